Source: an optimization exercise on an open RTL-to-GDS flow (aim: small area and a short achievable clock period). Production flows keep margins and buffers that such runs may drop.
RTL that was checked went through simulation tests only; none was proved equivalent to the original.
The runs stand in the order in which they began. Some may have run side by side, so a run need not build on the results above it, and the first need not be the original design.
The series may have gaps, and a smaller design here may also do less where the tests do not look.
Function not checked in run 2: the RTL went through the layout flow alone.

$ cat flow/config.mk
export PLATFORM = sky130hd
export DESIGN_NAME = MIPS
export DESIGN_NICKNAME = MIPS
export VERILOG_FILES = /design/flow/design.v
export SDC_FILE = /design/flow/constraint.sdc
export NUM_CORES = 4
export LEC_CHECK = 0
export CAP_MARGIN = 20
export CORE_MARGIN = 2
export CORE_UTILIZATION = 25
export PLACE_DENSITY = 0.5
export SLEW_MARGIN = 20
$ cat flow/constraint.sdc
create_clock -name core_clock -period 14.0 [get_ports {clk}]
set_input_delay 2.8000 -clock core_clock [delete_from_list [all_inputs] [get_ports {clk}]]
set_output_delay 2.8000 -clock core_clock [all_outputs]
set_load 0.01 [all_outputs]
$ cat flow/design.v
`timescale 1ns / 1ps
module Control(
    input [31:26] c,
    output RegDst,
    output Branch,
    output MemRead,
    output MemtoReg,
    output [1:0] Alu_op,
    output MemWrite,
    output AluSrc,
    output RegWrite,
    output J
    );
	 assign RegDst = ( ~c[31] & ~c[30] & ~c[29] & ~c[28] & ~c[27] & ~c[26] );
	 assign Branch = ( ~c[31] & ~c[30] & ~c[29] & c[28] & ~c[27] & ~c[26] );
	 assign MemRead = ( c[31] & ~c[30] & ~c[29] & ~c[28] & c[27] & c[26] );
	 assign MemtoReg = ( c[31] & ~c[30] & ~c[28] & c[27] & c[26] );
	 assign Alu_op [1] = ( ~c[31] & ~c[30] & ~c[29] & ~c[28] & ~c[26] );
	 assign Alu_op [0] = ( ~c[31] & ~c[30] & ~c[29] & c[28] & ~c[27] & ~c[26] );
	 assign MemWrite = ( c[31] & ~c[30] & c[29] & ~c[28] & c[27] & c[26] );
	 assign AluSrc = ( ~c[31] & ~c[30] & c[29] & ~c[28] & ~c[27] & c[26] ) | ( c[31] & ~c[30] & ~c[28] & c[27] & c[26] );
	 assign RegWrite = ( ~c[31] & ~c[30] & ~c[29] & ~c[28] & ~c[27] & ~c[26] ) | ( ~c[31] & ~c[30] & c[29] & ~c[28] & ~c[27] & c[26] ) | ( c[31] & ~c[30] & ~c[29] & ~c[28] & c[27] & c[26] );
	 assign J = ( ~c[31] & ~c[30] & ~c[29] & ~c[28] & c[27] );
endmodule
`timescale 1ns / 1ps
module ControlInstructionMemory(
    input [31:0] ReadAddress,
    output RegDst,
    output Branch,
    output MemRead,
    output MemtoReg,
    output [1:0] Alu_op,
    output MemWrite,
    output AluSrc,
    output RegWrite,
    output J,
    output [4:0] Address1,
    output [4:0] Address2,
    output [4:0] Address3,
    output [15:0] extender,
    output [25:0] AddressJ
    );
	assign Address1 = ReadAddress [25:21];
	assign Address2 = ReadAddress [20:16];
	assign Address3 = ReadAddress [15:11];
	assign extender = ReadAddress [15:0];
	assign AddressJ = ReadAddress [25:0];
	Control C1(
	.c(ReadAddress[31:26]),
	.RegDst(RegDst),
	.Branch(Branch),
	.MemRead(MemRead),
	.MemtoReg(MemtoReg),
	.Alu_op(Alu_op),
	.MemWrite(MemWrite),
	.AluSrc(AluSrc),
	.RegWrite(RegWrite),
	.J(J)
	);
endmodule
`timescale 1ns / 1ps
module RegisterBank(
    input RegWrite,
    input [4:0] ReadRegister1,
    input [4:0] ReadRegister2,
    input [4:0] WriteRegister,
    input clk,
	 input rst,
    input [31:0] WriteData,
    output [31:0] ReadData1,
    output [31:0] ReadData2
    );
	 logic  [31:0] reg0, reg1, reg2, reg3, reg4, reg5, reg6, reg7, reg8, reg9, reg10,
					reg11, reg12, reg13, reg14, reg15, reg16, reg17, reg18, reg19, reg20,
					reg21, reg22, reg23, reg24, reg25, reg26, reg27, reg28, reg29, reg30, reg31;
	assign ReadData1 = (ReadRegister1 == 0) ? reg0 :
					       (ReadRegister1 == 1) ? reg1 :
							 (ReadRegister1 == 2) ? reg2 :
					       (ReadRegister1 == 3) ? reg3 :
							 (ReadRegister1 == 4) ? reg4 :
					       (ReadRegister1 == 5) ? reg5 :
							 (ReadRegister1 == 6) ? reg6 :
					       (ReadRegister1 == 7) ? reg7 :
							 (ReadRegister1 == 8) ? reg8 :
					       (ReadRegister1 == 9) ? reg9 :
							 (ReadRegister1 == 10) ? reg10 :
					       (ReadRegister1 == 11) ? reg11 :
							 (ReadRegister1 == 12) ? reg12 :
					       (ReadRegister1 == 13) ? reg13 :
							 (ReadRegister1 == 14) ? reg14 :
					       (ReadRegister1 == 15) ? reg15 :
							 (ReadRegister1 == 16) ? reg16 :
					       (ReadRegister1 == 17) ? reg17 :
							 (ReadRegister1 == 18) ? reg18 :
					       (ReadRegister1 == 19) ? reg19 :
							 (ReadRegister1 == 20) ? reg20 :
					       (ReadRegister1 == 21) ? reg21 :
							 (ReadRegister1 == 22) ? reg22 :
					       (ReadRegister1 == 23) ? reg23 :
							 (ReadRegister1 == 24) ? reg24 :
					       (ReadRegister1 == 25) ? reg25 :
							 (ReadRegister1 == 26) ? reg26 :
					       (ReadRegister1 == 27) ? reg27 :
							 (ReadRegister1 == 28) ? reg28 :
					       (ReadRegister1 == 29) ? reg29 :
							 (ReadRegister1 == 30) ? reg30 :
					       (ReadRegister1 == 31) ? reg31 :0;
	assign ReadData2 = (ReadRegister2 == 0) ? reg0 :
					       (ReadRegister2 == 1) ? reg1 :
							 (ReadRegister2 == 2) ? reg2 :
					       (ReadRegister2 == 3) ? reg3 :
							 (ReadRegister2 == 4) ? reg4 :
					       (ReadRegister2 == 5) ? reg5 :
							 (ReadRegister2 == 6) ? reg6 :
					       (ReadRegister2 == 7) ? reg7 :
							 (ReadRegister2 == 8) ? reg8 :
					       (ReadRegister2 == 9) ? reg9 :
							 (ReadRegister2 == 10) ? reg10 :
					       (ReadRegister2 == 11) ? reg11 :
							 (ReadRegister2 == 12) ? reg12 :
					       (ReadRegister2 == 13) ? reg13 :
							 (ReadRegister2 == 14) ? reg14 :
					       (ReadRegister2 == 15) ? reg15 :
							 (ReadRegister2 == 16) ? reg16 :
					       (ReadRegister2 == 17) ? reg17 :
							 (ReadRegister2 == 18) ? reg18 :
					       (ReadRegister2 == 19) ? reg19 :
							 (ReadRegister2 == 20) ? reg20 :
					       (ReadRegister2 == 21) ? reg21 :
							 (ReadRegister2 == 22) ? reg22 :
					       (ReadRegister2 == 23) ? reg23 :
							 (ReadRegister2 == 24) ? reg24 :
					       (ReadRegister2 == 25) ? reg25 :
							 (ReadRegister2 == 26) ? reg26 :
					       (ReadRegister2 == 27) ? reg27 :
							 (ReadRegister2 == 28) ? reg28 :
					       (ReadRegister2 == 29) ? reg29 :
							 (ReadRegister2 == 30) ? reg30 :
					       (ReadRegister2 == 31) ? reg31 :0;
		always @(posedge clk) begin
			if ( rst == 1 ) begin
				reg0 <= 0;
				reg1 <= 0;
				reg2 <= 0;
				reg3 <= 0;
				reg4 <= 0;
				reg5 <= 0;
				reg6 <= 0;
				reg7 <= 0;
				reg8 <= 0;
				reg9 <= 0;
				reg10 <= 0;
				reg11 <= 0;
				reg12 <= 0;
				reg13 <= 0;
				reg14 <= 0;
				reg15 <= 0;
				reg16 <= 0;
				reg17 <= 0;
				reg18 <= 0;
				reg19 <= 0;
				reg20 <= 0;
				reg21 <= 0;
				reg22 <= 0;
				reg23 <= 0;
				reg24 <= 0;
				reg25 <= 0;
				reg26 <= 0;
				reg27 <= 0;
				reg28 <= 0;
				reg29 <= 0;
				reg30 <= 0;
				reg31 <= 0;
			end
			else begin
				if (RegWrite)
					case(WriteRegister)
						0: reg0 <= WriteData;
						1: reg1 <= WriteData;
						2: reg2 <= WriteData;
						3: reg3 <= WriteData;
						4: reg4 <= WriteData;
						5: reg5 <= WriteData;
						6: reg6 <= WriteData;
						7: reg7 <= WriteData;
						8: reg8 <= WriteData;
						9: reg9 <= WriteData;
						10: reg10 <= WriteData;
						11: reg11 <= WriteData;
						12: reg12 <= WriteData;
						13: reg13 <= WriteData;
						14: reg14 <= WriteData;
						15: reg15 <= WriteData;
						16: reg16 <= WriteData;
						17: reg17 <= WriteData;
						18: reg18 <= WriteData;
						19: reg19 <= WriteData;
						20: reg20 <= WriteData;
						21: reg21 <= WriteData;
						22: reg22 <= WriteData;
						23: reg23 <= WriteData;
						24: reg24 <= WriteData;
						25: reg25 <= WriteData;
						26: reg26 <= WriteData;
						27: reg27 <= WriteData;
						28: reg28 <= WriteData;
						29: reg29 <= WriteData;
						30: reg30 <= WriteData;
						31: reg31 <= WriteData;
				endcase
			end
		end
endmodule
`timescale 1ns / 1ps
module SignExtend_16X32(
    input [15:0] Input_16,
    output [31:0] Output_32
    );
	 assign Output_32 = {{16{Input_16[15]}},Input_16[15:0]};
endmodule
`timescale 1ns / 1ps
module SignExtend_26X32(
    input [25:0] Input_26,
    output [31:0] Output_32
    );
	  assign Output_32 = {{6{Input_26[25]}},Input_26[25:0]};
endmodule
`timescale 1ns / 1ps
module Shifter_2(
    input [31:0] Input,
    output [31:0] Output
    );
	 assign Output = Input ;
endmodule
`timescale 1ns / 1ps
module ALU(
   input [31:0] a,
    input [31:0] b,
    input [3:0] ctrl,
    output zero,
    output reg [31:0] result
    );
	 always @ * begin
		case (ctrl)
			4'b0000: result = a & b;
			4'b0001: result = a | b;
			4'b0010: result = a + b;
			4'b0110: result = a - b;
			4'b0111: result = a < b;
			4'b1100: result = ~a;
			default: result = 0;
		endcase
	end
		assign zero = (result == 0);
endmodule
`timescale 1ns / 1ps
module Alu_ctrl(
    input [1:0] Alu_op,
    input [5:0] funct,
    output logic[3:0] ctrl
    );
	 always @ * begin
		case (Alu_op)
			2'b00: ctrl = 4'b0010;   
			2'b01: ctrl = 4'b0110;   
			2'b10: case (funct)
				6'b100000: ctrl = 4'b0010;  
				6'b100010: ctrl = 4'b0110;  
				6'b100100: ctrl = 4'b0000;  
				6'b100101: ctrl = 4'b0001;  
				6'b101010: ctrl = 4'b0111;  
				default: ctrl = 4'b1111;  
				endcase
			default: ctrl = 4'b1111;
		endcase
	end
endmodule
`timescale 1ns / 1ps
module Alu_final(
    input [31:0] a,
    input [31:0] b,
    input [1:0] Alu_op,
    input [5:0] funct,
    output zero,
    output [31:0] result
    );
	 logic [5:0] control;
	 ALU A1(
	 .a(a),
	 .b(b),
	 .ctrl(control),
	 .zero (zero),
	 .result (result)
	 );
	 Alu_ctrl C2(
	 .Alu_op(Alu_op),
	 .funct(funct),
	 .ctrl(control)
	 );
endmodule
`timescale 1ns / 1ps
module ReadEnable(
    input MemRead,
    input [31:0] read,
    output [31:0] ReadData
    );
	 assign ReadData = MemRead ? read:0; 
endmodule
`timescale 1ns / 1ps
module MIPS(
    input clk,
	 input rst,
	 input [31:0] instr,       
	 input [31:0] mem_rdata,   
	 output [31:0] mem_addr,
	 output [31:0] mem_wdata,
	 output mem_we,
	 output mem_re,
	 output [31:0] direccion,
	 output [31:0] palabra,
	 output [31:0] leer_dato,
	 output wr_en,
	 output [31:0] wr_addr,
	 output [31:0] wr_data
    );
	 logic [31:0] Word;  
	 logic [31:0] Word_4;   
	 logic [31:0] Address_branch;  
	 logic [31:0] Address_final;   
	 logic [25:0] Address_jump;   
	 logic [31:0] Address_jump_final;   
	 logic RegDst;   
	 logic Branch;
	 logic MemRead;
	 logic MemtoReg;
	 logic [1:0] Alu_op;
	 logic AluSrc;
	 logic RegWrite;
	 logic [4:0] Address1;
	 logic [4:0] Address2;
	 logic[4:0] Address3;
	 logic [15:0] extender;
	 logic J;  
	 logic [31:0] ReadData1;   
	 logic [31:0] ReadData2;   
	 logic [4:0] Mux_Address3;  
	 logic [31:0] Extend_32;   
	 logic [31:0] Shifter_32;   
	 logic [31:0] Mux_Alu;   
	 logic zero;  
	 logic [31:0] result;  
	 logic And;  
	 logic [31:0] Data_DataMemory;   
	 logic [31:0] WriteData;   
	 logic [31:0] Address;   
	 logic MemWrite;
	 assign wr_en = RegWrite;
	 assign wr_addr= Mux_Address3;
	 assign wr_data = WriteData;
	 assign Word = instr;
	 ControlInstructionMemory ControlInstructionMemory(
	.ReadAddress(Word),
   .RegDst(RegDst),
   .Branch(Branch),
   .MemRead(MemRead),
	.MemtoReg(MemtoReg),
	.Alu_op(Alu_op),
	.MemWrite(MemWrite),
	.AluSrc(AluSrc),
	.RegWrite(RegWrite),
	.J(J),
	.Address1(Address1),
	.Address2(Address2),
	.Address3(Address3),
	.extender(extender),
	.AddressJ(Address_jump)
	 );
	 SignExtend_26X32 SignExtend_26x32(
	 .Input_26(Address_jump),
	 .Output_32(Address_jump_final)
	 );
	 RegisterBank RegisterBank(
	 .RegWrite(RegWrite),
	 .ReadRegister1(Address1),
	 .ReadRegister2(Address2),
	 .WriteRegister(Mux_Address3),
	 .clk(clk),
	 .rst(rst),
	 .WriteData(WriteData), 
	 .ReadData1(ReadData1),
	 .ReadData2(ReadData2)
	 );
	 SignExtend_16X32 SignExtend_16X32(
	 .Input_16(extender),
	 .Output_32(Extend_32)
	 );
	 Shifter_2 Shifter_2(
	 .Input(Extend_32),
	 .Output(Shifter_32)
	 );
	 Alu_final Alu_final(
	 .a(ReadData1),
	 .b(Mux_Alu),
	 .Alu_op(Alu_op),
	 .funct(extender[5:0]),
	 .zero(zero),
	 .result(result)
	 );
	 assign mem_addr = result;
	 assign mem_wdata = ReadData2;
	 assign mem_we = MemWrite;
	 assign mem_re = MemRead;
	 ReadEnable ReadEnable(
	 .MemRead(MemRead),
	 .read(mem_rdata),
	 .ReadData(Data_DataMemory)
	 );
	 assign Word_4 = Address + 4;
	 assign Address_branch = Word_4 + Shifter_32; 
	 assign Address_final = (And) ? Address_branch:Word_4;               
	 always @(posedge clk) begin
		if (rst == 1 ) Address <= 0;
		else Address <= (J) ? Address_jump_final:Address_final; 
	 end
	 assign Mux_Address3 = (RegDst) ? Address3:Address2;
	 assign Mux_Alu = (AluSrc) ? Extend_32:ReadData2;
	 assign direccion = Address;
	 assign And = (Branch & zero);
	 assign WriteData = (MemtoReg) ? Data_DataMemory:result;
	 assign palabra = Word;
	 assign leer_dato = WriteData;
endmodule
$ cat flow/run.sh
#!/bin/bash
# synth_recipe.tcl (not shown) runs the flow's synth.tcl, then flattens the netlist and writes it again
# the make line also repeats each setting of config.mk as NAME=value (left out here)
make -C /OpenROAD-flow-scripts/flow DESIGN_CONFIG=/design/flow/config.mk WORK_HOME=/design/flow/orfs CLKGATE_MAP_FILE= SYNTH_SCRIPT=/design/flow/synth_recipe.tcl finish
==> key figures, run 1 <==
Floorplan
  • Starting Density: 0.251
  • Die width: 481 um
  • Die height: between 400 and 500 um
  • Core area: 227000 um^2
  • Total Die Area: between 200000 and 250000 um^2
  • I/O pin cnt: about 290
  • Row cnt: about 180

Clocking
  • H-tree levels: 3
  • Root Buffer Master: clkbuf_16
  • CTS tree: yes
  • TritonCTS buffer count: around 120
  • Clock tree buffer depth: 3
  • CTS sink cnt: 1056
  • Worst-path clk slew: around 60 ps
  • Clock latency on the worst-skew pair: approximately 800 ps

Cells and area
  • Most common cell after layout, fill and taps aside: nor2_1
  • Post-Route Utilization: 0.300
  • Share of layout cells above drive strength 1: 0.110
  • Net count, final: just over 7000
  • Final instance area: between 60000 and 70000 um^2
  • Most frequent cells in the layout: nor2_1 (1243), a211oi_1 (1065), dfxtp_1 (1056)
  • Synth-to-Final Area Change: 19.6%

Synthesis
  • Cell taking the most area after synthesis: dfxtp_1
  • Top-area cell type share of the netlist area: 0.371
  • Post-synth EDFFs: 0
  • Synth Instances: 7038
  • Synth top area cells: dfxtp_1 (37%), a211oi_1 (14%), nor2_1 (8.8%)
  • Flops & latches, synth: between 1000 and 1500
  • Seq/Total Area, Yosys: 0.371
  • Yosys Warn Count: 6
  • Mapped Avg Cell Area: a little over 8 um^2
  • Synth Flop Type: dfxtp_1
  • Synth cell types: 96
  • Synth Cell Area: ~57000 um^2
  • FFs w/ async S/R, synth: 0

Worst setup path
  • Crit-path slowest cell: a221oi_1
  • Family with the most delay on the worst path: compound AO/OA/AOI/OAI gates
  • Required time of the critical path: roughly 11000 ps
  • Setup CP Type: in2out
  • Worst reg-to-reg setup slack: around 5500 ps
  • FF-to-FF End: Address[29]
  • Slowest stage delay, CP: 680 ps
  • R2R cell count: 26
  • Worst setup path startpoint: instr[18]
  • Worst EP arrival: between 10000 and 15000 ps
  • Setup crit start kind: input pin
  • R2r startpoint: RegisterBank.reg30[27]
  • Crit path buf inv count: 7
  • Critical path fanouts, max: 25
  • Most Frequent Cell on Critical Path: buf_4
  • Crit path capture type: output port

STA
  • Final period utilization: 0.988
  • Slew Limit Fails: 0
  • Worst Skew: 38.5 ps
  • Tmin final: ~14000 ps
  • Setup TNS: 0 ps
  • Setup violators final: 0
  • Worst-margin pin slew: ~1300 ps
  • RSZ-0062 raised after global routing: false
  • Fin. Hold Viols: 0
  • Slew HR: 0.129
  • FMAX: between 0.07 and 0.08 GHz

Detailed routing
  • WL/cell: about 35 um
  • Wirelength, routed: roughly 350000 um
  • Post-route DRC: 0
  • Routed vias/inst: between 6 and 7
  • DR vias: ~64000
  • ANT nets after route: 0
  • Initial DRC count: about 11000
  • 1st-pass router iterations: 9

Global route
  • Largest net degree at the start of global routing: ~200
  • Initial antenna violation count: 18
  • GR Overflow Total: 0
  • All-Layer GR Usage: 0.290
  • Vias in the first global route: between 50000 and 60000
  • Global-route wire length before repair: about 480000 um

Placed design
  • DP Area: 64100 um^2
  • Placer Congestion: a little over 1
  • Port bufs: 265
  • Hpwl dp: between 200000 and 250000 um

Min path
  • Min-delay worst type: reg2reg
  • Hold endpoint: RegisterBank.reg19[17]
  • HP Start: RegisterBank.reg19[17]
  • Hold Path Depth: 2

Run status
  • Status: timing/DRC/antenna clean

Flow run
  • Max_cap viols: 0
## cells in the mapped netlist (26+ instances only)
cell      instances
inv_1           153
a22o_1          157
o221ai_1         26
mux2i_1          56
a222oi_1         26
a21o_1           38
nand3_1         172
a22oi_1         459
nor2_1         1330
buf_4            94
a221oi_1        182
o22ai_1          61
a211oi_1       1065
o21ai_0         141
ha_1            132
nand4_1          80
o21a_1           26
dfxtp_1        1056
nor4_1           43
clkbuf_1        645
a21oi_1         252
nor3_1           69
nand2_1         210
buf_1            29
a31oi_1          42
and3_1           46
xnor2_1          36
## layer usage
metal,share of wire,vias to the layer above,track usage
met5,0.00057,-,0
li1,-,26546,-
met4,0.073,24,0.174
met1,0.38,30671,0.366
met2,0.41,5119,0.425
met3,0.13,1466,0.0989
## worst max-delay path by stage
| stage | cells after the start | to |
|---|---|---|
| 6_report | 25 | leer_dato[0] |
| 5_1_grt | 25 | leer_dato[0] |
| 4_1_cts | 25 | leer_dato[0] |
| 3_5_place_dp | 25 | leer_dato[0] |
| 3_3_place_gp | 25 | wr_data[0] |
| 2_1_floorplan | 27 | wr_data[24] |
## stage by stage
step           cells  hold slack (ps)  setup WS, ps
4_1_cts        10147              512          90.9
2_1_floorplan   7064              486          2020
6_report       10166              515           171
5_1_grt        10150              530          70.9
3_5_place_dp    9929              504           114
3_3_place_gp    9928              500          68.7
## cell type report
class / count / area [um^2]
well taps: 3009 / 3760
clock inverters: 45 / 522
inverters: 154 / 578
multi-input cells: 5068 / 33100
clock buffers: 173 / 3400
fillers: 23877 / 159000
diodes: 17 / 42.5
repair buffers: 644 / 5610
flip-flops and latches: 1056 / 21100
## kinds of logic (layout without fill, tap and decap cells)
family | count (synthesis) | count (layout) | synth area share
fa+ha+maj | 135 | 135 | 0.0301
simple gates | 2097 | 2097 | 0.160
buf+inv | 940 | 1016 | 0.0693
flops | 1056 | 1056 | 0.371
other cells | 1 | 44 | 0.0000658
compound gates | 2685 | 2685 | 0.348
xor+xnor | 57 | 57 | 0.00876
mux | 67 | 67 | 0.0122
## worst reg2reg max path, cell delays in order (launching register included)
cell and delay [ps]:
dfxtp_1 360, a21oi_1 150, nor2_1 60, a21oi_1 180
o32a_1 210, o21ai_0 90, a222oi_1 300, a21o_1 160
a31oi_1 80, nor2_1 610, o2111ai_1 450, a221oi_1 680
buf_4 310, a21o_1 160, ha_1 320, nor4_2 440
nand3_1 200, o221ai_1 420, o2111ai_1 150, a21oi_1 530
o221ai_1 470, nand2b_1 330, nor4_4 510, and2_2 490
buf_12 270, mux2_2 370, a21oi_1 140
## what timing repair did
action                                  CTS  global route
resized for setup                         0             1
endpoints found under the setup margin    0             5
hold buffers                              0             0
setup buffers                             0             1
Power of run 1 is not shown: the default activity estimate is doubtful for this run.
==> run 2: changes to the inputs <==
--- a/flow/design.v
+++ b/flow/design.v
@@ -306,127 +306,85 @@
     );
 	 assign ReadData = MemRead ? read:0; 
 endmodule
-`timescale 1ns / 1ps
 module MIPS(
     input clk,
-	 input rst,
-	 input [31:0] instr,       
-	 input [31:0] mem_rdata,   
-	 output [31:0] mem_addr,
-	 output [31:0] mem_wdata,
-	 output mem_we,
-	 output mem_re,
-	 output [31:0] direccion,
-	 output [31:0] palabra,
-	 output [31:0] leer_dato,
-	 output wr_en,
-	 output [31:0] wr_addr,
-	 output [31:0] wr_data
+    input rst,
+    input [31:0] instr,
+    input [31:0] mem_rdata,
+    output [31:0] mem_addr,
+    output [31:0] mem_wdata,
+    output mem_we,
+    output mem_re,
+    output [31:0] direccion,
+    output [31:0] palabra,
+    output [31:0] leer_dato,
+    output wr_en,
+    output [31:0] wr_addr,
+    output [31:0] wr_data
     );
-	 logic [31:0] Word;  
-	 logic [31:0] Word_4;   
-	 logic [31:0] Address_branch;  
-	 logic [31:0] Address_final;   
-	 logic [25:0] Address_jump;   
-	 logic [31:0] Address_jump_final;   
-	 logic RegDst;   
-	 logic Branch;
-	 logic MemRead;
-	 logic MemtoReg;
-	 logic [1:0] Alu_op;
-	 logic AluSrc;
-	 logic RegWrite;
-	 logic [4:0] Address1;
-	 logic [4:0] Address2;
-	 logic[4:0] Address3;
-	 logic [15:0] extender;
-	 logic J;  
-	 logic [31:0] ReadData1;   
-	 logic [31:0] ReadData2;   
-	 logic [4:0] Mux_Address3;  
-	 logic [31:0] Extend_32;   
-	 logic [31:0] Shifter_32;   
-	 logic [31:0] Mux_Alu;   
-	 logic zero;  
-	 logic [31:0] result;  
-	 logic And;  
-	 logic [31:0] Data_DataMemory;   
-	 logic [31:0] WriteData;   
-	 logic [31:0] Address;   
-	 logic MemWrite;
-	 assign wr_en = RegWrite;
-	 assign wr_addr= Mux_Address3;
-	 assign wr_data = WriteData;
-	 assign Word = instr;
-	 ControlInstructionMemory ControlInstructionMemory(
-	.ReadAddress(Word),
-   .RegDst(RegDst),
-   .Branch(Branch),
-   .MemRead(MemRead),
-	.MemtoReg(MemtoReg),
-	.Alu_op(Alu_op),
-	.MemWrite(MemWrite),
-	.AluSrc(AluSrc),
-	.RegWrite(RegWrite),
-	.J(J),
-	.Address1(Address1),
-	.Address2(Address2),
-	.Address3(Address3),
-	.extender(extender),
-	.AddressJ(Address_jump)
-	 );
-	 SignExtend_26X32 SignExtend_26x32(
-	 .Input_26(Address_jump),
-	 .Output_32(Address_jump_final)
-	 );
-	 RegisterBank RegisterBank(
-	 .RegWrite(RegWrite),
-	 .ReadRegister1(Address1),
-	 .ReadRegister2(Address2),
-	 .WriteRegister(Mux_Address3),
-	 .clk(clk),
-	 .rst(rst),
-	 .WriteData(WriteData), 
-	 .ReadData1(ReadData1),
-	 .ReadData2(ReadData2)
-	 );
-	 SignExtend_16X32 SignExtend_16X32(
-	 .Input_16(extender),
-	 .Output_32(Extend_32)
-	 );
-	 Shifter_2 Shifter_2(
-	 .Input(Extend_32),
-	 .Output(Shifter_32)
-	 );
-	 Alu_final Alu_final(
-	 .a(ReadData1),
-	 .b(Mux_Alu),
-	 .Alu_op(Alu_op),
-	 .funct(extender[5:0]),
-	 .zero(zero),
-	 .result(result)
-	 );
-	 assign mem_addr = result;
-	 assign mem_wdata = ReadData2;
-	 assign mem_we = MemWrite;
-	 assign mem_re = MemRead;
-	 ReadEnable ReadEnable(
-	 .MemRead(MemRead),
-	 .read(mem_rdata),
-	 .ReadData(Data_DataMemory)
-	 );
-	 assign Word_4 = Address + 4;
-	 assign Address_branch = Word_4 + Shifter_32; 
-	 assign Address_final = (And) ? Address_branch:Word_4;               
-	 always @(posedge clk) begin
-		if (rst == 1 ) Address <= 0;
-		else Address <= (J) ? Address_jump_final:Address_final; 
-	 end
-	 assign Mux_Address3 = (RegDst) ? Address3:Address2;
-	 assign Mux_Alu = (AluSrc) ? Extend_32:ReadData2;
-	 assign direccion = Address;
-	 assign And = (Branch & zero);
-	 assign WriteData = (MemtoReg) ? Data_DataMemory:result;
-	 assign palabra = Word;
-	 assign leer_dato = WriteData;
+  wire [5:0] op = instr[31:26];
+  wire [4:0] rs = instr[25:21];
+  wire [4:0] rt = instr[20:16];
+  wire [4:0] rd = instr[15:11];
+  wire [5:0] fn = instr[5:0];
+  wire [31:0] ext = {{16{instr[15]}}, instr[15:0]};
+  wire RegDst   = (op == 6'b000000);
+  wire Branch   = (op == 6'b000100);
+  wire MemRead  = (op == 6'b100011);
+  wire MemtoReg = op[5] & ~op[4] & ~op[2] & op[1] & op[0];
+  wire AluOp1   = ~op[5] & ~op[4] & ~op[3] & ~op[2] & ~op[0];
+  wire MemWrite = (op == 6'b101011);
+  wire AluSrc   = (op == 6'b001001) | MemtoReg;
+  wire RegWrite = RegDst | (op == 6'b001001) | MemRead;
+  wire J        = (op[5:1] == 5'b00001);
+  wire f_add = AluOp1 & (fn == 6'b100000);
+  wire f_sub = AluOp1 & (fn == 6'b100010);
+  wire f_and = AluOp1 & (fn == 6'b100100);
+  wire f_or  = AluOp1 & (fn == 6'b100101);
+  wire f_slt = AluOp1 & (fn == 6'b101010);
+  wire s_add = f_add | (~AluOp1 & ~Branch);
+  wire s_sub = f_sub | Branch;
+  reg [31:0] R [0:31];
+  reg [31:0] PC;
+  wire [31:0] A  = R[rs];
+  wire [31:0] Rt = R[rt];
+  wire [31:0] B  = AluSrc ? ext : Rt;
+  wire [31:0] sum  = A + B;
+  wire [32:0] dif  = {1'b0, A} - {1'b0, Rt};
+  wire [31:0] result = ({32{s_add}} & sum) |
+                       ({32{s_sub}} & dif[31:0]) |
+                       ({32{f_and}} & (A & Rt)) |
+                       ({32{f_or}}  & (A | Rt)) |
+                       {31'b0, f_slt & dif[32]};
+  wire eq = (A == Rt);
+  wire [31:0] WriteData = MemtoReg ? (MemRead ? mem_rdata : 32'b0) : result;
+  wire [4:0]  wa = RegDst ? rd : rt;
+  wire [31:0] pc4 = PC + 32'd4;
+  wire [31:0] pcb = pc4 + ext;
+  wire [31:0] npc = J ? {{6{instr[25]}}, instr[25:0]} : ((Branch & eq) ? pcb : pc4);
+  always @(posedge clk) begin
+    if (rst) PC <= 32'b0;
+    else PC <= npc;
+  end
+  wire [31:0] wdm = WriteData & {32{~rst}};
+  reg  [31:0] wen;
+  integer i;
+  always @* begin
+    for (i = 0; i < 32; i = i + 1)
+      wen[i] = rst | (RegWrite & (wa == i[4:0]));
+  end
+  always @(posedge clk) begin
+    for (i = 0; i < 32; i = i + 1)
+      if (wen[i]) R[i] <= wdm;
+  end
+  assign mem_addr  = result;
+  assign mem_wdata = Rt;
+  assign mem_we    = MemWrite;
+  assign mem_re    = MemRead;
+  assign direccion = PC;
+  assign palabra   = instr;
+  assign leer_dato = WriteData;
+  assign wr_en     = RegWrite;
+  assign wr_addr   = {27'b0, wa};
+  assign wr_data   = WriteData;
 endmodule
--- a/flow/config.mk
+++ b/flow/config.mk
@@ -5,6 +5,7 @@
 export SDC_FILE = /design/flow/constraint.sdc
 export NUM_CORES = 4
 export LEC_CHECK = 0
+export ABC_AREA = 1
 export CAP_MARGIN = 20
 export CORE_MARGIN = 2
 export CORE_UTILIZATION = 25
==> key figures, run 2 <==
Worst setup path
  • Slowest stage delay, CP: 1050 ps (was 680 ps)
  • R2R cell count: 25 (was 26)
  • Worst setup path startpoint: instr[24] (was instr[18])
  • Setup CP Type: in2out (unchanged)
  • Crit path buf inv count: 6 (was 7)
  • Worst reg-to-reg setup slack: 7440 ps (was 5520 ps)
  • R2r startpoint: R[17][2] (was RegisterBank.reg30[27])
  • CP endpoint: wr_data[26] (was leer_dato[0])
  • Family with the most delay on the worst path: simple AND/OR/NAND/NOR gates (was compound AO/OA/AOI/OAI gates)
  • Crit path depth: 25 (unchanged)
  • Crit path capture type: output port (unchanged)
  • Required time of the critical path: 11200 ps (about the same)
  • Worst EP arrival: 10850 ps (was 11030 ps)
  • Critical path fanouts, max: 17 (was 25)
  • FF-to-FF End: R[11][20] (was Address[29])
  • Crit-path slowest cell: clkdlybuf4s50_1 (was a221oi_1)
  • Setup crit start kind: input pin (unchanged)
  • Most Frequent Cell on Critical Path: nand2_1 (was buf_4)

Synthesis
  • Post-synth EDFFs: 1024 (was 0)
  • Top-count cell post-synth: nand2_1 (was nor2_1)
  • Cell taking the most area after synthesis: edfxtp_1 (was dfxtp_1)
  • Flops & latches, synth: 1056 (unchanged)
  • Synth cell types: 59 (was 96)
  • Synth Cell Area: 55900 um^2 (was 57000 um^2)
  • Synth top area cells: edfxtp_1 (55%), nand2_1 (8.8%), inv_1 (4.8%) (was dfxtp_1 (37%), a211oi_1 (14%), nor2_1 (8.8%))
  • Top-area cell type share of the netlist area: 0.551 (was 0.371)
  • Synth Flop Type: edfxtp_1 (was dfxtp_1)
  • Mapped Avg Cell Area: 9.64 um^2 (was 8.09 um^2)
  • Synth Instances: 5793 (was 7038)
  • Yosys Warn Count: 2 (was 6)
  • Seq/Total Area, Yosys: 0.562 (was 0.371)
  • FFs w/ async S/R, synth: 0 (unchanged)
  • Most common library cells after synthesis: nand2_1 (1309), edfxtp_1 (1024), inv_1 (714), o21ai_0 (347), nor2_1 (333) (was nor2_1 (1330), a211oi_1 (1065), dfxtp_1 (1056), clkbuf_1 (645), a22oi_1 (459))

Clocking
  • Clock latency on the worst-skew pair: 770 ps (was 800 ps)
  • Hold buffer count at CTS: 0 (unchanged)
  • Postcts setup bufs: 0 (unchanged)
  • CTS sink cnt: 1056 (unchanged)
  • CTS tree: yes (unchanged)
  • H-tree levels: 3 (unchanged)
  • TritonCTS buffer count: 113 (was 117)
  • PostCTS Resize Cnt: 0 (unchanged)
  • Clock tree buffer depth: 3 (unchanged)
  • Worst-path clk slew: 50 ps (was 60 ps)
  • Root Buffer Master: clkbuf_16 (unchanged)

Min path
  • Hold Path Depth: 2 (unchanged)
  • Min-delay worst type: reg2reg (unchanged)
  • HP Start: PC[0] (was RegisterBank.reg19[17])

STA
  • Worst-margin pin slew: 1340 ps (was 1300 ps)
  • Final period utilization: 0.975 (was 0.988)
  • FMAX: 0.0733 GHz (was 0.0723 GHz)
  • Setup TNS: 0 ps (unchanged)
  • Slew Limit Fails: 0 (unchanged)
  • Slew HR: 0.109 (was 0.129)
  • Final worst-path setup slack: 350 ps (was 171 ps)
  • Fin. Hold Viols: 0 (unchanged)
  • Worst hold slack: 594 ps (was 515 ps)
  • Tmin final: 13650 ps (was 13830 ps)
  • RSZ-0062 raised after global routing: false (unchanged)
  • Worst Skew: 52.6 ps (was 38.5 ps)
  • Setup violators final: 0 (unchanged)

Global route
  • GR Overflow Total: 0 (unchanged)
  • All-Layer GR Usage: 0.247 (was 0.290)
  • Largest net degree at the start of global routing: 45 (was 201)
  • Initial antenna violation count: 36 (was 18)
  • Global-route wire length before repair: 395000 um (was 478000 um)
  • Vias in the first global route: 47831 (was 58043)

Detailed routing
  • Post-route DRC: 0 (unchanged)
  • Routed length on met3: 37200 um (was 46700 um)
  • WL met1: 114000 um (was 136000 um)
  • Routed wl met2: 125000 um (was 144000 um)
  • Top Layer Used: met5 (unchanged)
  • ANT nets after route: 0 (unchanged)
  • WL/cell: 31.4 um (was 34.6 um)
  • Routed vias/inst: 5.49 (was 6.28)
  • Wirelength, routed: 292000 um (was 352000 um)
  • 1st-pass router iterations: 8 (was 9)
  • Initial DRC count: 8062 (was 10906)
  • DR vias: 51217 (was 63826)

Cells and area
  • Post-Route Utilization: 0.307 (was 0.300)
  • Filler cell count in the final layout: 22952 (was 23877)
  • Largest reg by FF count: R
  • Synth-to-Final Area Change: 21.9% (was 19.6%)
  • Share of layout cells above drive strength 1: 0.107 (was 0.110)
  • Net count, final: 6475 (was 7242)
  • Most common cell after layout, fill and taps aside: nand2_1 (was nor2_1)
  • Flip-flop count of the largest register after layout: just over 1000
  • Most frequent cells in the layout: nand2_1 (1308), edfxtp_1 (1024), inv_1 (713) (was nor2_1 (1243), a211oi_1 (1065), dfxtp_1 (1056))
  • Largest regs: R (1024), PC (32)

Placed design
  • Dpl ws: 586 ps (was 114 ps)
  • Port bufs: 265 (unchanged)
  • Hpwl dp: 210000 um (was 235000 um)
  • Placer Congestion: 0.998 (was 1.04)

Floorplan
  • Die width: 477 um (was 481 um)
  • I/O pin cnt: 293 (unchanged)
  • Core area: 222000 um^2 (was 227000 um^2)
  • Die height: 477 um (was 481 um)
  • Starting Density: 0.252 (was 0.251)
  • Row cnt: 173 (was 175)
  • Total Die Area: 227000 um^2 (was 232000 um^2)

Flow run
  • Max_cap viols: 0 (unchanged)

Run status
  • Status: timing/DRC/antenna clean (unchanged)
==> run 2: cell count changes in the layout (fill, tap and decap cells not counted), moves of 399 or more <==
cell      previous run  this run
inv_1              153       713
edfxtp_1             0      1024
nand2_1            209      1308
nor2_1            1243       316
a22oi_1            454        55
dfxtp_1           1056        32
a211oi_1          1065        10
==> run 2: how the worst min path moves through the flow <==
stage	endpoint	slack, ps
2_1_floorplan	PC[0]	560
3_3_place_gp	PC[0]	550
3_5_place_dp	PC[0]	570
4_1_cts	PC[0]	580
5_1_grt	PC[0]	650
6_report	PC[0]	590
==> run 2: kinds of logic after synthesis <==
family,count (synthesis),synth area share
compound gates,1312,0.151
xor+xnor,38,0.00596
fa+ha+maj,162,0.0367
buf+inv,1041,0.0779
flops,1056,0.562
other cells,1,0.0000671
simple gates,2183,0.166
==> run 2: routing by layer <==
layer	track usage	vias to the layer above
met4	0.113	20
met5	0.00504	-
met3	0.0755	744
met1	0.320	25234
li1	-	21562
met2	0.376	3657
==> run 2: through the flow <==
step,cells,area [um^2]
after floorplan,5819,56000
after global placement,9100,64200
after detailed placement,9101,64200
after CTS,9307,67900
after global routing,9316,68100
final,9321,68100
==> run 2: cell type report <==
cell class | instances | area, um^2 | share of cell area
flip-flops and latches | 1056 | 31400 | 0.461
multi-input cells | 3722 | 21000 | 0.309
repair buffers | 616 | 5440 | 0.0799
well taps | 2975 | 3720 | 0.0547
clock buffers | 134 | 2930 | 0.0430
inverters | 738 | 2770 | 0.0407
clock inverters | 72 | 768 | 0.0113
diodes | 8 | 20.0 | 0.000294
==> run 2: tightest hold or removal path, cell delays in order (launching register included) <==
cell      delay (ps)
dfxtp_1          390
a221oi_1          90
nor2_1            80
Power of run 2 is not shown: the default activity estimate is doubtful for this run.
==> run 3: changes to the inputs <==
==> flow/design.v (replaced) <==
`timescale 1ns / 1ps
module Control(
    input [31:26] c,
    output RegDst,
    output Branch,
    output MemRead,
    output MemtoReg,
    output [1:0] Alu_op,
    output MemWrite,
    output AluSrc,
    output RegWrite,
    output J
    );
	 assign RegDst = ( ~c[31] & ~c[30] & ~c[29] & ~c[28] & ~c[27] & ~c[26] );
	 assign Branch = ( ~c[31] & ~c[30] & ~c[29] & c[28] & ~c[27] & ~c[26] );
	 assign MemRead = ( c[31] & ~c[30] & ~c[29] & ~c[28] & c[27] & c[26] );
	 assign MemtoReg = ( c[31] & ~c[30] & ~c[28] & c[27] & c[26] );
	 assign Alu_op [1] = ( ~c[31] & ~c[30] & ~c[29] & ~c[28] & ~c[26] );
	 assign Alu_op [0] = ( ~c[31] & ~c[30] & ~c[29] & c[28] & ~c[27] & ~c[26] );
	 assign MemWrite = ( c[31] & ~c[30] & c[29] & ~c[28] & c[27] & c[26] );
	 assign AluSrc = ( ~c[31] & ~c[30] & c[29] & ~c[28] & ~c[27] & c[26] ) | ( c[31] & ~c[30] & ~c[28] & c[27] & c[26] );
	 assign RegWrite = ( ~c[31] & ~c[30] & ~c[29] & ~c[28] & ~c[27] & ~c[26] ) | ( ~c[31] & ~c[30] & c[29] & ~c[28] & ~c[27] & c[26] ) | ( c[31] & ~c[30] & ~c[29] & ~c[28] & c[27] & c[26] );
	 assign J = ( ~c[31] & ~c[30] & ~c[29] & ~c[28] & c[27] );
endmodule
`timescale 1ns / 1ps
module ControlInstructionMemory(
    input [31:0] ReadAddress,
    output RegDst,
    output Branch,
    output MemRead,
    output MemtoReg,
    output [1:0] Alu_op,
    output MemWrite,
    output AluSrc,
    output RegWrite,
    output J,
    output [4:0] Address1,
    output [4:0] Address2,
    output [4:0] Address3,
    output [15:0] extender,
    output [25:0] AddressJ
    );
	assign Address1 = ReadAddress [25:21];
	assign Address2 = ReadAddress [20:16];
	assign Address3 = ReadAddress [15:11];
	assign extender = ReadAddress [15:0];
	assign AddressJ = ReadAddress [25:0];
	Control C1(
	.c(ReadAddress[31:26]),
	.RegDst(RegDst),
	.Branch(Branch),
	.MemRead(MemRead),
	.MemtoReg(MemtoReg),
	.Alu_op(Alu_op),
	.MemWrite(MemWrite),
	.AluSrc(AluSrc),
	.RegWrite(RegWrite),
	.J(J)
	);
endmodule
module rb_ao22(input a1, input a2, input b1, input b2, output y);
  assign y = (a1 & a2) | (b1 & b2);
endmodule
module rb_aoi222(input a1, input a2, input b1, input b2, input c1, input c2, output y);
  assign y = ~((a1 & a2) | (b1 & b2) | (c1 & c2));
endmodule
module rb_aoi22(input a1, input a2, input b1, input b2, output y);
  assign y = ~((a1 & a2) | (b1 & b2));
endmodule
module rb_nand4(input a, input b, input c, input d, output y);
  assign y = ~(a & b & c & d);
endmodule
module rb_nand3(input a, input b, input c, output y);
  assign y = ~(a & b & c);
endmodule
module rb_or3(input a, input b, input c, output y);
  assign y = a | b | c;
endmodule
module rb_mux32(input [31:0] d, input [31:0] s, output y);
  wire [10:0] n;
  genvar g;
  generate
    for (g = 0; g < 10; g = g + 1) begin : grp
      rb_aoi222 u(.a1(d[3*g]), .a2(s[3*g]), .b1(d[3*g+1]), .b2(s[3*g+1]),
                  .c1(d[3*g+2]), .c2(s[3*g+2]), .y(n[g]));
    end
  endgenerate
  rb_aoi22 u10(.a1(d[30]), .a2(s[30]), .b1(d[31]), .b2(s[31]), .y(n[10]));
  wire p0, p1, p2;
  rb_nand4 u11(.a(n[0]), .b(n[1]), .c(n[2]), .d(n[3]), .y(p0));
  rb_nand4 u12(.a(n[4]), .b(n[5]), .c(n[6]), .d(n[7]), .y(p1));
  rb_nand3 u13(.a(n[8]), .b(n[9]), .c(n[10]), .y(p2));
  rb_or3 u14(.a(p0), .b(p1), .c(p2), .y(y));
endmodule
`timescale 1ns / 1ps
module SignExtend_16X32(
    input [15:0] Input_16,
    output [31:0] Output_32
    );
	 assign Output_32 = {{16{Input_16[15]}},Input_16[15:0]};
endmodule
`timescale 1ns / 1ps
module SignExtend_26X32(
    input [25:0] Input_26,
    output [31:0] Output_32
    );
	  assign Output_32 = {{6{Input_26[25]}},Input_26[25:0]};
endmodule
`timescale 1ns / 1ps
module Shifter_2(
    input [31:0] Input,
    output [31:0] Output
    );
	 assign Output = Input ;
endmodule
`timescale 1ns / 1ps
module ALU(
   input [31:0] a,
    input [31:0] b,
    input [3:0] ctrl,
    output zero,
    output reg [31:0] result
    );
	 always @ * begin
		case (ctrl)
			4'b0000: result = a & b;
			4'b0001: result = a | b;
			4'b0010: result = a + b;
			4'b0110: result = a - b;
			4'b0111: result = a < b;
			4'b1100: result = ~a;
			default: result = 0;
		endcase
	end
		assign zero = (result == 0);
endmodule
`timescale 1ns / 1ps
module Alu_ctrl(
    input [1:0] Alu_op,
    input [5:0] funct,
    output logic[3:0] ctrl
    );
	 always @ * begin
		case (Alu_op)
			2'b00: ctrl = 4'b0010;   
			2'b01: ctrl = 4'b0110;   
			2'b10: case (funct)
				6'b100000: ctrl = 4'b0010;  
				6'b100010: ctrl = 4'b0110;  
				6'b100100: ctrl = 4'b0000;  
				6'b100101: ctrl = 4'b0001;  
				6'b101010: ctrl = 4'b0111;  
				default: ctrl = 4'b1111;  
				endcase
			default: ctrl = 4'b1111;
		endcase
	end
endmodule
`timescale 1ns / 1ps
module Alu_final(
    input [31:0] a,
    input [31:0] b,
    input [1:0] Alu_op,
    input [5:0] funct,
    output zero,
    output [31:0] result
    );
	 logic [5:0] control;
	 ALU A1(
	 .a(a),
	 .b(b),
	 .ctrl(control),
	 .zero (zero),
	 .result (result)
	 );
	 Alu_ctrl C2(
	 .Alu_op(Alu_op),
	 .funct(funct),
	 .ctrl(control)
	 );
endmodule
`timescale 1ns / 1ps
module ReadEnable(
    input MemRead,
    input [31:0] read,
    output [31:0] ReadData
    );
	 assign ReadData = MemRead ? read:0; 
endmodule
module MIPS(
    input clk,
    input rst,
    input [31:0] instr,
    input [31:0] mem_rdata,
    output [31:0] mem_addr,
    output [31:0] mem_wdata,
    output mem_we,
    output mem_re,
    output [31:0] direccion,
    output [31:0] palabra,
    output [31:0] leer_dato,
    output wr_en,
    output [31:0] wr_addr,
    output [31:0] wr_data
    );
  wire [5:0] op = instr[31:26];
  wire [4:0] rs = instr[25:21];
  wire [4:0] rt = instr[20:16];
  wire [4:0] rd = instr[15:11];
  wire [5:0] fn = instr[5:0];
  wire [31:0] ext = {{16{instr[15]}}, instr[15:0]};
  wire RegDst   = (op == 6'b000000);
  wire Branch   = (op == 6'b000100);
  wire MemRead  = (op == 6'b100011);
  wire MemtoReg = op[5] & ~op[4] & ~op[2] & op[1] & op[0];
  wire AluOp1   = ~op[5] & ~op[4] & ~op[3] & ~op[2] & ~op[0];
  wire MemWrite = (op == 6'b101011);
  wire AluSrc   = (op == 6'b001001) | MemtoReg;
  wire RegWrite = RegDst | (op == 6'b001001) | MemRead;
  wire J        = (op[5:1] == 5'b00001);
  wire f_add = AluOp1 & (fn == 6'b100000);
  wire f_sub = AluOp1 & (fn == 6'b100010);
  wire f_and = AluOp1 & (fn == 6'b100100);
  wire f_or  = AluOp1 & (fn == 6'b100101);
  wire f_slt = AluOp1 & (fn == 6'b101010);
  wire s_add = f_add | (~AluOp1 & ~Branch);
  wire s_sub = f_sub | Branch;
  reg [31:0] R [0:31];
  reg [31:0] PC;
  reg [31:0] sa, sb;
  integer k;
  always @* begin
    for (k = 0; k < 32; k = k + 1) begin
      sa[k] = (rs == k[4:0]);
      sb[k] = (rt == k[4:0]);
    end
  end
  wire [31:0] A, Rt;
  genvar gb, gr;
  generate
    for (gb = 0; gb < 32; gb = gb + 1) begin : rdbit
      wire [31:0] col;
      for (gr = 0; gr < 32; gr = gr + 1) begin : rdreg
        assign col[gr] = R[gr][gb];
      end
      rb_mux32 ma(.d(col), .s(sa), .y(A[gb]));
      rb_mux32 mb(.d(col), .s(sb), .y(Rt[gb]));
    end
  endgenerate
  wire [31:0] B  = AluSrc ? ext : Rt;
  wire [31:0] Bx = B ^ {32{s_sub | f_slt}};
  wire [32:0] sum = {1'b0, A} + {1'b0, Bx} + {32'b0, s_sub | f_slt};
  wire [31:0] result = ({32{s_add | s_sub}} & sum[31:0]) |
                       ({32{f_and}} & (A & Rt)) |
                       ({32{f_or}}  & (A | Rt)) |
                       {31'b0, f_slt & ~sum[32]};
  wire eq = (A == Rt);
  wire [31:0] WriteData = MemtoReg ? (MemRead ? mem_rdata : 32'b0) : result;
  wire [4:0]  wa = RegDst ? rd : rt;
  wire [31:0] pc4 = PC + 32'd4;
  wire [31:0] pcb = pc4 + ext;
  wire [31:0] npc = J ? {{6{instr[25]}}, instr[25:0]} : ((Branch & eq) ? pcb : pc4);
  always @(posedge clk) begin
    if (rst) PC <= 32'b0;
    else PC <= npc;
  end
  wire [31:0] wdm = WriteData & {32{~rst}};
  reg  [31:0] wen, hold;
  integer i;
  always @* begin
    for (i = 0; i < 32; i = i + 1) begin
      wen[i]  = rst | (RegWrite & (wa == i[4:0]));
      hold[i] = ~wen[i];
    end
  end
  wire [31:0] nxt [0:31];
  generate
    for (gr = 0; gr < 32; gr = gr + 1) begin : wrreg
      for (gb = 0; gb < 32; gb = gb + 1) begin : wrbit
        rb_ao22 u(.a1(wen[gr]), .a2(wdm[gb]), .b1(hold[gr]), .b2(R[gr][gb]), .y(nxt[gr][gb]));
      end
    end
  endgenerate
  always @(posedge clk) begin
    for (i = 0; i < 32; i = i + 1)
      R[i] <= nxt[i];
  end
  assign mem_addr  = result;
  assign mem_wdata = Rt;
  assign mem_we    = MemWrite;
  assign mem_re    = MemRead;
  assign direccion = PC;
  assign palabra   = instr;
  assign leer_dato = WriteData;
  assign wr_en     = RegWrite;
  assign wr_addr   = {27'b0, wa};
  assign wr_data   = WriteData;
endmodule
==> flow/config.mk (replaced) <==
export PLATFORM = sky130hd
export DESIGN_NAME = MIPS
export DESIGN_NICKNAME = MIPS
export VERILOG_FILES = /design/flow/design.v
export SDC_FILE = /design/flow/constraint.sdc
export NUM_CORES = 4
export LEC_CHECK = 0
export CAP_MARGIN = 20
export CORE_MARGIN = 2
export CORE_UTILIZATION = 50
export PLACE_DENSITY = 0.65
export SETUP_SLACK_MARGIN = 5
export SLEW_MARGIN = 20
export SYNTH_HIERARCHICAL = 1
export SYNTH_MINIMUM_KEEP_SIZE = 0
==> key figures, run 3 <==
STA
  • Fin. Hold Viols: 0 (unchanged)
  • Worst Skew: 49.9 ps (was 52.6 ps)
  • Slew HR: 0.137 (was 0.109)
  • RSZ-0062 raised after global routing: true (was false)
  • Setup TNS: 0 ps (unchanged)
  • FMAX: 0.0930 GHz (was 0.0733 GHz)
  • Setup violators final: 0 (unchanged)
  • Final period utilization: 0.768 (was 0.975)
  • Slew Limit Fails: 0 (unchanged)
  • Tmin final: 10750 ps (was 13650 ps)
  • Worst-margin pin slew: 1290 ps (was 1340 ps)

Clocking
  • CTS sink cnt: 1056 (unchanged)
  • TritonCTS buffer count: 109 (was 113)
  • Clock latency on the worst-skew pair: 750 ps (was 770 ps)
  • Root Buffer Master: clkbuf_16 (unchanged)
  • H-tree levels: 3 (unchanged)
  • CTS tree: yes (unchanged)
  • Worst-path clk slew: 60 ps (was 50 ps)
  • Clock tree buffer depth: 3 (unchanged)

Global route
  • All-Layer GR Usage: 0.485 (was 0.247)
  • Largest net degree at the start of global routing: 63 (was 45)
  • Met1 usage: 0.615 (was 0.320)
  • Gr busiest metal: met2 (unchanged)
  • GR Overflow Total: 0 (unchanged)
  • Initial antenna violation count: 29 (was 36)
  • Vias in the first global route: 48051 (was 47831)
  • Global-route wire length before repair: 352000 um (was 395000 um)
  • Routing usage on met2: 0.666 (was 0.376)
  • Met3 demand-to-capacity share in global routing: 0.204 (was 0.0755)

Worst setup path
  • Worst EP arrival: 7950 ps (was 10850 ps)
  • Setup CP Type: in2out (unchanged)
  • Worst reg-to-reg setup slack: 8000 ps (was 7440 ps)
  • Critical path fanouts, max: 8 (was 17)
  • Setup crit start kind: input pin (unchanged)
  • Crit path capture type: output port (unchanged)
  • Required time of the critical path: 11200 ps (about the same)

Synthesis
  • Top-area cell type share of the netlist area: 0.437 (was 0.551)
  • Synth cell types: 86 (was 59)
  • Cell taking the most area after synthesis: dfxtp_1 (was edfxtp_1)
  • Synth Flop Type: dfxtp_1 (was edfxtp_1)
  • Yosys Warn Count: 9 (was 2)
  • Most common library cells after synthesis: dfxtp_1 (1056), a22o_1 (1033), a222oi_1 (640), nor2_1 (194), nand2_1 (192) (was nand2_1 (1309), edfxtp_1 (1024), inv_1 (714), o21ai_0 (347), nor2_1 (333))
  • Synth Cell Area: 48400 um^2 (was 55900 um^2)
  • Mapped Avg Cell Area: 10.6 um^2 (was 9.64 um^2)
  • Seq/Total Area, Yosys: 0.437 (was 0.562)
  • Synth top area cells: dfxtp_1 (44%), a22o_1 (19%), a222oi_1 (13%) (was edfxtp_1 (55%), nand2_1 (8.8%), inv_1 (4.8%))
  • Flops & latches, synth: 1056 (unchanged)
  • Top-count cell post-synth: dfxtp_1 (was nand2_1)
  • Synth Instances: 4563 (was 5793)
  • FFs w/ async S/R, synth: 0 (unchanged)
  • Post-synth EDFFs: 0 (was 1024)

Floorplan
  • I/O pin cnt: 293 (unchanged)
  • Starting Density: 0.502 (was 0.252)
  • Total Die Area: 99200 um^2 (was 227000 um^2)
  • Row cnt: 114 (was 173)
  • Die height: 315 um (was 477 um)
  • Core area: 96300 um^2 (was 222000 um^2)
  • Die width: 315 um (was 477 um)

Cells and area
  • Synth-to-Final Area Change: 28.0% (was 21.9%)
  • Register cell area after layout: 21100 um^2 (was 31400 um^2)
  • Most frequent cells in the layout: dfxtp_1 (1056), a22o_1 (1032), a222oi_1 (640) (was nand2_1 (1308), edfxtp_1 (1024), inv_1 (713))
  • Share of layout cells above drive strength 1: 0.216 (was 0.107)
  • Largest regs: R (1024), PC (32) (unchanged)
  • Net count, final: 5469 (was 6475)
  • Largest reg by FF count: R (unchanged)
  • Filler cell count in the final layout: 7720 (was 22952)
  • Flip-flop count of the largest register after layout: 1024 (unchanged)
  • Multi-input combinational cell area: 28400 um^2 (was 21000 um^2)
  • Most common cell after layout, fill and taps aside: dfxtp_1 (was nand2_1)

Run status
  • Status: timing/DRC/antenna clean (unchanged)

Detailed routing
  • Wirelength, routed: 253000 um (was 292000 um)
  • Initial DRC count: 12577 (was 8062)
  • Routed vias/inst: 7.88 (was 5.49)
  • ANT nets after route: 0 (unchanged)
  • DR vias: 52418 (was 51217)
  • WL/cell: 38.0 um (was 31.4 um)
  • 1st-pass router iterations: 14 (was 8)
  • Post-route DRC: 0 (unchanged)

Min path
  • Min-delay worst type: reg2reg (unchanged)

Placed design
  • Hpwl dp: 154000 um (was 210000 um)
  • Port bufs: 265 (unchanged)
  • Placer Congestion: 1.04 (was 0.998)

Flow run
  • Max_cap viols: 0 (unchanged)
[run 3: changes by cell type after synthesis, sizes merged, moves of 109 or more]
| cell | previous run | this run |
|---|---|---|
| nand2 | 1318 | 192 |
| dfxtp | 32 | 1056 |
| edfxtp | 1024 | 0 |
| a22o | 27 | 1033 |
| a222oi | 0 | 640 |
| inv | 733 | 127 |
| o21ai | 358 | 82 |
| o22ai | 208 | 25 |
| nor2 | 340 | 195 |
| a21oi | 269 | 126 |
| a221oi | 146 | 6 |
| nand3 | 207 | 98 |
[run 3: final cells by class]
class,instances,area share
multi-input cells,3273,0.459
flip-flops and latches,1056,0.341
repair buffers,699,0.104
clock buffers,158,0.0517
well taps,1276,0.0258
clock inverters,44,0.00992
inverters,127,0.00770
diodes,15,0.000606
[run 3: per-module statistics from Yosys (local to each module, per instance), excerpt]
module	cell area, um^2	flip-flops and latches	copies in the design	cells
MIPS	30700	1056	1	2579
rb_nand3	5.00	0	64	1
rb_nand4	6.26	0	128	1
rb_aoi222	10.0	0	640	1
rb_ao22	8.76	0	1024	1
rb_aoi22	12.5	0	64	1
rb_or3	6.26	0	64	1
[run 3: worst paths after layout]
check / start / to / cells past startpoint
hold reg to reg: PC[0] / PC[0] / 2
setup reg to reg: R[6][0] / R[21][28] / 22
setup / recovery: instr[16] / wr_data[5] / 21
hold / removal: PC[0] / PC[0] / 2
[run 3: layer usage]
layer / wire, um / vias to the layer above
met4: 21400 / 22
met3: 41500 / 1093
li1: - / 21108
met5: 182 / -
met2: 99000 / 4905
met1: 90900 / 25290
[run 3: through the flow]
step / utilization / worst slack (ps) / area (um^2) / std cells / hold WS [ps]
CTS: 0.638 / 3570 / 61400 / 6613 / 495
detailed placement: 0.560 / 1610 / 53900 / 6133 / 477
global placement: 0.560 / 1620 / 53900 / 6133 / 466
finish: 0.643 / 3250 / 61900 / 6648 / 496
global route: 0.643 / 3230 / 61900 / 6634 / 508
floorplan: - / 4010 / 49300 / 4589 / 461
[run 3: timing repair]
action                     4_1_cts  5_1_grt
buffers inserted               242       19
hold buffers                     0        0
gates resized for setup        650      109
cloned                          36        0
pin swaps                      262       60
setup endpoints to repair      407       96
[run 3: cell families after synthesis]
family	after synthesis	share of synthesized area
fa+ha+maj	137	0.0358
simple gates	824	0.0853
flops	1056	0.437
other cells	1	0.0000776
compound gates	2126	0.388
xor+xnor	105	0.0190
buf+inv	289	0.0295
mux	25	0.00528
[run 3: critical path, cell delays in order]
cell,delay (ps)
buf_12,110
nand2b_4,230
buf_6,150
buf_4,110
nor2_4,80
buf_12,170
a222oi_1,440
nand4_1,490
or3_4,520
mux2i_1,170
xnor2_1,100
ha_2,410
a21oi_4,90
and2_4,180
o2bb2ai_4,170
a31oi_1,300
xnor2_1,120
o22ai_1,450
nor2_1,100
nor2_2,160
clkdlybuf4s50_1,560
Power of run 3 is not shown: the default activity estimate is doubtful for this run.
==> run 4: changes to the inputs <==
--- a/flow/config.mk
+++ b/flow/config.mk
@@ -7,8 +7,8 @@
 export LEC_CHECK = 0
 export CAP_MARGIN = 20
 export CORE_MARGIN = 2
-export CORE_UTILIZATION = 50
-export PLACE_DENSITY = 0.65
+export CORE_UTILIZATION = 42
+export PLACE_DENSITY = 0.58
 export SETUP_SLACK_MARGIN = 5
 export SLEW_MARGIN = 20
 export SYNTH_HIERARCHICAL = 1
==> key figures, run 4 <==
Worst setup path
  • Setup CP Type: in2out (unchanged)
  • Crit path capture type: output port (unchanged)
  • R2r startpoint: R[9][0] (was R[6][0])
  • Critical path fanouts, max: 16 (was 8)
  • Crit path depth: 27 (was 21)
  • Slowest stage delay, CP: 530 ps (was 560 ps)
  • Crit-path slowest cell: nor2_4 (was clkdlybuf4s50_1)
  • Worst EP arrival: 7910 ps (was 7950 ps)
  • Required time of the critical path: 11200 ps (about the same)
  • Most Frequent Cell on Critical Path: buf_4
  • Worst reg-to-reg setup slack: 8150 ps (was 8000 ps)
  • Setup crit start kind: input pin (unchanged)
  • Family with the most delay on the worst path: compound AO/OA/AOI/OAI gates (was simple AND/OR/NAND/NOR gates)
  • FF-to-FF End: R[12][26] (was R[21][28])
  • R2R cell count: 23 (was 22)
  • Crit path buf inv count: 7 (was 5)

Run status
  • Status: timing/DRC/antenna clean (unchanged)

Detailed routing
  • Wirelength, routed: 245000 um (was 253000 um)
  • Initial DRC count: 11401 (was 12577)
  • Post-route DRC: 0 (unchanged)
  • 1st-pass router iterations: 15 (was 14)
  • ANT nets after route: 0 (unchanged)
  • WL/cell: 35.7 um (was 38.0 um)
  • Routed vias/inst: 7.41 (was 7.88)
  • DR vias: 50788 (was 52418)

Synthesis
  • Cell taking the most area after synthesis: dfxtp_1 (unchanged)
  • Seq/Total Area, Yosys: 0.437 (unchanged)
  • Synth Instances: 4563 (unchanged)
  • Top-area cell type share of the netlist area: 0.437 (unchanged)
  • Yosys Warn Count: 9 (unchanged)
  • Synth cell types: 86 (unchanged)
  • Flops & latches, synth: 1056 (unchanged)
  • Synth Cell Area: 48400 um^2 (unchanged)
  • Most common library cells after synthesis: dfxtp_1 (1056), a22o_1 (1033), a222oi_1 (640), nor2_1 (194), nand2_1 (192) (unchanged)
  • FFs w/ async S/R, synth: 0 (unchanged)
  • Mapped Avg Cell Area: 10.6 um^2 (unchanged)
  • Synth Flop Type: dfxtp_1 (unchanged)
  • Post-synth EDFFs: 0 (unchanged)
  • Synth top area cells: dfxtp_1 (44%), a22o_1 (19%), a222oi_1 (13%) (unchanged)
  • Top-count cell post-synth: dfxtp_1 (unchanged)

Cells and area
  • Most common cell after layout, fill and taps aside: dfxtp_1 (unchanged)
  • Non-Filler Instances: 6852 (was 6648)
  • Flip-flop count of the largest register after layout: 1024 (unchanged)
  • Most frequent cells in the layout: dfxtp_1 (1056), a22o_1 (1033), a222oi_1 (640) (was dfxtp_1 (1056), a22o_1 (1032), a222oi_1 (640))
  • Final instance area: 62000 um^2 (was 61900 um^2)
  • Largest regs: R (1024), PC (32) (unchanged)
  • Share of layout cells above drive strength 1: 0.218 (was 0.216)
  • Largest reg by FF count: R (unchanged)
  • Synth-to-Final Area Change: 28.2% (was 28.0%)
  • Net count, final: 5451 (was 5469)

STA
  • Slew Limit Fails: 0 (unchanged)
  • Final period utilization: 0.765 (was 0.768)
  • Worst hold slack: 499 ps (was 496 ps)
  • Slew HR: 0.185 (was 0.137)
  • RSZ-0062 raised after global routing: true (unchanged)
  • Worst Skew: 57.6 ps (was 49.9 ps)
  • Setup violators final: 0 (unchanged)
  • Worst-margin pin slew: 1220 ps (was 1290 ps)
  • FMAX: 0.0934 GHz (was 0.0930 GHz)
  • Setup TNS: 0 ps (unchanged)
  • Tmin final: 10710 ps (was 10750 ps)
  • Fin. Hold Viols: 0 (unchanged)

Clocking
  • CTS tree: yes (unchanged)
  • Worst-path clk slew: 60 ps (about the same)
  • H-tree levels: 3 (unchanged)
  • Clock tree buffer depth: 3 (unchanged)
  • Clock latency on the worst-skew pair: 730 ps (was 750 ps)
  • CTS sink cnt: 1056 (unchanged)
  • Root Buffer Master: clkbuf_16 (unchanged)
  • TritonCTS buffer count: 111 (was 109)

Min path
  • HP Start: R[16][24] (was PC[0])
  • Hold Path Depth: 1 (was 2)
  • Hold endpoint: R[16][24] (was PC[0])
  • Min-delay worst type: reg2reg (unchanged)

Floorplan
  • Die height: 343 um (was 315 um)
  • Core area: 114000 um^2 (was 96300 um^2)
  • Starting Density: 0.423 (was 0.502)
  • I/O pin cnt: 293 (unchanged)
  • Row cnt: 124 (was 114)
  • Die width: 343 um (was 315 um)
  • Total Die Area: 118000 um^2 (was 99200 um^2)

Placed design
  • Hpwl dp: 154000 um (about the same)
  • Placed insts: 6380 (was 6133)
  • Port bufs: 265 (unchanged)
  • Placer Congestion: 1.04 (about the same)
  • DP Area: 54400 um^2 (was 53900 um^2)

Flow run
  • Max_cap viols: 0 (unchanged)

Global route
  • GR Overflow Total: 0 (unchanged)
  • All-Layer GR Usage: 0.396 (was 0.485)
  • Global-route wire length before repair: 344000 um (was 352000 um)
  • Met3 demand-to-capacity share in global routing: 0.119 (was 0.204)
  • Largest net degree at the start of global routing: 67 (was 63)
  • Met1 usage: 0.531 (was 0.615)
  • Routing usage on met2: 0.546 (was 0.666)
  • Initial antenna violation count: 8 (was 29)
  • Vias in the first global route: 46876 (was 48051)
  • Gr busiest metal: met2 (unchanged)
[run 4: cell counts after synthesis]
Identical to the previous run, type by type.
[run 4: how the worst max path moves through the flow]
stage | slack, ps | endpoint | startpoint
after global routing | 3180 | wr_data[0] | instr[18]
after CTS | 3460 | wr_data[28] | instr[18]
after floorplan | 4010 | wr_data[30] | instr[19]
after global placement | 1440 | wr_data[28] | instr[20]
final | 3290 | leer_dato[30] | instr[18]
after detailed placement | 1380 | wr_data[28] | instr[20]
[run 4: through the flow]
step,setup slack [ps],util
2_1_floorplan,4010,-
3_3_place_gp,1440,0.476
3_5_place_dp,1380,0.476
4_1_cts,3460,0.536
5_1_grt,3180,0.543
6_report,3290,0.543
[run 4: cell families (layout without fill, tap and decap cells)]
family / after synthesis / count (layout) / synth area share
simple gates: 824 / 827 / 0.0853
mux: 25 / 25 / 0.00528
buf+inv: 289 / 1032 / 0.0295
flops: 1056 / 1056 / 0.437
other cells: 1 / 32 / 0.0000776
fa+ha+maj: 137 / 137 / 0.0358
xor+xnor: 105 / 105 / 0.0190
compound gates: 2126 / 2126 / 0.388
[run 4: final cells by class]
cell class / count / area (um^2)
sequential: 1056 / 21100
antenna: 5 / 12.5
clock inverter: 37 / 539
clock buffer: 163 / 3220
tap: 1512 / 1890
fill: 10061 / 52200
multi-input combinational: 3247 / 28300
inverter: 127 / 477
timing repair buffer: 705 / 6420
[run 4: repair_timing]
| action | CTS | global route |
|---|---|---|
| pin swaps | 231 | 94 |
| gates cloned | 8 | 0 |
| setup endpoints to repair | 266 | 96 |
| setup buffers | 204 | 52 |
| gates resized for setup | 675 | 140 |
| endpoints found under the hold margin | 0 | 0 |
| hold buffers | 0 | 0 |
[run 4: metal layers]
metal / part of all wire / up-vias
met5: 0.00022 / -
met4: 0.077 / 8
met3: 0.14 / 706
met2: 0.40 / 4242
met1: 0.39 / 24827
li1: - / 21005
[run 4: Yosys stat by module (local to each module, per instance), a selection]
module     times used  area [um^2]
rb_aoi22           64         12.5
rb_ao22          1024         8.76
rb_aoi222         640         10.0
rb_nand4          128         6.26
rb_or3             64         6.26
MIPS                1        30700
rb_nand3           64         5.00
Power of run 4 is not shown: the default activity estimate is doubtful for this run.
==> run 5: changes to the inputs <==
--- a/flow/design.v
+++ b/flow/design.v
@@ -113,26 +113,88 @@
     );
 	 assign Output = Input ;
 endmodule
-`timescale 1ns / 1ps
-module ALU(
-   input [31:0] a,
-    input [31:0] b,
-    input [3:0] ctrl,
-    output zero,
-    output reg [31:0] result
-    );
-	 always @ * begin
-		case (ctrl)
-			4'b0000: result = a & b;
-			4'b0001: result = a | b;
-			4'b0010: result = a + b;
-			4'b0110: result = a - b;
-			4'b0111: result = a < b;
-			4'b1100: result = ~a;
-			default: result = 0;
-		endcase
-	end
-		assign zero = (result == 0);
+module ks_xor(input a, input b, output y);
+  assign y = a ^ b;
+endmodule
+module ks_pa(input gh, input ph, input gl, input pl, output gn, output pn);
+  assign gn = ~(gh | (ph & gl));
+  assign pn = ~(ph & pl);
+endmodule
+module ks_pb(input ghn, input phn, input gln, input pln, output g, output p);
+  assign g = ~(ghn & (phn | gln));
+  assign p = ~(phn | pln);
+endmodule
+module ks_ga(input gh, input ph, input gl, output gn);
+  assign gn = ~(gh | (ph & gl));
+endmodule
+module ks_gb(input ghn, input phn, input gln, output g);
+  assign g = ~(ghn & (phn | gln));
+endmodule
+module ks_inv(input a, output y);
+  assign y = ~a;
+endmodule
+module ks_add32(input [31:0] a, input [31:0] b, input cin, output [31:0] s, output co);
+  wire [31:0] p, g;
+  genvar i;
+  generate
+    for (i = 0; i < 32; i = i + 1) begin : pg
+      ks_xor x(.a(a[i]), .b(b[i]), .y(p[i]));
+      if (i == 0) begin : g0
+        assign g[i] = (a[i] & b[i]) | (a[i] & cin) | (b[i] & cin);
+      end else begin : gi
+        assign g[i] = a[i] & b[i];
+      end
+    end
+  endgenerate
+  wire [31:0] g1, p1, g2, p2, g3, p3, g4, p4, g5;
+  generate
+    for (i = 0; i < 32; i = i + 1) begin : l1
+      if (i >= 1) begin : c
+        ks_pa u(.gh(g[i]), .ph(p[i]), .gl(g[i-1]), .pl(p[i-1]), .gn(g1[i]), .pn(p1[i]));
+      end else begin : t
+        ks_inv ug(.a(g[i]), .y(g1[i]));
+        assign p1[i] = 1'b1;
+      end
+    end
+    for (i = 0; i < 32; i = i + 1) begin : l2
+      if (i >= 2) begin : c
+        ks_pb u(.ghn(g1[i]), .phn(p1[i]), .gln(g1[i-2]), .pln(p1[i-2]), .g(g2[i]), .p(p2[i]));
+      end else begin : t
+        ks_inv ug(.a(g1[i]), .y(g2[i]));
+        assign p2[i] = 1'b0;
+      end
+    end
+    for (i = 0; i < 32; i = i + 1) begin : l3
+      if (i >= 4) begin : c
+        ks_pa u(.gh(g2[i]), .ph(p2[i]), .gl(g2[i-4]), .pl(p2[i-4]), .gn(g3[i]), .pn(p3[i]));
+      end else begin : t
+        ks_inv ug(.a(g2[i]), .y(g3[i]));
+        assign p3[i] = 1'b1;
+      end
+    end
+    for (i = 0; i < 32; i = i + 1) begin : l4
+      if (i >= 8) begin : c
+        ks_pb u(.ghn(g3[i]), .phn(p3[i]), .gln(g3[i-8]), .pln(p3[i-8]), .g(g4[i]), .p(p4[i]));
+      end else begin : t
+        ks_inv ug(.a(g3[i]), .y(g4[i]));
+        assign p4[i] = 1'b0;
+      end
+    end
+    for (i = 0; i < 32; i = i + 1) begin : l5
+      if (i >= 16) begin : c
+        ks_ga u(.gh(g4[i]), .ph(p4[i]), .gl(g4[i-16]), .gn(g5[i]));
+      end else begin : t
+        ks_inv ug(.a(g4[i]), .y(g5[i]));
+      end
+    end
+  endgenerate
+  assign s[0] = p[0] ^ cin;
+  generate
+    for (i = 1; i < 32; i = i + 1) begin : sm
+      assign s[i] = ~(p[i] ^ g5[i-1]);
+    end
+  endgenerate
+  assign co = ~g5[31];
 endmodule
 `timescale 1ns / 1ps
 module Alu_ctrl(
@@ -249,7 +311,8 @@
   endgenerate
   wire [31:0] B  = AluSrc ? ext : Rt;
   wire [31:0] Bx = B ^ {32{s_sub | f_slt}};
-  wire [32:0] sum = {1'b0, A} + {1'b0, Bx} + {32'b0, s_sub | f_slt};
+  wire [32:0] sum;
+  ks_add32 add(.a(A), .b(Bx), .cin(s_sub | f_slt), .s(sum[31:0]), .co(sum[32]));
   wire [31:0] result = ({32{s_add | s_sub}} & sum[31:0]) |
                        ({32{f_and}} & (A & Rt)) |
                        ({32{f_or}}  & (A | Rt)) |
--- a/flow/config.mk
+++ b/flow/config.mk
@@ -7,9 +7,10 @@
 export LEC_CHECK = 0
 export CAP_MARGIN = 20
 export CORE_MARGIN = 2
-export CORE_UTILIZATION = 42
-export PLACE_DENSITY = 0.58
-export SETUP_SLACK_MARGIN = 5
+export CORE_UTILIZATION = 50
+export CTS_BUF_LIST = sky130_fd_sc_hd__clkbuf_8
+export PLACE_DENSITY = 0.65
+export SETUP_SLACK_MARGIN = 4
 export SLEW_MARGIN = 20
 export SYNTH_HIERARCHICAL = 1
 export SYNTH_MINIMUM_KEEP_SIZE = 0
==> key figures, run 5 <==
Run status
  • Status: timing/DRC/antenna clean (unchanged)

Min path
  • Hold Path Depth: 2 (was 1)
  • Min-delay worst type: reg2reg (unchanged)
  • HP Start: PC[0] (was R[16][24])
  • Hold endpoint: PC[0] (was R[16][24])

Placed design
  • Placed insts: 6203 (was 6380)
  • Hpwl dp: 146000 um (was 154000 um)
  • Placer Congestion: 1.01 (was 1.04)
  • Port bufs: 265 (unchanged)

STA
  • Slew HR: 0.274 (was 0.185)
  • RSZ-0062 raised after global routing: true (unchanged)
  • Final period utilization: 0.739 (was 0.765)
  • Slew Limit Fails: 0 (unchanged)
  • Fin. Hold Viols: 0 (unchanged)
  • Tmin final: 10350 ps (was 10710 ps)
  • Setup violators final: 0 (unchanged)
  • Worst Skew: 55.9 ps (was 57.6 ps)
  • Worst hold slack: 476 ps (was 499 ps)
  • Setup TNS: 0 ps (unchanged)
  • Worst-margin pin slew: 1080 ps (was 1220 ps)
  • FMAX: 0.0966 GHz (was 0.0934 GHz)

Detailed routing
  • 1st-pass router iterations: 15 (unchanged)
  • Routed vias/inst: 7.71 (was 7.41)
  • Wirelength, routed: 250000 um (was 245000 um)
  • Post-route DRC: 0 (unchanged)
  • WL/cell: 36.7 um (was 35.7 um)
  • DR vias: 52584 (was 50788)
  • Initial DRC count: 11860 (was 11401)
  • ANT nets after route: 0 (unchanged)

Global route
  • Vias in the first global route: 47674 (was 46876)
  • Initial antenna violation count: 8 (unchanged)
  • All-Layer GR Usage: 0.467 (was 0.396)
  • Largest net degree at the start of global routing: 58 (was 67)
  • Global-route wire length before repair: 343000 um (was 344000 um)
  • GR Overflow Total: 0 (unchanged)

Cells and area
  • Net count, final: 5573 (was 5451)
  • Synth-to-Final Area Change: 28.3% (was 28.2%)
  • Non-Filler Instances: 6822 (was 6852)
  • Largest reg by FF count: R (unchanged)
  • Post-Route Utilization: 0.648 (was 0.543)
  • Flip-flop count of the largest register after layout: 1024 (unchanged)
  • Filler cell count in the final layout: 7734 (was 10061)
  • Most common cell after layout, fill and taps aside: dfxtp_1 (unchanged)
  • Largest regs: R (1024), PC (32) (unchanged)
  • Share of layout cells above drive strength 1: 0.250 (was 0.218)
  • Multi-input combinational cell area: 29100 um^2 (was 28300 um^2)
  • Register cell area after layout: 21100 um^2 (unchanged)
  • Most frequent cells in the layout: dfxtp_1 (1056), a22o_1 (1046), a222oi_1 (640) (was dfxtp_1 (1056), a22o_1 (1033), a222oi_1 (640))

Worst setup path
  • Family with the most delay on the worst path: simple AND/OR/NAND/NOR gates (was compound AO/OA/AOI/OAI gates)
  • Worst reg-to-reg setup slack: 8680 ps (was 8150 ps)
  • Worst EP arrival: 7550 ps (was 7910 ps)
  • FF-to-FF End: R[7][9] (was R[12][26])
  • Most Frequent Cell on Critical Path: buf_12 (was buf_4)
  • Critical path fanouts, max: 32 (was 16)
  • R2R cell count: 18 (was 23)
  • Required time of the critical path: 11200 ps (about the same)
  • Worst path cell trace: buf_12 -> nand2b_4 -> buf_4 -> nor2_4 -> buf_12 -> a222oi_1 -> nand4_1 -> or3_4 -> mux2i_4 -> xnor2_2 -> xor2_2 -> nand2_2 -> buf_6 -> nor2_4 -> buf_12 -> nand2_4 -> o21ai_4 -> inv_2 -> xnor2_2 -> a22o_1 -> nand2_1 -> o21ai_2 -> clkdlybuf4s15_2
  • Setup CP Type: in2out (unchanged)
  • Crit-path slowest cell: or3_4 (was nor2_4)
  • Slowest stage delay, CP: 620 ps (was 530 ps)
  • Crit path buf inv count: 7 (unchanged)
  • Setup crit start kind: input pin (unchanged)
  • Crit path capture type: output port (unchanged)
  • R2r startpoint: R[12][5] (was R[9][0])

Clocking
  • Clock latency on the worst-skew pair: 900 ps (was 730 ps)
  • CTS tree: yes (unchanged)
  • CTS sink cnt: 1056 (unchanged)
  • TritonCTS buffer count: 174 (was 111)
  • Hold buffer count at CTS: 0 (unchanged)
  • Clock tree buffer depth: 3 (unchanged)
  • H-tree levels: 4 (was 3)
  • Root Buffer Master: clkbuf_8 (was clkbuf_16)
  • Worst-path clk slew: 60 ps (about the same)

Floorplan
  • Total Die Area: 100000 um^2 (was 118000 um^2)
  • Starting Density: 0.505 (was 0.423)
  • Die height: 317 um (was 343 um)
  • I/O pin cnt: 293 (unchanged)
  • Die width: 317 um (was 343 um)
  • Core area: 96700 um^2 (was 114000 um^2)
  • Row cnt: 114 (was 124)

Synthesis
  • Synth Instances: 4618 (was 4563)
  • Mapped Avg Cell Area: 10.6 um^2 (about the same)
  • Yosys Warn Count: 9 (unchanged)
  • Synth Cell Area: 48900 um^2 (was 48400 um^2)

Flow run
  • Max_cap viols: 0 (unchanged)
-- run 5: through the flow --
| step | instance area, um^2 | worst slack [ps] |
|---|---|---|
| 2_1_floorplan | 49000 | 4010 |
| 3_3_place_gp | 54100 | 1790 |
| 3_5_place_dp | 54100 | 1880 |
| 4_1_cts | 60700 | 3880 |
| 5_1_grt | 62700 | 3700 |
| 6_report | 62700 | 3650 |
-- run 5: worst max-delay path by stage --
stage          startpoint             to  slack [ps]  cells after the start
2_1_floorplan   instr[24]     wr_data[0]        4010                     18
3_3_place_gp    instr[17]  leer_dato[22]        1790                     19
3_5_place_dp    instr[17]  leer_dato[28]        1880                     19
4_1_cts         instr[16]  leer_dato[15]        3880                     22
5_1_grt         instr[17]     wr_data[9]        3700                     21
6_report        instr[17]  leer_dato[12]        3650                     23
-- run 5: cell type report --
| cell class | count | area share |
|---|---|---|
| clock buffer | 212 | 0.0466 |
| timing repair buffer | 718 | 0.105 |
| sequential | 1056 | 0.337 |
| multi-input combinational | 3287 | 0.464 |
| antenna | 6 | 0.000240 |
| tap | 1276 | 0.0255 |
| clock inverter | 102 | 0.0105 |
| inverter | 165 | 0.0100 |
-- run 5: per-layer routing --
layer,share of wire,up-vias,GRT usage
met5,0.0017,-,0.0109
met4,0.086,14,0.323
met3,0.17,1104,0.205
met2,0.39,5117,0.641
met1,0.35,25145,0.584
li1,-,21204,-
-- run 5: timing repair --
item,CTS,global route
pin swaps,222,194
setup endpoints to repair,96,95
setup buffers,169,103
cloned,18,9
hold endpoints to repair,0,0
resized for setup,558,346
-- run 5: worst reg2reg max path, cell delays in order, from the launching register on --
cell      delay [ps]
dfxtp_1          340
a222oi_1         410
nand4_1          540
or3_4            580
mux2i_1          180
xnor2_1          200
xor2_2           170
buf_4            190
nand2_2          130
nor2_4           210
nand2_1          160
o21ai_4          240
inv_1            100
xnor2_1          200
a22o_1           230
nand2_1           70
o21ai_1          170
and2_2           810
a22o_1           310
Power of run 5 is not shown: the default activity estimate is doubtful for this run.
==> run 6: changes to the inputs <==
--- a/flow/design.v
+++ b/flow/design.v
@@ -92,6 +92,23 @@
   rb_nand3 u13(.a(n[8]), .b(n[9]), .c(n[10]), .y(p2));
   rb_or3 u14(.a(p0), .b(p1), .c(p2), .y(y));
 endmodule
+module rb_dec5(input [4:0] a, output [31:0] y);
+  genvar k;
+  generate
+    for (k = 0; k < 32; k = k + 1) begin : d
+      assign y[k] = (a == k);
+    end
+  endgenerate
+endmodule
+module rb_wdec(input [4:0] a, input we, input rst, output [31:0] en, output [31:0] hold);
+  genvar k;
+  generate
+    for (k = 0; k < 32; k = k + 1) begin : d
+      assign en[k]   = rst | (we & (a == k));
+      assign hold[k] = ~(rst | (we & (a == k)));
+    end
+  endgenerate
+endmodule
 `timescale 1ns / 1ps
 module SignExtend_16X32(
     input [15:0] Input_16,
@@ -196,6 +213,26 @@
   endgenerate
   assign co = ~g5[31];
 endmodule
+module ALU(
+   input [31:0] a,
+    input [31:0] b,
+    input [3:0] ctrl,
+    output zero,
+    output reg [31:0] result
+    );
+	 always @ * begin
+		case (ctrl)
+			4'b0000: result = a & b;
+			4'b0001: result = a | b;
+			4'b0010: result = a + b;
+			4'b0110: result = a - b;
+			4'b0111: result = a < b;
+			4'b1100: result = ~a;
+			default: result = 0;
+		endcase
+	end
+		assign zero = (result == 0);
+endmodule
 `timescale 1ns / 1ps
 module Alu_ctrl(
     input [1:0] Alu_op,
@@ -289,14 +326,19 @@
   wire s_sub = f_sub | Branch;
   reg [31:0] R [0:31];
   reg [31:0] PC;
-  reg [31:0] sa, sb;
-  integer k;
-  always @* begin
-    for (k = 0; k < 32; k = k + 1) begin
-      sa[k] = (rs == k[4:0]);
-      sb[k] = (rt == k[4:0]);
+  wire [31:0] sa [0:3];
+  wire [31:0] sb [0:3];
+  wire [31:0] wen [0:3];
+  wire [31:0] hold [0:3];
+  wire [4:0]  wa = RegDst ? rd : rt;
+  genvar gq;
+  generate
+    for (gq = 0; gq < 4; gq = gq + 1) begin : dq
+      rb_dec5 da(.a(rs), .y(sa[gq]));
+      rb_dec5 db(.a(rt), .y(sb[gq]));
+      rb_wdec dw(.a(wa), .we(RegWrite), .rst(rst), .en(wen[gq]), .hold(hold[gq]));
     end
-  end
+  endgenerate
   wire [31:0] A, Rt;
   genvar gb, gr;
   generate
@@ -305,8 +347,8 @@
       for (gr = 0; gr < 32; gr = gr + 1) begin : rdreg
         assign col[gr] = R[gr][gb];
       end
-      rb_mux32 ma(.d(col), .s(sa), .y(A[gb]));
-      rb_mux32 mb(.d(col), .s(sb), .y(Rt[gb]));
+      rb_mux32 ma(.d(col), .s(sa[gb/8]), .y(A[gb]));
+      rb_mux32 mb(.d(col), .s(sb[gb/8]), .y(Rt[gb]));
     end
   endgenerate
   wire [31:0] B  = AluSrc ? ext : Rt;
@@ -319,7 +361,6 @@
                        {31'b0, f_slt & ~sum[32]};
   wire eq = (A == Rt);
   wire [31:0] WriteData = MemtoReg ? (MemRead ? mem_rdata : 32'b0) : result;
-  wire [4:0]  wa = RegDst ? rd : rt;
   wire [31:0] pc4 = PC + 32'd4;
   wire [31:0] pcb = pc4 + ext;
   wire [31:0] npc = J ? {{6{instr[25]}}, instr[25:0]} : ((Branch & eq) ? pcb : pc4);
@@ -328,22 +369,15 @@
     else PC <= npc;
   end
   wire [31:0] wdm = WriteData & {32{~rst}};
-  reg  [31:0] wen, hold;
-  integer i;
-  always @* begin
-    for (i = 0; i < 32; i = i + 1) begin
-      wen[i]  = rst | (RegWrite & (wa == i[4:0]));
-      hold[i] = ~wen[i];
-    end
-  end
   wire [31:0] nxt [0:31];
   generate
     for (gr = 0; gr < 32; gr = gr + 1) begin : wrreg
       for (gb = 0; gb < 32; gb = gb + 1) begin : wrbit
-        rb_ao22 u(.a1(wen[gr]), .a2(wdm[gb]), .b1(hold[gr]), .b2(R[gr][gb]), .y(nxt[gr][gb]));
+        rb_ao22 u(.a1(wen[gb/8][gr]), .a2(wdm[gb]), .b1(hold[gb/8][gr]), .b2(R[gr][gb]), .y(nxt[gr][gb]));
       end
     end
   endgenerate
+  integer i;
   always @(posedge clk) begin
     for (i = 0; i < 32; i = i + 1)
       R[i] <= nxt[i];
==> flow/flow/run.sh (new file) <==
#!/bin/bash
# Layout flow: the standard flow (standard.sh: synthesis to finish),
# with the port buffers made from sky130_fd_sc_hd__buf_2 instead of ORFS's
# default buffer cell. Every input and output port still gets a buffer.
set -o pipefail
export BUFFER_PORTS_ARGS="-buffer_cell sky130_fd_sc_hd__buf_2"
cp standard.sh standard_sh_copy.log
bash standard.sh > standard_flow.log 2>&1
status=$?
tail -20 standard_flow.log
exit $status
==> flow/standard.sh (new file) <==
#!/bin/bash
# synth_recipe.tcl (not shown) runs the flow's synth.tcl, then flattens the netlist and writes it again
# the make line also repeats each setting of config.mk as NAME=value (left out here)
make -C /OpenROAD-flow-scripts/flow DESIGN_CONFIG=/design/flow/config.mk WORK_HOME=/design/flow/orfs CLKGATE_MAP_FILE= SYNTH_SCRIPT=/design/flow/synth_recipe.tcl "${@:-finish}"
--- a/flow/config.mk
+++ b/flow/config.mk
@@ -8,7 +8,6 @@
 export CAP_MARGIN = 20
 export CORE_MARGIN = 2
 export CORE_UTILIZATION = 50
-export CTS_BUF_LIST = sky130_fd_sc_hd__clkbuf_8
 export PLACE_DENSITY = 0.65
 export SETUP_SLACK_MARGIN = 4
 export SLEW_MARGIN = 20
removed: flow/run.sh
==> key figures, run 6 <==
STA
  • Final period utilization: 0.718 (was 0.739)
  • Worst-margin pin slew: 1160 ps (was 1080 ps)
  • Setup violators final: 0 (unchanged)
  • Fin. Hold Viols: 0 (unchanged)
  • Slew Limit Fails: 0 (unchanged)
  • Slew HR: 0.222 (was 0.274)
  • FMAX: 0.0995 GHz (was 0.0966 GHz)
  • Tmin final: 10050 ps (was 10350 ps)
  • Worst Skew: 31.2 ps (was 55.9 ps)
  • RSZ-0062 raised after global routing: true (unchanged)
  • Setup TNS: 0 ps (unchanged)

Cells and area
  • Share of layout cells above drive strength 1: 0.198 (was 0.250)
  • Post-Route Utilization: 0.582 (was 0.648)
  • Most frequent cells in the layout: dfxtp_1 (1056), a22o_1 (1037), a222oi_1 (647) (was dfxtp_1 (1056), a22o_1 (1046), a222oi_1 (640))
  • Net count, final: 5625 (was 5573)
  • Synth-to-Final Area Change: 15.1% (was 28.3%)
  • Filler cell count in the final layout: 9137 (was 7734)
  • Flip-flop count of the largest register after layout: 1024 (unchanged)
  • Largest regs: R (1024), PC (32) (unchanged)
  • Most common cell after layout, fill and taps aside: dfxtp_1 (unchanged)
  • Largest reg by FF count: R (unchanged)
  • Non-Filler Instances: 6929 (was 6822)

Detailed routing
  • 1st-pass router iterations: 17 (was 15)
  • Post-route DRC: 0 (unchanged)
  • Initial DRC count: 12187 (was 11860)
  • ANT nets after route: 0 (unchanged)
  • DR vias: 52173 (was 52584)
  • WL/cell: 32.9 um (was 36.7 um)
  • Wirelength, routed: 228000 um (was 250000 um)
  • Routed vias/inst: 7.53 (was 7.71)

Clocking
  • CTS tree: yes (unchanged)
  • TritonCTS buffer count: 109 (was 174)
  • CTS sink cnt: 1056 (unchanged)
  • Root Buffer Master: clkbuf_16 (was clkbuf_8)
  • Worst-path clk slew: 60 ps (about the same)
  • Clock latency on the worst-skew pair: 730 ps (was 900 ps)
  • Clock tree buffer depth: 3 (unchanged)
  • H-tree levels: 3 (was 4)

Global route
  • Vias in the first global route: 46347 (was 47674)
  • All-Layer GR Usage: 0.399 (was 0.467)
  • GR Overflow Total: 0 (unchanged)
  • Largest net degree at the start of global routing: 129 (was 58)
  • Initial antenna violation count: 7 (was 8)
  • Global-route wire length before repair: 325000 um (was 343000 um)

Floorplan
  • Total Die Area: 108000 um^2 (was 100000 um^2)
  • I/O pin cnt: 293 (unchanged)
  • Core area: 104000 um^2 (was 96700 um^2)
  • Die width: 328 um (was 317 um)
  • Die height: 328 um (was 317 um)
  • Starting Density: 0.505 (about the same)
  • Row cnt: 118 (was 114)

Worst setup path
  • Worst EP arrival: 7250 ps (was 7550 ps)
  • Critical path fanouts, max: 8 (was 32)
  • Crit path capture type: output port (unchanged)
  • Required time of the critical path: 11200 ps (about the same)
  • Setup crit start kind: input pin (unchanged)
  • R2R cell count: 12 (was 18)
  • Setup CP Type: in2out (unchanged)
  • Worst reg-to-reg setup slack: 8820 ps (was 8680 ps)

Synthesis
  • Synth Cell Area: 52500 um^2 (was 48900 um^2)
  • Yosys Warn Count: 9 (unchanged)
  • Mapped Avg Cell Area: 10.2 um^2 (was 10.6 um^2)
  • Synth Instances: 5176 (was 4618)

Min path
  • Hold Path Depth: 2 (unchanged)
  • Min-delay worst type: reg2reg (unchanged)

Placed design
  • Hpwl dp: 157000 um (was 146000 um)
  • Placer Congestion: 1.09 (was 1.01)
  • Placed insts: 6663 (was 6203)
  • Port bufs: 265 (unchanged)

Flow run
  • Max_cap viols: 0 (unchanged)

Run status
  • Status: timing/DRC/antenna clean (unchanged)
-- run 6: final cells by class --
class / count / area [um^2] / share of cell area
clock inverters: 57 / 767 / 0.0127
flip-flops and latches: 1056 / 21100 / 0.350
inverters: 123 / 462 / 0.00763
multi-input cells: 3776 / 30700 / 0.508
clock buffers: 147 / 3150 / 0.0521
well taps: 1380 / 1730 / 0.0285
repair buffers: 388 / 2510 / 0.0415
diodes: 2 / 5.00 / 0.0000828
-- run 6: layer usage --
layer  track usage  vias to the layer above  routed length [um]
met1         0.566                    25500               94600
li1              -                    22188                   -
met4         0.201                        0               13200
met2         0.567                     3783               93900
met3        0.0861                      702               26300
met5             0                        -                   0
-- run 6: final timing paths --
| path | from | to |
|---|---|---|
| worst min-delay path | PC[0] | PC[0] |
| worst max-delay path | instr[19] | wr_data[10] |
| worst max register to register | R[0][18] | PC[22] |
| worst min register to register | PC[0] | PC[0] |
-- run 6: stage by stage --
step                      instance area, um^2  setup WS, ps  hold WS, ps
after floorplan                         52600          4890          461
after global placement                  54600          2890          467
after detailed placement                54600          2890          475
after CTS                               59300          3970          488
after global routing                    60500          3970          510
final                                   60500          3950          490
-- run 6: worst max-delay path, cell delays in order --
cell and delay (ps):
buf_16 130, buf_12 150, or3b_4 320, nor2_4 90
a222oi_1 620, nand4_1 300, or3_4 490, mux2i_4 190
xnor2_2 170, xor2_2 300, nand2_2 150, nor2_4 160
nand2_2 110, o21ai_4 220, inv_1 100, xnor2_2 210
a22o_1 210, nand2_1 120, o21ai_4 190, buf_2 190
-- run 6: timing repair --
action                                  in CTS  in global routing
gates resized for setup                    137                210
endpoints found under the setup margin      96                 88
cloned                                       0                  4
pin swaps                                   67                130
hold buffers                                 0                  0
setup buffers                               19                 37
Power of run 6 is not shown: the default activity estimate is doubtful for this run.
==> run 7: changes to the inputs <==
--- a/flow/config.mk
+++ b/flow/config.mk
@@ -8,6 +8,7 @@
 export CAP_MARGIN = 20
 export CORE_MARGIN = 2
 export CORE_UTILIZATION = 50
+export CTS_CLUSTER_SIZE = 10
 export PLACE_DENSITY = 0.65
 export SETUP_SLACK_MARGIN = 4
 export SLEW_MARGIN = 20
==> key figures, run 7 <==
Detailed routing
  • Post-route DRC: 0 (unchanged)
  • 1st-pass router iterations: 22 (was 17)
  • ANT nets after route: 0 (unchanged)
  • DR vias: 52249 (was 52173)
  • Wirelength, routed: 229000 um (was 228000 um)
  • WL/cell: 33.2 um (was 32.9 um)
  • Initial DRC count: 11818 (was 12187)
  • Routed vias/inst: 7.58 (was 7.53)

Cells and area
  • Most frequent cells in the layout: dfxtp_1 (1056), a22o_1 (1034), a222oi_1 (647) (was dfxtp_1 (1056), a22o_1 (1037), a222oi_1 (647))
  • Final instance area: 60200 um^2 (was 60500 um^2)
  • Flip-flop count of the largest register after layout: 1024 (unchanged)
  • Share of layout cells above drive strength 1: 0.192 (was 0.198)
  • Most common cell after layout, fill and taps aside: dfxtp_1 (unchanged)
  • Largest reg by FF count: R (unchanged)
  • Largest regs: R (1024), PC (32) (unchanged)
  • Synth-to-Final Area Change: 14.5% (was 15.1%)
  • Net count, final: 5644 (was 5625)

STA
  • Fin. Hold Viols: 0 (unchanged)
  • Tmin final: 10050 ps (about the same)
  • Slew Limit Fails: 0 (unchanged)
  • RSZ-0062 raised after global routing: true (unchanged)
  • Setup violators final: 0 (unchanged)
  • Worst Skew: 27.2 ps (was 31.2 ps)
  • FMAX: 0.0995 GHz (about the same)
  • Final period utilization: 0.718 (about the same)
  • Final worst-path setup slack: 3950 ps (about the same)
  • Slew HR: 0.261 (was 0.222)
  • Worst-margin pin slew: 1110 ps (was 1160 ps)
  • Setup TNS: 0 ps (unchanged)
  • Worst hold slack: 488 ps (was 490 ps)

Global route
  • Vias in the first global route: 46597 (was 46347)
  • Global-route wire length before repair: 325000 um (about the same)
  • All-Layer GR Usage: 0.399 (about the same)
  • Largest net degree at the start of global routing: 129 (unchanged)
  • GR Overflow Total: 0 (unchanged)
  • Initial antenna violation count: 9 (was 7)

Floorplan
  • Core area: 104000 um^2 (unchanged)
  • Die width: 328 um (unchanged)
  • Total Die Area: 108000 um^2 (unchanged)
  • Starting Density: 0.505 (unchanged)
  • Row cnt: 118 (unchanged)
  • Die height: 328 um (unchanged)
  • I/O pin cnt: 293 (unchanged)

Synthesis
  • Synth Instances: 5176 (unchanged)
  • Yosys Warn Count: 9 (unchanged)
  • Mapped Avg Cell Area: 10.2 um^2 (unchanged)
  • Synth Cell Area: 52500 um^2 (unchanged)

Placed design
  • DP Area: 54600 um^2 (unchanged)
  • Hpwl dp: 157000 um (unchanged)
  • Port bufs: 265 (unchanged)
  • Placer Congestion: 1.09 (unchanged)
  • Dpl ws: 2890 ps (unchanged)

Worst setup path
  • Crit path capture type: output port (unchanged)
  • Setup crit start kind: input pin (unchanged)
  • Required time of the critical path: 11200 ps (about the same)
  • Worst EP arrival: 7250 ps (about the same)
  • Setup CP Type: in2out (unchanged)
  • Crit-path slowest cell: a222oi_1 (unchanged)
  • Worst path cell trace: buf_16 -> buf_12 -> or3b_4 -> nor2_4 -> a222oi_1 -> nand4_1 -> or3_4 -> mux2i_4 -> xnor2_2 -> xor2_2 -> nand2_2 -> nor2_2 -> nand2_2 -> o21ai_4 -> inv_1 -> xnor2_2 -> a22o_1 -> nand2_1 -> o21ai_4 -> buf_2 (was buf_16 -> buf_12 -> or3b_4 -> nor2_4 -> a222oi_1 -> nand4_1 -> or3_4 -> mux2i_4 -> xnor2_2 -> xor2_2 -> nand2_2 -> nor2_4 -> nand2_2 -> o21ai_4 -> inv_1 -> xnor2_2 -> a22o_1 -> nand2_1 -> o21ai_4 -> buf_2)
  • Slowest stage delay, CP: 530 ps (was 620 ps)
  • Critical path fanouts, max: 8 (unchanged)

Clocking
  • TritonCTS buffer count: 120 (was 109)
  • Hold buffer count at CTS: 0 (unchanged)
  • Worst-path clk slew: 50 ps (was 60 ps)
  • CTS tree: yes (unchanged)
  • CTS sink cnt: 1056 (unchanged)
  • Clock latency on the worst-skew pair: 740 ps (was 730 ps)
  • Clock tree buffer depth: 3 (unchanged)
  • Root Buffer Master: clkbuf_16 (unchanged)
  • H-tree levels: 3 (unchanged)

Run status
  • Status: timing/DRC/antenna clean (unchanged)

Min path
  • Min-delay worst type: reg2reg (unchanged)

Flow run
  • Max_cap viols: 0 (unchanged)
[run 7: cell type report]
type	instances	area, um^2
repair buffers	396	2590
fillers	9170	43800
inverters	123	462
clock buffers	144	3290
clock inverters	9	178
flip-flops and latches	1056	21100
diodes	6	15.0
well taps	1380	1730
multi-input cells	3776	30800
[run 7: routing by layer]
metal | wire length (um) | part of all wire | track usage | up-vias
li1 | - | - | - | 22162
met1 | 93400 | 0.41 | 0.562 | 25360
met2 | 94200 | 0.41 | 0.567 | 3981
met3 | 28000 | 0.12 | 0.0912 | 740
met4 | 13400 | 0.058 | 0.205 | 6
met5 | 45 | 0.00020 | 0 | -
[run 7: per-stage QoR]
step | utilization | cells
2_1_floorplan | - | 5202
3_3_place_gp | 0.525 | 6663
3_5_place_dp | 0.526 | 6663
4_1_cts | 0.565 | 6832
5_1_grt | 0.579 | 6884
6_report | 0.579 | 6890
[run 7: path summary, 6_finish.rpt]
check / startpoint / to / slack [ps] / cells past startpoint
max: instr[19] / wr_data[10] / 3950 / 20
max reg2reg: R[0][18] / PC[22] / 8840 / 12
min: PC[0] / PC[0] / 490 / 2
min reg2reg: PC[0] / PC[0] / 490 / 2
[run 7: critical path, delay by kind of cell]
| kind | cells | cell delay (ps) |
|---|---|---|
| and+or+nand+nor | 8 | 1810 |
| AOI/OAI and AO/OA | 4 | 1170 |
| xor gates and xnor gates | 3 | 660 |
| buffers and inverters | 4 | 570 |
| muxes | 1 | 200 |
[run 7: repair_timing]
item,CTS,global route
endpoints found under the setup margin,96,89
pin swaps,59,147
gates cloned,0,5
gates resized for setup,124,224
setup buffers,16,46
Power of run 7 is not shown: the default activity estimate is doubtful for this run.
==> run 8: changes to the inputs <==
--- a/flow/config.mk
+++ b/flow/config.mk
@@ -8,7 +8,9 @@
 export CAP_MARGIN = 20
 export CORE_MARGIN = 2
 export CORE_UTILIZATION = 50
-export CTS_CLUSTER_SIZE = 10
+export CTS_BUF_LIST = sky130_fd_sc_hd__clkbuf_16
+export CTS_CLUSTER_DIAMETER = 70
+export CTS_CLUSTER_SIZE = 16
 export PLACE_DENSITY = 0.65
 export SETUP_SLACK_MARGIN = 4
 export SLEW_MARGIN = 20
==> key figures, run 8 <==
Detailed routing
  • Routed vias/inst: 7.57 (was 7.58)
  • DR vias: 51843 (was 52249)
  • Post-route DRC: 0 (unchanged)
  • Wirelength, routed: 227000 um (was 229000 um)
  • ANT nets after route: 0 (unchanged)
  • Initial DRC count: 12675 (was 11818)
  • WL/cell: 33.2 um (about the same)
  • 1st-pass router iterations: 22 (unchanged)

Floorplan
  • Total Die Area: 108000 um^2 (unchanged)
  • Starting Density: 0.505 (unchanged)
  • Core area: 104000 um^2 (unchanged)
  • I/O pin cnt: 293 (unchanged)
  • Die height: 328 um (unchanged)
  • Row cnt: 118 (unchanged)
  • Die width: 328 um (unchanged)

Clocking
  • Clock latency on the worst-skew pair: 700 ps (was 740 ps)
  • Worst-path clk slew: 70 ps (was 50 ps)
  • TritonCTS buffer count: 85 (was 120)
  • Clock tree buffer depth: 3 (unchanged)
  • H-tree levels: 3 (unchanged)
  • CTS tree: yes (unchanged)
  • Root Buffer Master: clkbuf_16 (unchanged)
  • CTS sink cnt: 1056 (unchanged)

STA
  • Slew Limit Fails: 0 (unchanged)
  • Worst hold slack: 493 ps (was 488 ps)
  • Setup TNS: 0 ps (unchanged)
  • Worst-margin pin slew: 1200 ps (was 1110 ps)
  • RSZ-0062 raised after global routing: true (unchanged)
  • Setup violators final: 0 (unchanged)
  • Fin. Hold Viols: 0 (unchanged)
  • Worst Skew: 21.6 ps (was 27.2 ps)
  • Final period utilization: 0.716 (was 0.718)
  • Tmin final: 10030 ps (was 10050 ps)
  • FMAX: 0.0997 GHz (was 0.0995 GHz)
  • Slew HR: 0.200 (was 0.261)

Cells and area
  • Synth-to-Final Area Change: 12.7% (was 14.5%)
  • Share of layout cells above drive strength 1: 0.185 (was 0.192)
  • Flip-flop count of the largest register after layout: 1024 (unchanged)
  • Net count, final: 5607 (was 5644)
  • Non-Filler Instances: 6853 (was 6890)
  • Largest reg by FF count: R (unchanged)
  • Largest regs: R (1024), PC (32) (unchanged)
  • Filler cell count in the final layout: 9280 (was 9170)
  • Most frequent cells in the layout: dfxtp_1 (1056), a22o_1 (1033), a222oi_1 (647) (was dfxtp_1 (1056), a22o_1 (1034), a222oi_1 (647))
  • Most common cell after layout, fill and taps aside: dfxtp_1 (unchanged)
  • Final instance area: 59200 um^2 (was 60200 um^2)

Global route
  • Initial antenna violation count: 7 (was 9)
  • Largest net degree at the start of global routing: 129 (unchanged)
  • Routing usage on met2: 0.569 (was 0.567)
  • Gr busiest metal: met2 (unchanged)
  • Global-route wire length before repair: 324000 um (was 325000 um)
  • Met3 demand-to-capacity share in global routing: 0.0833 (was 0.0912)
  • Vias in the first global route: 46218 (was 46597)
  • All-Layer GR Usage: 0.397 (was 0.399)
  • Met1 usage: 0.563 (was 0.562)
  • GR Overflow Total: 0 (unchanged)

Worst setup path
  • Crit path capture type: output port (unchanged)
  • Required time of the critical path: 11200 ps (about the same)
  • Setup CP Type: in2out (unchanged)
  • Critical path fanouts, max: 8 (unchanged)
  • Setup crit start kind: input pin (unchanged)
  • Worst EP arrival: 7230 ps (was 7250 ps)

Synthesis
  • Synth Cell Area: 52500 um^2 (unchanged)
  • Mapped Avg Cell Area: 10.2 um^2 (unchanged)
  • Yosys Warn Count: 9 (unchanged)
  • Synth Instances: 5176 (unchanged)

Run status
  • Status: timing/DRC/antenna clean (unchanged)

Placed design
  • DP Area: 54600 um^2 (unchanged)
  • Placed insts: 6663 (unchanged)
  • Placer Congestion: 1.09 (unchanged)
  • Port bufs: 265 (unchanged)
  • Hpwl dp: 157000 um (unchanged)

Flow run
  • Max_cap viols: 0 (unchanged)

Min path
  • Min-delay worst type: reg2reg (unchanged)
[run 8: per-layer routing]
layer | up-vias | share of wire
met2 | 3772 | 0.42
met3 | 684 | 0.12
met5 | - | 0.00014
met4 | 4 | 0.058
met1 | 25260 | 0.41
li1 | 22123 | -
[run 8: repair_timing]
action | CTS | global route
cloned | 0 | 4
pin swaps | 62 | 157
gates resized for setup | 124 | 231
endpoints found under the setup margin | 96 | 87
hold buffers | 0 | 0
setup buffers | 16 | 46
[run 8: worst max-delay path, cell delays in order]
cell	delay, ps
buf_16	130
clkbuf_16	170
or3b_4	320
nor2_4	100
a222oi_1	620
nand4_1	300
or3_4	480
mux2i_4	180
xnor2_2	200
xor2_4	310
nand2_4	130
nor2_4	140
nand2_1	130
o21ai_2	260
a21oi_2	100
xnor2_1	190
a22o_1	190
nand2_1	100
o21ai_4	170
buf_2	190
[run 8: area by class of cell]
type / count / area [um^2] / share of cell area
Timing Repair Buffer: 394 / 2560 / 0.0433
Clock buffer: 87 / 2180 / 0.0368
Antenna cell: 2 / 5.00 / 0.0000845
Multi-Input combinational cell: 3776 / 30800 / 0.520
Inverter: 123 / 462 / 0.00780
Tap cell: 1380 / 1730 / 0.0292
Clock inverter: 35 / 373 / 0.00630
Sequential cell: 1056 / 21100 / 0.357
[run 8: path summary, 6_finish.rpt]
path                            cells after the start  slack (ps)            end  startpoint
worst min-delay path                                2         490          PC[0]       PC[0]
worst max-delay path                               20        3970  leer_dato[30]   instr[19]
worst max register to register                     12        8830         PC[22]    R[0][18]
worst min register to register                      2         490          PC[0]       PC[0]
[run 8: through the flow]
step / worst slack [ps] / utilization
detailed placement: 2890 / 0.526
finish: 3970 / 0.570
CTS: 3960 / 0.557
global route: 3920 / 0.570
floorplan: 4890 / -
global placement: 2890 / 0.525
Power of run 8 is not shown: the default activity estimate is doubtful for this run.
==> run 9: changes to the inputs <==
--- a/flow/config.mk
+++ b/flow/config.mk
@@ -8,9 +8,9 @@
 export CAP_MARGIN = 20
 export CORE_MARGIN = 2
 export CORE_UTILIZATION = 50
-export CTS_BUF_LIST = sky130_fd_sc_hd__clkbuf_16
-export CTS_CLUSTER_DIAMETER = 70
-export CTS_CLUSTER_SIZE = 16
+export CTS_BUF_LIST = sky130_fd_sc_hd__clkbuf_8
+export CTS_CLUSTER_DIAMETER = 55
+export CTS_CLUSTER_SIZE = 14
 export PLACE_DENSITY = 0.65
 export SETUP_SLACK_MARGIN = 4
 export SLEW_MARGIN = 20
==> key figures, run 9 <==
Run status
  • Status: timing/DRC/antenna clean (unchanged)

Cells and area
  • Most frequent cells in the layout: dfxtp_1 (1056), a22o_1 (1034), a222oi_1 (647) (was dfxtp_1 (1056), a22o_1 (1033), a222oi_1 (647))
  • Share of layout cells above drive strength 1: 0.194 (was 0.185)
  • Filler cell count in the final layout: 9338 (was 9280)
  • Post-Route Utilization: 0.566 (was 0.570)
  • Largest reg by FF count: R (unchanged)
  • Net count, final: 5633 (was 5607)
  • Flip-flop count of the largest register after layout: 1024 (unchanged)
  • Largest regs: R (1024), PC (32) (unchanged)
  • Synth-to-Final Area Change: 12.0% (was 12.7%)
  • Non-Filler Instances: 6906 (was 6853)
  • Most common cell after layout, fill and taps aside: dfxtp_1 (unchanged)

Min path
  • HP Start: PC[0] (unchanged)
  • Min-delay worst type: reg2reg (unchanged)
  • Hold Path Depth: 2 (unchanged)
  • Hold endpoint: PC[0] (unchanged)

Placed design
  • Hpwl dp: 157000 um (unchanged)
  • Port bufs: 265 (unchanged)
  • Placer Congestion: 1.09 (unchanged)
  • Placed insts: 6663 (unchanged)

Detailed routing
  • WL/cell: 33.4 um (was 33.2 um)
  • DR vias: 52064 (was 51843)
  • Wirelength, routed: 230000 um (was 227000 um)
  • 1st-pass router iterations: 23 (was 22)
  • Initial DRC count: 12572 (was 12675)
  • ANT nets after route: 0 (unchanged)
  • Post-route DRC: 0 (unchanged)
  • Routed vias/inst: 7.54 (was 7.57)

Clocking
  • H-tree levels: 3 (unchanged)
  • Hold buffer count at CTS: 0 (unchanged)
  • CTS sink cnt: 1056 (unchanged)
  • Clock latency on the worst-skew pair: 850 ps (was 700 ps)
  • Root Buffer Master: clkbuf_8 (was clkbuf_16)
  • Worst-path clk slew: 80 ps (was 70 ps)
  • CTS tree: yes (unchanged)
  • TritonCTS buffer count: 104 (was 85)
  • Clock tree buffer depth: 3 (unchanged)

STA
  • Slew HR: 0.215 (was 0.200)
  • Setup violators final: 0 (unchanged)
  • FMAX: 0.0992 GHz (was 0.0997 GHz)
  • Worst Skew: 45.7 ps (was 21.6 ps)
  • Slew Limit Fails: 0 (unchanged)
  • Worst-margin pin slew: 1180 ps (was 1200 ps)
  • Setup TNS: 0 ps (unchanged)
  • Fin. Hold Viols: 0 (unchanged)
  • Worst hold slack: 491 ps (was 493 ps)
  • Tmin final: 10080 ps (was 10030 ps)
  • Final period utilization: 0.720 (was 0.716)
  • RSZ-0062 raised after global routing: true (unchanged)

Worst setup path
  • Crit path capture type: output port (unchanged)
  • Critical path fanouts, max: 8 (unchanged)
  • Worst reg-to-reg setup slack: 8890 ps (was 8830 ps)
  • Setup CP Type: in2out (unchanged)
  • R2R cell count: 12 (unchanged)
  • FF-to-FF End: PC[22] (unchanged)
  • R2r startpoint: R[15][18] (was R[0][18])
  • Worst EP arrival: 7280 ps (was 7230 ps)
  • Setup crit start kind: input pin (unchanged)
  • Required time of the critical path: 11200 ps (about the same)

Global route
  • Met3 demand-to-capacity share in global routing: 0.0847 (was 0.0833)
  • Global-route wire length before repair: 324000 um (about the same)
  • Met1 usage: 0.564 (was 0.563)
  • GR Overflow Total: 0 (unchanged)
  • Routing usage on met2: 0.567 (was 0.569)
  • Vias in the first global route: 46378 (was 46218)
  • Gr busiest metal: met2 (unchanged)
  • Initial antenna violation count: 12 (was 7)
  • Largest net degree at the start of global routing: 129 (unchanged)
  • All-Layer GR Usage: 0.398 (was 0.397)

Floorplan
  • Starting Density: 0.505 (unchanged)
  • Row cnt: 118 (unchanged)
  • I/O pin cnt: 293 (unchanged)
  • Total Die Area: 108000 um^2 (unchanged)
  • Core area: 104000 um^2 (unchanged)
  • Die width: 328 um (unchanged)
  • Die height: 328 um (unchanged)

Synthesis
  • Synth Instances: 5176 (unchanged)
  • Yosys Warn Count: 9 (unchanged)
  • Synth Cell Area: 52500 um^2 (unchanged)
  • Mapped Avg Cell Area: 10.2 um^2 (unchanged)

Flow run
  • Max_cap viols: 0 (unchanged)
## run 9: area by class of cell
class                           instances  area [um^2]  area share
Tap cell                             1380         1730      0.0293
Clock inverter                         54          539     0.00917
Timing Repair Buffer                  401         2700      0.0459
Clock buffer                          114         1570      0.0267
Inverter                              123          462     0.00785
Multi-Input combinational cell       3776        30700       0.522
Sequential cell                      1056        21100       0.359
Antenna cell                            2         5.00   0.0000851
## run 9: how the worst max path moves through the flow
stage / cells past startpoint / endpoint / slack (ps) / startpoint
global placement: 19 / leer_dato[10] / 2890 / instr[16]
detailed placement: 19 / leer_dato[10] / 2890 / instr[18]
finish: 20 / wr_data[10] / 3920 / instr[19]
floorplan: 20 / wr_data[0] / 4890 / instr[20]
CTS: 21 / leer_dato[25] / 3960 / instr[19]
global route: 19 / wr_data[20] / 3940 / instr[17]
## run 9: timing repair
item / in CTS / in global routing
setup endpoints to repair: 96 / 92
buffers inserted: 17 / 48
cloned: 0 / 8
pin swaps: 59 / 129
gates resized for setup: 124 / 217
endpoints found under the hold margin: 0 / 0
## run 9: critical path, cell delays in order
cell and delay (ps):
buf_16 140, clkbuf_16 170, or3b_4 310, nor2_4 90, a222oi_1 590, nand4_1 290, or3_4 480, mux2i_4 190
xnor2_2 170, xor2_2 330, nand2_2 170, nor2_4 170, nand2_2 110, o21ai_4 230, inv_1 100, xnor2_2 220
a22o_1 210, nand2_1 110, o21ai_4 190, buf_2 200
## run 9: per-stage QoR
| stage | cell area, um^2 | setup WS, ps |
|---|---|---|
| floorplan | 52600 | 4890 |
| global placement | 54600 | 2890 |
| detailed placement | 54600 | 2890 |
| CTS | 57400 | 3960 |
| global route | 58800 | 3940 |
| finish | 58800 | 3920 |
## run 9: layer usage
metal / up-vias / share of wire
met4: 8 / 0.061
met1: 25310 / 0.41
li1: 22155 / -
met2: 3870 / 0.41
met3: 721 / 0.12
met5: - / 0.00026
Power of run 9 is not shown: the default activity estimate is doubtful for this run.
==> run 10: changes to the inputs <==
--- a/flow/config.mk
+++ b/flow/config.mk
@@ -8,9 +8,9 @@
 export CAP_MARGIN = 20
 export CORE_MARGIN = 2
 export CORE_UTILIZATION = 50
-export CTS_BUF_LIST = sky130_fd_sc_hd__clkbuf_8
-export CTS_CLUSTER_DIAMETER = 55
-export CTS_CLUSTER_SIZE = 14
+export CTS_BUF_LIST = sky130_fd_sc_hd__clkbuf_16
+export CTS_CLUSTER_DIAMETER = 80
+export CTS_CLUSTER_SIZE = 20
 export PLACE_DENSITY = 0.65
 export SETUP_SLACK_MARGIN = 4
 export SLEW_MARGIN = 20
==> key figures, run 10 <==
Cells and area
  • Share of layout cells above drive strength 1: 0.182 (was 0.194)
  • Synth-to-Final Area Change: 11.5% (was 12.0%)
  • Filler cell count in the final layout: 9307 (was 9338)
  • Non-Filler Instances: 6824 (was 6906)
  • Most frequent cells in the layout: dfxtp_1 (1056), a22o_1 (1034), a222oi_1 (647) (unchanged)
  • Net count, final: 5592 (was 5633)
  • Most common cell after layout, fill and taps aside: dfxtp_1 (unchanged)
  • Post-Route Utilization: 0.564 (was 0.566)
  • Largest reg by FF count: R (unchanged)
  • Final instance area: 58600 um^2 (was 58800 um^2)
  • Multi-input combinational cell area: 30700 um^2 (about the same)
  • Register cell area after layout: 21100 um^2 (unchanged)
  • Largest regs: R (1024), PC (32) (unchanged)
  • Flip-flop count of the largest register after layout: 1024 (unchanged)

Clocking
  • TritonCTS buffer count: 67 (was 104)
  • CTS sink cnt: 1056 (unchanged)
  • Clock tree buffer depth: 3 (unchanged)
  • H-tree levels: 3 (unchanged)
  • CTS tree: yes (unchanged)
  • Clock latency on the worst-skew pair: 680 ps (was 850 ps)
  • Root Buffer Master: clkbuf_16 (was clkbuf_8)
  • Worst-path clk slew: 80 ps (about the same)

STA
  • Setup violators final: 0 (unchanged)
  • Worst-margin pin slew: 1180 ps (about the same)
  • Final period utilization: 0.720 (about the same)
  • RSZ-0062 raised after global routing: true (unchanged)
  • Fin. Hold Viols: 0 (unchanged)
  • Slew HR: 0.212 (was 0.215)
  • Setup TNS: 0 ps (unchanged)
  • Slew Limit Fails: 0 (unchanged)
  • Tmin final: 10080 ps (about the same)
  • FMAX: 0.0992 GHz (about the same)
  • Worst Skew: 32.1 ps (was 45.7 ps)

Detailed routing
  • 1st-pass router iterations: 17 (was 23)
  • Routed vias/inst: 7.56 (was 7.54)
  • DR vias: 51557 (was 52064)
  • Initial DRC count: 12670 (was 12572)
  • ANT nets after route: 0 (unchanged)
  • Wirelength, routed: 227000 um (was 230000 um)
  • WL/cell: 33.3 um (was 33.4 um)
  • Post-route DRC: 0 (unchanged)

Global route
  • GR Overflow Total: 0 (unchanged)
  • All-Layer GR Usage: 0.396 (was 0.398)
  • Global-route wire length before repair: 323000 um (was 324000 um)
  • Largest net degree at the start of global routing: 129 (unchanged)
  • Initial antenna violation count: 7 (was 12)
  • Vias in the first global route: 45890 (was 46378)

Floorplan
  • Die width: 328 um (unchanged)
  • Core area: 104000 um^2 (unchanged)
  • Starting Density: 0.505 (unchanged)
  • Die height: 328 um (unchanged)
  • Row cnt: 118 (unchanged)
  • Total Die Area: 108000 um^2 (unchanged)
  • I/O pin cnt: 293 (unchanged)

Worst setup path
  • Setup crit start kind: input pin (unchanged)
  • Required time of the critical path: 11200 ps (about the same)
  • Setup CP Type: in2out (unchanged)
  • Worst reg-to-reg setup slack: 8820 ps (was 8890 ps)
  • FF-to-FF End: PC[22] (unchanged)
  • R2R cell count: 12 (unchanged)
  • Crit path capture type: output port (unchanged)
  • Critical path fanouts, max: 8 (unchanged)
  • Worst EP arrival: 7280 ps (about the same)
  • R2r startpoint: R[15][21] (was R[15][18])

Run status
  • Status: timing/DRC/antenna clean (unchanged)

Synthesis
  • Mapped Avg Cell Area: 10.2 um^2 (unchanged)
  • Synth Instances: 5176 (unchanged)
  • Yosys Warn Count: 9 (unchanged)
  • Synth Cell Area: 52500 um^2 (unchanged)

Min path
  • HP Start: PC[0] (unchanged)
  • Min-delay worst type: reg2reg (unchanged)
  • Hold endpoint: PC[0] (unchanged)
  • Hold Path Depth: 2 (unchanged)

Placed design
  • DP Area: 54600 um^2 (unchanged)
  • Port bufs: 265 (unchanged)
  • Hpwl dp: 157000 um (unchanged)
  • Placer Congestion: 1.09 (unchanged)
  • Placed insts: 6663 (unchanged)

Flow run
  • Max_cap viols: 0 (unchanged)
-- run 10: timing repair --
item	CTS	global route
setup endpoints to repair	96	89
setup buffers	16	48
pin swaps	62	129
gates cloned	0	5
hold buffers	0	0
resized for setup	124	205
-- run 10: worst max-delay path by stage --
stage                         start             to  slack, ps  cells past startpoint
final                     instr[19]  leer_dato[12]       3920                     20
after global routing      instr[19]  leer_dato[12]       3910                     20
after CTS                 instr[19]  leer_dato[25]       3960                     21
after detailed placement  instr[18]  leer_dato[10]       2890                     19
after global placement    instr[16]  leer_dato[10]       2890                     19
after floorplan           instr[20]     wr_data[0]       4890                     20
-- run 10: per-stage QoR --
step | hold slack [ps] | setup slack, ps
finish | 489 | 3920
floorplan | 461 | 4890
global route | 513 | 3910
CTS | 491 | 3960
global placement | 467 | 2890
detailed placement | 475 | 2890
-- run 10: layout make-up --
type                    instances  area share
multi-input cells            3776       0.524
flip-flops and latches       1056       0.361
repair buffers                397      0.0444
clock buffers                  71      0.0303
well taps                    1380      0.0295
inverters                     123     0.00788
clock inverters                18     0.00316
diodes                          3    0.000128
-- run 10: metal layers --
metal,up-vias,GRT usage,part of all wire
met5,-,0,0
met4,0,0.186,0.056
met3,635,0.0871,0.12
met2,3784,0.569,0.41
met1,25083,0.563,0.41
li1,22055,-,-
-- run 10: critical path, cell delays in order --
cell and delay (ps):
buf_16 140, buf_12 150, or3b_4 320, nor2_4 100, a222oi_1 570, nand4_1 280, or3_4 470, mux2i_4 190
xnor2_2 170, xor2_2 320, nand2_2 160, nor2_2 230, nand2_1 120, o21ai_2 190, inv_1 100, xnor2_1 240
a22o_2 300, nand2_1 70, o21ai_0 160, buf_2 190
Power of run 10 is not shown: the default activity estimate is doubtful for this run.
==> run 11: changes to the inputs <==
--- a/flow/design.v
+++ b/flow/design.v
@@ -150,19 +150,8 @@
 module ks_inv(input a, output y);
   assign y = ~a;
 endmodule
-module ks_add32(input [31:0] a, input [31:0] b, input cin, output [31:0] s, output co);
-  wire [31:0] p, g;
+module ks_carry32(input [31:0] p, input [31:0] g, output [31:0] cn);
   genvar i;
-  generate
-    for (i = 0; i < 32; i = i + 1) begin : pg
-      ks_xor x(.a(a[i]), .b(b[i]), .y(p[i]));
-      if (i == 0) begin : g0
-        assign g[i] = (a[i] & b[i]) | (a[i] & cin) | (b[i] & cin);
-      end else begin : gi
-        assign g[i] = a[i] & b[i];
-      end
-    end
-  endgenerate
   wire [31:0] g1, p1, g2, p2, g3, p3, g4, p4, g5;
   generate
     for (i = 0; i < 32; i = i + 1) begin : l1
@@ -205,13 +194,10 @@
       end
     end
   endgenerate
-  assign s[0] = p[0] ^ cin;
-  generate
-    for (i = 1; i < 32; i = i + 1) begin : sm
-      assign s[i] = ~(p[i] ^ g5[i-1]);
-    end
-  endgenerate
-  assign co = ~g5[31];
+  assign cn = g5;
+endmodule
+module ks_cmux(input s, input a, input b, output y);
+  assign y = s ? b : a;
 endmodule
 module ALU(
    input [31:0] a,
@@ -351,16 +337,46 @@
       rb_mux32 mb(.d(col), .s(sb[gb/8]), .y(Rt[gb]));
     end
   endgenerate
-  wire [31:0] B  = AluSrc ? ext : Rt;
-  wire [31:0] Bx = B ^ {32{s_sub | f_slt}};
-  wire [32:0] sum;
-  ks_add32 add(.a(A), .b(Bx), .cin(s_sub | f_slt), .s(sum[31:0]), .co(sum[32]));
-  wire [31:0] result = ({32{s_add | s_sub}} & sum[31:0]) |
-                       ({32{f_and}} & (A & Rt)) |
-                       ({32{f_or}}  & (A | Rt)) |
-                       {31'b0, f_slt & ~sum[32]};
-  wire eq = (A == Rt);
-  wire [31:0] WriteData = MemtoReg ? (MemRead ? mem_rdata : 32'b0) : result;
+  wire sub  = s_sub | f_slt;
+  wire selE = AluSrc;
+  wire selP = ~AluSrc & ~sub;
+  wire selN = ~AluSrc & sub;
+  wire [31:0] xr, xe;
+  genvar gx;
+  generate
+    for (gx = 0; gx < 32; gx = gx + 1) begin : px
+      ks_xor ur(.a(A[gx]), .b(Rt[gx]), .y(xr[gx]));
+      ks_xor ue(.a(A[gx]), .b(ext[gx]), .y(xe[gx]));
+    end
+  endgenerate
+  wire [31:0] p = ({32{selE}} & xe) | ({32{selP}} & xr) | ({32{selN}} & ~xr);
+  wire [31:0] g;
+  assign g[31:1] = ({31{selE}} & A[31:1] & ext[31:1]) |
+                   ({31{selP}} & A[31:1] & Rt[31:1]) |
+                   ({31{selN}} & A[31:1] & ~Rt[31:1]);
+  assign g[0] = (selE & A[0] & ext[0]) | (selP & A[0] & Rt[0]) | (selN & (A[0] | ~Rt[0]));
+  wire [31:0] cn;    
+  ks_carry32 cy(.p(p), .g(g), .cn(cn));
+  wire sa_ = s_add | s_sub;
+  wire [31:0] X  = ({32{f_and}} & (A & Rt)) | ({32{f_or}} & (A | Rt));
+  wire [31:0] Xw = X | ({32{MemRead}} & mem_rdata);
+  wire sw_ = sa_ & ~MemtoReg;
+  wire [31:0] r0 = X  | ({32{sa_}} & p);     
+  wire [31:0] r1 = X  | ({32{sa_}} & ~p);    
+  wire [31:0] w0 = Xw | ({32{sw_}} & p);
+  wire [31:0] w1 = Xw | ({32{sw_}} & ~p);
+  wire y0  = X[0]  | (sa_ & (p[0] ^ sub));
+  wire yw0 = Xw[0] | (sw_ & (p[0] ^ sub));
+  wire [31:0] result, WriteData;
+  ks_cmux mr0(.s(cn[31]), .a(y0),  .b(y0 | f_slt),  .y(result[0]));
+  ks_cmux mw0(.s(cn[31]), .a(yw0), .b(yw0 | f_slt), .y(WriteData[0]));
+  generate
+    for (gx = 1; gx < 32; gx = gx + 1) begin : rs_
+      ks_cmux mr(.s(cn[gx-1]), .a(r1[gx]), .b(r0[gx]), .y(result[gx]));
+      ks_cmux mw(.s(cn[gx-1]), .a(w1[gx]), .b(w0[gx]), .y(WriteData[gx]));
+    end
+  endgenerate
+  wire eq = ~|xr;
   wire [31:0] pc4 = PC + 32'd4;
   wire [31:0] pcb = pc4 + ext;
   wire [31:0] npc = J ? {{6{instr[25]}}, instr[25:0]} : ((Branch & eq) ? pcb : pc4);
==> key figures, run 11 <==
Worst setup path
  • Critical path fanouts, max: 18 (was 8)
  • Family with the most delay on the worst path: simple AND/OR/NAND/NOR gates (unchanged)
  • Setup crit start kind: input pin (unchanged)
  • Setup CP Type: in2out (unchanged)
  • Slowest stage delay, CP: 570 ps (about the same)
  • Worst reg-to-reg setup slack: 8580 ps (was 8820 ps)
  • Worst path cell trace: buf_8 -> nand2b_2 -> nor2_1 -> a222oi_1 -> nand4_1 -> or3_4 -> xor2_1 -> nor2_1 -> a21oi_1 -> a21oi_2 -> inv_1 -> nand2_1 -> nor2_1 -> nand2_1 -> o21ai_2 -> inv_1 -> mux2_4 -> buf_2 (was buf_16 -> buf_12 -> or3b_4 -> nor2_4 -> a222oi_1 -> nand4_1 -> or3_4 -> mux2i_4 -> xnor2_2 -> xor2_2 -> nand2_2 -> nor2_2 -> nand2_1 -> o21ai_2 -> inv_1 -> xnor2_1 -> a22o_2 -> nand2_1 -> o21ai_0 -> buf_2)
  • Most Frequent Cell on Critical Path: nor2_1 (was nand2_1)
  • Crit path buf inv count: 4 (unchanged)
  • Required time of the critical path: 11200 ps (about the same)
  • Worst EP arrival: 7210 ps (was 7280 ps)
  • Crit path capture type: output port (unchanged)
  • Crit-path slowest cell: a222oi_1 (unchanged)

Detailed routing
  • Initial DRC count: 12334 (was 12670)
  • ANT nets after route: 0 (unchanged)
  • DR vias: 53665 (was 51557)
  • Routed vias/inst: 7.75 (was 7.56)
  • Post-route DRC: 0 (unchanged)
  • WL/cell: 33.8 um (was 33.3 um)
  • 1st-pass router iterations: 17 (unchanged)
  • Wirelength, routed: 234000 um (was 227000 um)

Cells and area
  • Non-Filler Instances: 6925 (was 6824)
  • Most common cell after layout, fill and taps aside: dfxtp_1 (unchanged)
  • Share of layout cells above drive strength 1: 0.171 (was 0.182)
  • Net count, final: 5610 (was 5592)
  • Largest regs: R (1024), PC (32) (unchanged)
  • Largest reg by FF count: R (unchanged)
  • Most frequent cells in the layout: dfxtp_1 (1056), a22o_1 (1024), a222oi_1 (640) (was dfxtp_1 (1056), a22o_1 (1034), a222oi_1 (647))
  • Synth-to-Final Area Change: 9.39% (was 11.5%)
  • Flip-flop count of the largest register after layout: 1024 (unchanged)

Clocking
  • Clock latency on the worst-skew pair: 690 ps (was 680 ps)
  • CTS tree: yes (unchanged)
  • Clock tree buffer depth: 3 (unchanged)
  • Worst-path clk slew: 80 ps (about the same)
  • H-tree levels: 3 (unchanged)
  • CTS sink cnt: 1056 (unchanged)
  • Root Buffer Master: clkbuf_16 (unchanged)
  • TritonCTS buffer count: 67 (unchanged)

STA
  • Setup violators final: 0 (unchanged)
  • Worst Skew: 25.8 ps (was 32.1 ps)
  • Worst-margin pin slew: 1140 ps (was 1180 ps)
  • Setup TNS: 0 ps (unchanged)
  • Tmin final: 10010 ps (was 10080 ps)
  • RSZ-0062 raised after global routing: false (was true)
  • Slew HR: 0.238 (was 0.212)
  • Slew Limit Fails: 0 (unchanged)
  • FMAX: 0.0999 GHz (was 0.0992 GHz)
  • Final period utilization: 0.715 (was 0.720)
  • Fin. Hold Viols: 0 (unchanged)

Global route
  • GR Overflow Total: 0 (unchanged)
  • Initial antenna violation count: 17 (was 7)
  • Global-route wire length before repair: 332000 um (was 323000 um)
  • Vias in the first global route: 47321 (was 45890)
  • All-Layer GR Usage: 0.405 (was 0.396)
  • Largest net degree at the start of global routing: 155 (was 129)
  • Gr busiest metal: met2 (unchanged)
  • Routing usage on met2: 0.579 (was 0.569)
  • Met1 usage: 0.550 (was 0.563)
  • Met3 demand-to-capacity share in global routing: 0.129 (was 0.0871)

Placed design
  • Port bufs: 265 (unchanged)
  • Placed insts: 6811 (was 6663)
  • Placer Congestion: 1.09 (about the same)
  • Hpwl dp: 165000 um (was 157000 um)

Floorplan
  • Row cnt: 119 (was 118)
  • Die height: 331 um (was 328 um)
  • Starting Density: 0.506 (was 0.505)
  • I/O pin cnt: 293 (unchanged)
  • Core area: 106000 um^2 (was 104000 um^2)
  • Total Die Area: 109000 um^2 (was 108000 um^2)
  • Die width: 331 um (was 328 um)

Min path
  • Min-delay worst type: reg2reg (unchanged)

Flow run
  • Max_cap viols: 0 (unchanged)

Synthesis
  • Synth Instances: 5328 (was 5176)
  • Mapped Avg Cell Area: 10.0 um^2 (was 10.2 um^2)
  • Synth Cell Area: 53400 um^2 (was 52500 um^2)
  • Yosys Warn Count: 9 (unchanged)

Run status
  • Status: timing/DRC/antenna clean (unchanged)
[run 11: cell count changes in the layout (fill, tap and decap cells not counted), moves of 31 or more]
cell,delta
o21ai_0,+134
ha_1,-64
nor2_1,+63
and2_1,-61
mux2_4,+61
inv_1,-59
buf_4,-43
xor2_1,+42
xnor2_1,-41
a22oi_1,+33
maj3_1,+32
nor2b_2,+32
a21oi_1,+31
[run 11: per-stage QoR]
step                      hold WS, ps  worst slack [ps]  instance area [um^2]   util
after floorplan                   461              5250                 53500      -
final                             507              3990                 58400  0.553
after detailed placement          480              3230                 55600  0.527
after global placement            475              3290                 55600  0.527
after CTS                         507              4000                 57700  0.547
after global routing              521              3990                 58400  0.553
[run 11: final timing paths]
| path | from | to | depth (start not counted) |
|---|---|---|---|
| worst max-delay path | instr[23] | wr_data[12] | 18 |
| worst max register to register | R[3][23] | PC[20] | 12 |
| worst min-delay path | R[19][3] | R[19][3] | 1 |
| worst min register to register | R[19][3] | R[19][3] | 1 |
[run 11: cell type report]
class	count	area, um^2
diodes	12	30.0
inverters	74	278
clock inverters	17	144
clock buffers	71	1780
fillers	9389	47100
well taps	1391	1740
flip-flops and latches	1056	21100
repair buffers	349	2140
multi-input cells	3955	31200
[run 11: routing by layer]
metal  wire, um  part of all wire
met1      92600              0.40
met2      96100              0.41
met3      31700              0.14
met4      13300             0.057
met5         21          0.000090
[run 11: what timing repair did]
item	CTS	global route
hold buffers	0	0
gates resized for setup	52	129
pin swaps	7	52
endpoints found under the setup margin	93	92
endpoints found under the hold margin	0	0
buffers inserted	1	12
[run 11: worst reg2reg max path: stages (launching register included)]
cell	delay (ps)
dfxtp_1	340
a222oi_1	510
nand4_1	280
or3_1	610
xor2_1	250
nor4_1	830
nand4_1	500
nor3_4	270
buf_4	400
inv_2	260
nand2_1	490
o22ai_1	170
a211oi_1	380
Power of run 11 is not shown: the default activity estimate is doubtful for this run.

## re-timing with driven ports
No port has a modelled driver above. Below, the same layouts with a new extraction and two added sets of constraints. Step 1 sets driving cells, clkbuf_16 on the clock port and buf_2 on the other inputs (assumed; they add their load-dependent delay and slew). Step 2 also shifts input and output timing later by t, the mid clock arrival at the registers, as if the neighbouring blocks saw the same clock. Three values: ideal ports, drivers, drivers and shift; two values: the first two.
run | t, ns | setup slack, ns | worst hold slack (ns)
run 1 | 0.881 | 0.171 / 0.148 / 0.148 | 0.515 / 0.515 / 0.515
run 2 | 0.828 | 0.350 / 0.322 / 0.322 | 0.594 / 0.594 / 0.594
run 3 | 0.809 | 3.250 / 3.185 / 3.185 | 0.496 / 0.496 / 0.496
run 4 | 0.775 | 3.294 / 3.254 / 3.254 | 0.499 / 0.499 / 0.499
run 5 | 0.939 | 3.647 / 3.551 / 3.551 | 0.476 / 0.476 / 0.476
run 6 | 0.797 | 3.946 / 3.709 / 3.709 | 0.490 / 0.490 / 0.490
run 7 | 0.804 | 3.952 / 3.712 / 3.712 | 0.488 / 0.488 / 0.488
run 8 | 0.768 | 3.973 / 3.707 / 3.707 | 0.493 / 0.493 / 0.493
run 9 | 0.907 | 3.922 / 3.724 / 3.724 | 0.491 / 0.491 / 0.491
run 10 | 0.743 | 3.923 / 3.710 / 3.710 | 0.489 / 0.489 / 0.489
run 11 | 0.762 | 3.994 / 3.903 / 3.903 | 0.507 / 0.507 / 0.507
After both steps setup and hold are still met in every run listed. The setup slack of run 8, which loses most, moves by -0.266 ns with the drivers and by -0.266 ns with both steps.
